From an optimization exercise on the open Yosys and OpenROAD flow, aimed at small area and a short achievable clock period; shortcuts taken in it are not production practice.
At most, simulation tests tie the RTL to the original design; equivalence was not proved.
The runs stand in the order in which they began. Some may have run side by side, so a run need not build on the results above it, and the first need not be the original design.
Some runs may be left out. An edit can pass the tests and still lose a function that they never use.
Function not checked in runs 1 and 8: the RTL went through the layout flow alone.
The clock cells of runs 7 to 14 come from the design's own scripts or RTL, not from TritonCTS.
The flow treats the clock pin as an ideal source. Dropping or thinning the clock tree relies on that and would not hold on a real chip.

==> flow/design.v <==
module decryptor #(
    parameter N = 3233,         
    parameter d = 2753          
)(
    input  wire         clk,
    input  wire         reset,
    input  wire [15:0]  encrypted_char, 
    output reg  [7:0]   decrypted_char 
);
    reg [31:0] base;            
    reg [31:0] result;          
    reg [15:0] exponent;        
    reg [4:0]  bit_count;       
    reg        computing;       
    reg [15:0] input_buffer;    
    reg [31:0] next_base;
    reg [31:0] next_result;
    reg [15:0] next_exponent;
    reg [4:0]  next_bit_count;
    reg        next_computing;
    reg [15:0] next_input_buffer;
    reg [7:0]  next_decrypted_char;
    always @(*) begin
        next_base = base;
        next_result = result;
        next_exponent = exponent;
        next_bit_count = bit_count;
        next_computing = computing;
        next_input_buffer = input_buffer;
        next_decrypted_char = decrypted_char;
        if (!computing) begin
            if (encrypted_char != input_buffer) begin
                next_input_buffer = encrypted_char;
                next_base = encrypted_char;
                next_result = 32'd1;
                next_exponent = d;
                next_bit_count = 5'd12;   
                next_computing = 1'b1;
            end
        end else begin
            if (bit_count > 0) begin
                if (exponent[0]) begin
                    next_result = (result * base) % N;
                end
                next_base = (base * base) % N;
                next_exponent = exponent >> 1;
                next_bit_count = bit_count - 1;
            end else begin
                next_decrypted_char = result[7:0];   
                next_computing = 1'b0;
            end
        end
    end
    always @(posedge clk or posedge reset) begin
        if (reset) begin
            decrypted_char <= 8'b0;
            base <= 32'b0;
            result <= 32'b0;
            exponent <= 16'b0;
            bit_count <= 5'b0;
            computing <= 1'b0;
            input_buffer <= 16'b0;
        end else begin
            decrypted_char <= next_decrypted_char;
            base <= next_base;
            result <= next_result;
            exponent <= next_exponent;
            bit_count <= next_bit_count;
            computing <= next_computing;
            input_buffer <= next_input_buffer;
        end
    end
endmodule
==> flow/run.sh <==
#!/bin/bash
# synth_recipe.tcl (not shown) runs the flow's synth.tcl, then flattens the netlist and writes it again
# the make line also repeats each setting of config.mk as NAME=value (left out here)
make -C /OpenROAD-flow-scripts/flow DESIGN_CONFIG=/design/flow/config.mk WORK_HOME=/design/flow/orfs CLKGATE_MAP_FILE= SYNTH_SCRIPT=/design/flow/synth_recipe.tcl finish
==> flow/config.mk <==
export PLATFORM = sky130hd
export DESIGN_NAME = decryptor
export DESIGN_NICKNAME = decryptor
export VERILOG_FILES = /design/flow/design.v
export SDC_FILE = /design/flow/constraint.sdc
export NUM_CORES = 4
export LEC_CHECK = 0
export CAP_MARGIN = 20
export CORE_MARGIN = 2
export CORE_UTILIZATION = 40
export SLEW_MARGIN = 20
==> flow/constraint.sdc <==
create_clock -name core_clock -period 40.0 [get_ports {clk}]
set_input_delay 8.0000 -clock core_clock [delete_from_list [all_inputs] [get_ports {clk}]]
set_output_delay 8.0000 -clock core_clock [all_outputs]
set_load 0.01 [all_outputs]
==> impl_metrics.py, run 1 <==
metrics = {
    "grt": {
        "antenna_found_initial": 5,
        "grt_overflow": 0,
        "grt_pass1_wl_mm": 268.0,
        "grt_pass1_vias": 48620,
        "grt_use_total_pct": 22.34,
        "grt_max_degree": 65,
    },
    "clock_network": {
        "cts_buffers": 9,
        "cts_tree": "done",
        "ctsResizeCount": 0,
        "clk_path_buf_depth": 2,
        "clkTransAtPathRegs_ns": 0.10,
        "cts_sinks": 106,
        "cts_root_buffer": "clkbuf_16",
        "cts_setup_buffers": 0,
        "htree_levels": 3,
        "ctsHoldBuffers": 0,
        "clkLatencyLatePin_ns": 0.41,
    },
    "detailed_routing": {
        "via_per_inst": 5.664,
        "routed_wl_mm": 162.6,
        "via_count": 48570,
        "wire_per_inst_um": 18.96,
        "drtIter0Drc": 3566,
        "drtPass1Iterations": 6,
        "ant_nets": 0,
        "drc": 0,
    },
    "critical_path": {
        "r2r_cells": 103,
        "path_buf_inv": 9,
        "start_kind": "flop",
        "cpMaxStageDelayCell": "dfrtp_1",
        "path_class": "flop to flop",
        "worstPathMaxFanout": 25,
        "critical_path.top_delay_family": "compound AO/OA/AOI/OAI gates",
        "required_ns": 40.30,
        "end_kind": "flop",
        "arrival_ns": 34.53,
        "cpPeakStageDelay_ns": 1.01,
        "cp.depth": 103,
        "rrSetupSlack_ns": 5.78,
    },
    "synth": {
        "synth_top_family_by_area": "adder cells",
        "yosysUniqueCellTypes": 192,
        "synth_xor_xnor_area_share_pct": 7.344,
        "yosysTopAreaCellShare_pct": 27.42,
        "yosysTopAreaCell": "fa_1",
        "synthMuxAreaShare_pct": 2.080,
        "syn_avg_cell_area_um2": 8.248,
        "synthSimpleGateAreaFrac_pct": 20.42,
        "yosys.area_share.adder_pct": 33.47,
        "ys.flop_type": "dfrtp_1",
        "synth_compound_area_share_pct": 21.87,
        "syn-cell-area_mm2": 0.05673,
        "async_flop_share_pct": 100.0,
        "ys_seq_area_share_pct": 4.676,
        "syn_nets": 7935,
        "synth_area_leaders": "fa_1 27%, inv_1 6.8%, ha_1 5.8%, and2_1 5.0%, nand2_1 4.8%",
        "ys_ff_latch": 106,
        "synthCells": 6878,
        "synth_edf_count": 0,
        "synth_common_cells": "1,034 x inv_1, 777 x fa_1, 733 x nand2_1",
        "yosys_warnings": 1,
        "yosysMostFrequentCell": "inv_1",
    },
    "sta": {
        "tns_ns": 0,
        "period_needed_ns": 34.22,
        "fmax_ghz": 0.02922,
        "max-slew-margin-rel_pct": 22.74,
        "finClkSkew_ns": 0.02693,
        "fin_worst_hold_slack_ns": 0.4843,
        "worst_pin_slew_ns": 1.152,
        "hold_viol": 0,
        "min_period_over_period_pct": 85.56,
        "slew_viol_final": 0,
        "setup_viol_count_final": 0,
        "grt_setup_unrepaired": "false",
    },
    "floorplan": {
        "dieArea_mm2": 0.1449,
        "initial_core_util_pct": 40.17,
        "rows": 138,
        "die_h_um": 380.6,
        "io_pins": 26,
        "coreArea_mm2": 0.1412,
        "die_w_um": 380.6,
    },
    "flow_run": {
        "drv_cap": 0,
    },
    "hold_path": {
        "holdPathStages": 2,
        "min_path_type": "flop to flop",
    },
    "finish": {
        "final_cells": 8576,
        "area_delta_synth_final_pct": 2.605,
        "fillerInstances": 14510,
        "drive_gt1_share_pct": 9.741,
        "fin_nets": 7735,
    },
    "run_status": {
        "status": "no timing/DRC/antenna violations",
    },
    "place": {
        "dp_hpwl_mm": 130.0,
        "finalWeightedCongestion": 0.9029,
        "dpl.cell_count": 8556,
        "port_buffers": 25,
    },
}
[worst reg2reg max path: cells and delay by family, from the launching register on]
kind / cells / cell delay [ns]
AO/OA/AOI/OAI: 55 / 18.45
flip-flops: 1 / 1.01
AND/OR/NAND/NOR: 21 / 5.84
buffers and inverters: 9 / 1.07
multiplexers: 3 / 1.27
adder cells (fa/ha/maj): 11 / 4.86
XOR/XNOR: 4 / 1.57
[final cells by class]
cell class | count | area [µm²] | area share [%]
clock buffers | 10 | 229.0 | 0.3934
diodes | 3 | 7.507 | 0.01290
well taps | 1890 | 2365 | 4.063
multi-input cells | 5447 | 48350 | 83.07
repair buffers | 73 | 618.1 | 1.062
clock inverters | 6 | 61.31 | 0.1053
inverters | 1041 | 3910 | 6.717
flip-flops and latches | 106 | 2664 | 4.576
[metrics by stage]
stage                     setup slack (ns)  utilization, %  area (µm²)
after floorplan                      12.39               -       56730
after global placement               6.624           40.98       57880
after detailed placement             6.121           40.98       57890
after CTS                            5.953           41.19       58180
after global routing                 2.960           41.21       58210
final                                5.778           41.21       58210
[logic make-up (layout without fill, tap and decap cells)]
group / after synthesis / after routing
simple gates: 2230 / 2230
flops: 106 / 106
xor+xnor: 452 / 452
buf+inv: 1325 / 1130
compound gates: 1603 / 1603
mux: 108 / 108
fa+ha+maj: 1054 / 1054
other cells: 0 / 3
[metal layers]
layer | GRT usage, % | vias up | wire length [µm]
li1 | - | 22790 | -
met1 | 31.67 | 24300 | 75450
met2 | 37.09 | 1316 | 76630
met3 | 2.265 | 163 | 7559
met4 | 4.084 | 4 | 2966
met5 | 0 | - | 34
[sequential cells by signal (all words and copies together), names as in the netlist]
name,flops
base,32
bit_count,5
computing,1
decrypted_char,8
exponent,12
input_buffer,16
result,32
[worst paths after layout]
check,startpoint,to
setup / recovery,base[7],result[7]
hold / removal,exponent[7],exponent[7]
setup reg to reg,base[7],result[7]
hold reg to reg,exponent[7],exponent[7]
max in group asynchronous,reset,base[17]
min in group asynchronous,reset,input_buffer[6]
[layout by cell type (no fill, tap or decap), drive strengths merged, types with 57 or more instances in the layout]
cell,count
nor3,124
a211oi,84
and2,491
xor2,134
o211ai,79
xnor2,316
fa,777
dfrtp,106
or2,57
inv,1041
nand2,749
o21ai,305
a21oi,311
ha,262
nand3,142
a31oi,62
nor2,330
o21a,59
mux2i,60
a21o,97
Power of run 1 is left out: the tool's default activity adds up to more than one toggle a clock period on the data nets, which glitch-free logic cannot reach.
==> run 2, diff against run 1 <==
==> flow/design.v (replaced) <==
module decryptor #(
    parameter N = 3233,         
    parameter d = 2753          
)(
    input  wire         clk,
    input  wire         reset,
    input  wire [15:0]  encrypted_char,
    output reg  [7:0]   decrypted_char
);
    function [5:0] t61;
        input [5:0] x;
        case (x)
            6'd0: t61 = 6'd0;
            6'd1: t61 = 6'd38;
            6'd2: t61 = 6'd47;
            6'd3: t61 = 6'd50;
            6'd4: t61 = 6'd18;
            6'd5: t61 = 6'd51;
            6'd6: t61 = 6'd49;
            6'd7: t61 = 6'd25;
            6'd8: t61 = 6'd3;
            6'd9: t61 = 6'd8;
            6'd10: t61 = 6'd39;
            6'd11: t61 = 6'd52;
            6'd12: t61 = 6'd59;
            6'd13: t61 = 6'd17;
            6'd14: t61 = 6'd55;
            6'd15: t61 = 6'd35;
            6'd16: t61 = 6'd31;
            6'd17: t61 = 6'd46;
            6'd18: t61 = 6'd42;
            6'd19: t61 = 6'd40;
            6'd20: t61 = 6'd37;
            6'd21: t61 = 6'd4;
            6'd22: t61 = 6'd29;
            6'd23: t61 = 6'd34;
            6'd24: t61 = 6'd20;
            6'd25: t61 = 6'd54;
            6'd26: t61 = 6'd13;
            6'd27: t61 = 6'd33;
            6'd28: t61 = 6'd60;
            6'd29: t61 = 6'd5;
            6'd30: t61 = 6'd16;
            6'd31: t61 = 6'd45;
            6'd32: t61 = 6'd56;
            6'd33: t61 = 6'd1;
            6'd34: t61 = 6'd28;
            6'd35: t61 = 6'd48;
            6'd36: t61 = 6'd7;
            6'd37: t61 = 6'd41;
            6'd38: t61 = 6'd27;
            6'd39: t61 = 6'd32;
            6'd40: t61 = 6'd57;
            6'd41: t61 = 6'd24;
            6'd42: t61 = 6'd21;
            6'd43: t61 = 6'd19;
            6'd44: t61 = 6'd15;
            6'd45: t61 = 6'd30;
            6'd46: t61 = 6'd26;
            6'd47: t61 = 6'd6;
            6'd48: t61 = 6'd44;
            6'd49: t61 = 6'd2;
            6'd50: t61 = 6'd9;
            6'd51: t61 = 6'd22;
            6'd52: t61 = 6'd53;
            6'd53: t61 = 6'd58;
            6'd54: t61 = 6'd36;
            6'd55: t61 = 6'd12;
            6'd56: t61 = 6'd10;
            6'd57: t61 = 6'd43;
            6'd58: t61 = 6'd11;
            6'd59: t61 = 6'd14;
            6'd60: t61 = 6'd23;
            default: t61 = 6'd0;
        endcase
    endfunction
    function [5:0] b53;
        input [5:0] x;
        case (x)
            6'd0: b53 = 6'd0;
            6'd1: b53 = 6'd1;
            6'd2: b53 = 6'd20;
            6'd3: b53 = 6'd2;
            6'd4: b53 = 6'd29;
            6'd5: b53 = 6'd14;
            6'd6: b53 = 6'd40;
            6'd7: b53 = 6'd17;
            6'd8: b53 = 6'd50;
            6'd9: b53 = 6'd4;
            6'd10: b53 = 6'd15;
            6'd11: b53 = 6'd9;
            6'd12: b53 = 6'd5;
            6'd13: b53 = 6'd42;
            6'd14: b53 = 6'd22;
            6'd15: b53 = 6'd28;
            6'd16: b53 = 6'd46;
            6'd17: b53 = 6'd43;
            6'd18: b53 = 6'd27;
            6'd19: b53 = 6'd41;
            6'd20: b53 = 6'd35;
            6'd21: b53 = 6'd34;
            6'd22: b53 = 6'd21;
            6'd23: b53 = 6'd23;
            6'd24: b53 = 6'd47;
            6'd25: b53 = 6'd37;
            6'd26: b53 = 6'd45;
            6'd27: b53 = 6'd8;
            6'd28: b53 = 6'd16;
            6'd29: b53 = 6'd6;
            6'd30: b53 = 6'd30;
            6'd31: b53 = 6'd32;
            6'd32: b53 = 6'd19;
            6'd33: b53 = 6'd18;
            6'd34: b53 = 6'd12;
            6'd35: b53 = 6'd26;
            6'd36: b53 = 6'd10;
            6'd37: b53 = 6'd7;
            6'd38: b53 = 6'd25;
            6'd39: b53 = 6'd31;
            6'd40: b53 = 6'd11;
            6'd41: b53 = 6'd48;
            6'd42: b53 = 6'd44;
            6'd43: b53 = 6'd38;
            6'd44: b53 = 6'd49;
            6'd45: b53 = 6'd3;
            6'd46: b53 = 6'd36;
            6'd47: b53 = 6'd13;
            6'd48: b53 = 6'd39;
            6'd49: b53 = 6'd24;
            6'd50: b53 = 6'd51;
            6'd51: b53 = 6'd33;
            6'd52: b53 = 6'd52;
            default: b53 = 6'd0;
        endcase
    endfunction
    function [5:0] u53;
        input [5:0] x;
        case (x)
            6'd0: u53 = 6'd0;
            6'd1: u53 = 6'd38;
            6'd2: u53 = 6'd28;
            6'd3: u53 = 6'd15;
            6'd4: u53 = 6'd4;
            6'd5: u53 = 6'd44;
            6'd6: u53 = 6'd56;
            6'd7: u53 = 6'd36;
            6'd8: u53 = 6'd9;
            6'd9: u53 = 6'd30;
            6'd10: u53 = 6'd21;
            6'd11: u53 = 6'd37;
            6'd12: u53 = 6'd7;
            6'd13: u53 = 6'd10;
            6'd14: u53 = 6'd43;
            6'd15: u53 = 6'd27;
            6'd16: u53 = 6'd40;
            6'd17: u53 = 6'd48;
            6'd18: u53 = 6'd50;
            6'd19: u53 = 6'd33;
            6'd20: u53 = 6'd49;
            6'd21: u53 = 6'd11;
            6'd22: u53 = 6'd5;
            6'd23: u53 = 6'd20;
            6'd24: u53 = 6'd17;
            6'd25: u53 = 6'd3;
            6'd26: u53 = 6'd2;
            6'd27: u53 = 6'd60;
            6'd28: u53 = 6'd59;
            6'd29: u53 = 6'd45;
            6'd30: u53 = 6'd42;
            6'd31: u53 = 6'd57;
            6'd32: u53 = 6'd51;
            6'd33: u53 = 6'd13;
            6'd34: u53 = 6'd29;
            6'd35: u53 = 6'd12;
            6'd36: u53 = 6'd14;
            6'd37: u53 = 6'd22;
            6'd38: u53 = 6'd35;
            6'd39: u53 = 6'd19;
            6'd40: u53 = 6'd52;
            6'd41: u53 = 6'd55;
            6'd42: u53 = 6'd25;
            6'd43: u53 = 6'd41;
            6'd44: u53 = 6'd32;
            6'd45: u53 = 6'd53;
            6'd46: u53 = 6'd26;
            6'd47: u53 = 6'd6;
            6'd48: u53 = 6'd18;
            6'd49: u53 = 6'd58;
            6'd50: u53 = 6'd47;
            6'd51: u53 = 6'd34;
            6'd52: u53 = 6'd24;
            default: u53 = 6'd0;
        endcase
    endfunction
    reg  [3:0]  state;
    reg  [15:0] input_buffer;
    reg  [5:0]  r61, r53;       
    wire idle = (state == 4'd0);
    wire done = (state == 4'd13);
    wire accept = idle & (encrypted_char != input_buffer);
    wire tap = input_buffer[11];
    wire [6:0] s61 = {r61, tap};
    wire [6:0] s53 = {r53, tap};
    wire [5:0] n61 = (s61 >= 7'd61) ? s61 - 7'd61 : s61[5:0];
    wire [5:0] n53 = (s53 >= 7'd53) ? s53 - 7'd53 : s53[5:0];
    wire [5:0] tb = t61(r61);
    wire [5:0] bb = b53(r53);
    wire [5:0] ub = u53(r53);
    wire [6:0] df = {1'b0, tb} - {1'b0, ub};
    wire [5:0] h  = df[6] ? df[5:0] + 6'd61 : df[5:0];
    wire [7:0] x  = {2'b0, bb} + h * 8'd53;
    always @(posedge clk or posedge reset) begin
        if (reset) begin
            state <= 4'd0;
            input_buffer <= 16'd0;
            decrypted_char <= 8'd0;
        end else begin
            if (idle) begin
                input_buffer <= encrypted_char;
                state <= {3'b0, accept};
            end else begin
                input_buffer <= {input_buffer[15:13], input_buffer[11:0], input_buffer[12]};
                state <= done ? 4'd0 : state + 4'd1;
            end
            if (done)
                decrypted_char <= x;
        end
    end
    always @(posedge clk) begin
        if (idle) begin
            r61 <= {2'b0, encrypted_char[15:12]};
            r53 <= {2'b0, encrypted_char[15:12]};
        end else begin
            r61 <= n61;
            r53 <= n53;
        end
    end
endmodule
==> run 2 against run 1 <==
  * Register-to-register slack improved by 27 ns
  * Design area decreased by 91%
  * Global-route usage decreased by 3.7 points
  * Die area decreased by 91%
  * Non-clock buffer count decreased by 43
  * Via count decreased by 91%
  * Clock skew decreased by 0.019 ns
  * Worst hold slack got worse by 0.00092 ns
  * Critical path depth decreased by 102
  * Maximum frequency increased to 3.7 times the previous value
  * Area after synthesis decreased by 92%
  * Core utilization increased by 4.0 points
==> impl_metrics.py, run 2 <==
metrics = {
    "finish": {
        "area_delta_synth_final_pct": 9.618,
        "fillerInstances": 1196,
        "drive_gt1_share_pct": 5.181,
        "final_cell_mix": "89 x nand2_1, 61 x o21ai_0, 55 x nor2_1, 55 x a21oi_1, 51 x ha_1",
        "final_cell_area_mm2": 0.005205,
        "max_flop_register": "input_buffer",
        "top_regs": "input_buffer (16), decrypted_char (8)",
        "largest_register_ffs": 16,
        "insertedDiodeCount": 0,
        "layout_commonest_cell": "nand2_1",
        "fin_nets": 712,
    },
    "clock_network": {
        "cts_buffers": 5,
        "cts_root_buffer": "clkbuf_16",
        "cts_tree": "done",
        "cts_setup_buffers": 0,
        "htree_levels": 2,
        "cts_sinks": 40,
        "clkTransAtPathRegs_ns": 0.06,
        "clk_path_buf_depth": 2,
        "ctsHoldBuffers": 0,
        "ctsResizeCount": 0,
        "clkLatencyLatePin_ns": 0.29,
    },
    "synth": {
        "synth_common_cells": "89 x nand2_1, 61 x o21ai_0, 55 x a21oi_1, 55 x nor2_1, 51 x ha_1",
        "yosysTopAreaCellShare_pct": 14.76,
        "syn_nets": 720,
        "ys_seq_area_share_pct": 19.82,
        "synthMuxAreaShare_pct": 2.530,
        "async_flop_share_pct": 70.00,
        "synth_xor_xnor_area_share_pct": 8.748,
        "synth_top_family_by_area": "compound AO/OA/AOI/OAI gates",
        "synthCells": 644,
        "yosysTopAreaCell": "dfrtp_1",
        "syn-cell-area_mm2": 0.004748,
        "yosys_warnings": 1,
        "syn_avg_cell_area_um2": 7.373,
        "synth_compound_area_share_pct": 25.22,
        "ys_ff_latch": 40,
        "yosys.area_share.adder_pct": 16.39,
        "yosysMostFrequentCell": "nand2_1",
        "synth_area_leaders": "dfrtp_1 15%, ha_1 13%, xnor2_1 7.4%, nand2_1 7.0%, o21ai_0 6.4%",
        "synthSimpleGateAreaFrac_pct": 21.13,
        "synth_edf_count": 0,
        "yosysUniqueCellTypes": 58,
        "ys.flop_type": "dfrtp_1",
    },
    "detailed_routing": {
        "ant_nets": 0,
        "drc": 0,
        "wire_per_inst_um": 15.07,
        "routed_wl_mm": 11.75,
        "via_count": 4414,
        "via_per_inst": 5.659,
        "drtPass1Iterations": 5,
        "drtIter0Drc": 310,
    },
    "floorplan": {
        "rows": 39,
        "dieArea_mm2": 0.01276,
        "die_h_um": 113.0,
        "io_pins": 26,
        "die_w_um": 113.0,
        "coreArea_mm2": 0.01152,
        "initial_core_util_pct": 41.23,
    },
    "critical_path": {
        "r2r_cells": 30,
        "path_buf_inv": 1,
        "reg2reg_to": "decrypted_char[7]",
        "required_ns": 32.00,
        "worstPathMaxFanout": 2,
        "end_kind": "output port",
        "critical_path.top_delay_family": "buffers and inverters",
        "cp.depth": 1,
        "start_kind": "flop",
        "arrival_ns": 1.17,
        "cpPeakStageDelay_ns": 0.55,
        "worstPathCellList": "clkdlybuf4s50_1",
        "path_class": "flop to output port",
        "critPathLaunch": "decrypted_char[2]",
        "r2r-start": "r61[3]",
        "crit_path_end": "decrypted_char[2]",
        "cpMaxStageDelayCell": "clkdlybuf4s50_1",
        "rrSetupSlack_ns": 32.32,
    },
    "place": {
        "finalWeightedCongestion": 0.8972,
        "dpl_cell_area_mm2": 0.005040,
        "port_buffers": 25,
        "dp_hpwl_mm": 8.550,
    },
    "sta": {
        "period_needed_ns": 9.167,
        "grt_setup_unrepaired": "false",
        "max-slew-margin-rel_pct": 28.45,
        "min_period_over_period_pct": 22.92,
        "hold_viol": 0,
        "slew_viol_final": 0,
        "fmax_ghz": 0.1091,
        "setup_viol_count_final": 0,
        "worst_pin_slew_ns": 1.072,
        "finClkSkew_ns": 0.007576,
        "tns_ns": 0,
    },
    "grt": {
        "grt_pass1_vias": 4012,
        "grt_overflow": 0,
        "grt_max_degree": 70,
        "grt_use_total_pct": 18.61,
        "grt_pass1_wl_mm": 19.73,
        "antenna_found_initial": 0,
    },
    "run_status": {
        "status": "no timing/DRC/antenna violations",
    },
    "hold_path": {
        "min_path_type": "flop to flop",
    },
    "flow_run": {
        "drv_cap": 0,
    },
}
-- run 2: layout make-up --
| cell class | instances | area, µm² | area share, % |
|---|---|---|---|
| Multi-Input combinational cell | 528 | 3515 | 67.52 |
| Sequential cell | 40 | 942.2 | 18.10 |
| Timing Repair Buffer | 30 | 287.8 | 5.529 |
| Tap cell | 143 | 178.9 | 3.438 |
| Clock buffer | 6 | 150.1 | 2.885 |
| Inverter | 31 | 116.4 | 2.236 |
| Clock inverter | 2 | 15.01 | 0.2885 |
-- run 2: layer usage --
metal,part of all wire [%],vias up,wire length [µm],track usage [%]
met2,48,91,5612,29.92
met4,0.88,0,103,4.797
met3,3.2,8,382,1.768
li1,-,2237,-,-
met5,0,-,0,0
met1,48,2078,5656,26.94
-- run 2: how the worst min path moves through the flow --
stage / to / cells past startpoint / start
2_1_floorplan: state[3] / 1 / state[3]
3_3_place_gp: decrypted_char[6] / 2 / decrypted_char[6]
3_5_place_dp: decrypted_char[6] / 2 / decrypted_char[6]
4_1_cts: decrypted_char[6] / 2 / decrypted_char[6]
5_1_grt: decrypted_char[4] / 2 / decrypted_char[4]
6_report: decrypted_char[6] / 2 / decrypted_char[6]
-- run 2: per-stage QoR --
stage / hold slack (ns) / utilization (%) / cells / worst slack (ns)
floorplan: 0.4581 / - / 644 / 31.29
global placement: 0.4712 / 43.76 / 772 / 30.66
detailed placement: 0.4755 / 43.76 / 772 / 30.57
CTS: 0.4887 / 45.20 / 780 / 30.81
global route: 0.5120 / 45.20 / 780 / 30.79
finish: 0.4833 / 45.20 / 780 / 30.83
-- run 2: cells by family (layout without fill, tap and decap cells) --
logic type,after synthesis,in the layout
mux,9,9
compound gates,194,194
simple gates,222,222
fa+ha+maj,58,58
xor+xnor,45,45
buf+inv,76,69
flops,40,40
Power of run 2 is left out for the same reason.
==> run 3, diff against run 2 <==
==> flow/flow/run.sh (new file) <==
#!/bin/bash
# Own layout flow: the standard flow (standard.sh) with two changes:
#  * synthesis is the standard flow's script, but ABC maps with an area-oriented script (flow/area.abc)
#    instead of ORFS's delay-oriented one; registers are mapped exactly as before;
#  * ports are buffered with sky130_fd_sc_hd__buf_1 instead of the default buffer.
set -euo pipefail
W=$PWD
F=$W/flow
# ORFS synth.tcl with abc_args replaced right after the preamble that sets them
sed -e "s|^source \$::env(SCRIPTS_DIR)/synth_preamble.tcl\$|&\nset abc_args [list -script $F/area.abc {*}\$lib_args {*}\$lib_dont_use_args]|" \
    "$FLOW_HOME/scripts/synth.tcl" > "$W/own_synth.tcl"
grep -q "area.abc" "$W/own_synth.tcl"
sed -e "s|\$::env(SCRIPTS_DIR)/synth.tcl|$W/own_synth.tcl|" "$W/synth_recipe.tcl" > "$W/own_synth_recipe.tcl"
grep -q "own_synth.tcl" "$W/own_synth_recipe.tcl"
bash "$W/standard.sh" "SYNTH_SCRIPT=$W/own_synth_recipe.tcl" \
    "BUFFER_PORTS_ARGS=-buffer_cell sky130_fd_sc_hd__buf_1" finish > "$W/standard_make.log" 2>&1
==> flow/flow/area.abc (new file) <==
strash
&get -n
&deepsyn -T 20
&put
dch -f
map -a
topo
==> flow/standard.sh (new file) <==
#!/bin/bash
# synth_recipe.tcl (not shown) runs the flow's synth.tcl, then flattens the netlist and writes it again
# the make line also repeats each setting of config.mk as NAME=value (left out here)
make -C /OpenROAD-flow-scripts/flow DESIGN_CONFIG=/design/flow/config.mk WORK_HOME=/design/flow/orfs CLKGATE_MAP_FILE= SYNTH_SCRIPT=/design/flow/synth_recipe.tcl "${@:-finish}"
removed: flow/run.sh
==> run 3 against run 2 <==
  * Count of clock-buffer cells in the layout is 1 higher
  * Global-route usage is 3.6 points higher
  * Largest cell class unchanged
  * Cell count is 1.8% lower
  * Clock skew is 0.0031 ns higher
  * Still clean
  * Critical path depth stayed put
  * Via count is 0.11% higher
  * Sequential share of layout area is 2.5 points higher
==> impl_metrics.py, run 3 <==
metrics = {
    "detailed_routing": {
        "via_count": 4419,
        "wire_per_inst_um": 15.94,
        "via_per_inst": 5.769,
        "routed_wl_mm": 12.21,
        "drtIter0Drc": 349,
        "drtPass1Iterations": 6,
        "ant_nets": 0,
        "drc": 0,
    },
    "critical_path": {
        "path_class": "flop to output port",
        "cpPeakStageDelay_ns": 0.36,
        "r2r_cells": 30,
        "cp.depth": 1,
        "required_ns": 32.00,
        "critical_path.top_delay_family": "flip-flops",
        "start_kind": "flop",
        "worstPathCellList": "buf_1",
        "worstPathMaxFanout": 2,
        "cpMaxStageDelayCell": "dfrtp_1",
        "path_buf_inv": 1,
        "end_kind": "output port",
        "arrival_ns": 0.82,
    },
    "synth": {
        "ys_seq_area_share_pct": 22.60,
        "yosysTopAreaCellShare_pct": 16.83,
        "syn_nets": 671,
        "ys.flop_type": "dfrtp_1",
        "yosys_warnings": 1,
        "ys_ff_latch": 40,
        "syn-cell-area_mm2": 0.004163,
        "synth_common_cells": "97 x clkinv_1, 88 x nor2_1, 83 x nand2_1",
        "yosysUniqueCellTypes": 36,
        "async_flop_share_pct": 70.00,
        "synthCells": 595,
        "synth_edf_count": 0,
        "synth_area_leaders": "dfrtp_1 17%, ha_1 15%, clkinv_1 8.7%, nor2_1 7.9%, nand2_1 7.5%",
        "syn_avg_cell_area_um2": 6.996,
        "yosysMostFrequentCell": "clkinv_1",
        "yosysTopAreaCell": "dfrtp_1",
    },
    "floorplan": {
        "coreArea_mm2": 0.01023,
        "die_w_um": 106.0,
        "dieArea_mm2": 0.01124,
        "initial_core_util_pct": 40.69,
        "io_pins": 26,
        "die_h_um": 106.0,
        "rows": 37,
    },
    "clock_network": {
        "clkTransAtPathRegs_ns": 0.08,
        "ctsHoldBuffers": 0,
        "cts_sinks": 40,
        "cts_setup_buffers": 0,
        "htree_levels": 2,
        "clkLatencyLatePin_ns": 0.29,
        "cts_root_buffer": "clkbuf_8",
        "cts_buffers": 5,
        "clk_path_buf_depth": 2,
        "ctsResizeCount": 0,
        "cts_tree": "done",
    },
    "sta": {
        "fmax_ghz": 0.1134,
        "fin_worst_hold_slack_ns": 0.4893,
        "hold_viol": 0,
        "max-slew-margin-rel_pct": 58.23,
        "period_needed_ns": 8.820,
        "slew_viol_final": 0,
        "timing.final.ws_setup_ns": 31.18,
        "finClkSkew_ns": 0.01070,
        "grt_setup_unrepaired": "false",
        "worst_pin_slew_ns": 0.6265,
        "tns_ns": 0,
        "setup_viol_count_final": 0,
        "min_period_over_period_pct": 22.05,
    },
    "grt": {
        "use_met2_pct": 36.59,
        "grt_overflow": 0,
        "grt_max_degree": 38,
        "grt_busiest_layer": "met2",
        "grt_pass1_wl_mm": 20.36,
        "antenna_found_initial": 0,
        "met3_usage_pct": 3.679,
        "grt_use_met1_pct": 29.57,
        "grt_use_total_pct": 22.17,
        "grt_pass1_vias": 4203,
    },
    "finish": {
        "max_flop_register": "input_buffer",
        "largest_register_ffs": 16,
        "area_delta_synth_final_pct": 9.498,
        "layout_commonest_cell": "clkinv_1",
        "insertedDiodeCount": 0,
        "top_regs": "input_buffer (16), decrypted_char (8)",
        "drive_gt1_share_pct": 2.857,
        "fillerInstances": 1064,
        "final_cell_mix": "96 x clkinv_1, 88 x nor2_1, 83 x nand2_1",
        "fin_nets": 705,
    },
    "place": {
        "dp_hpwl_mm": 9.441,
        "finalWeightedCongestion": 1.016,
        "pre_cts_slack_ns": 31.03,
        "port_buffers": 25,
    },
    "flow_run": {
        "drv_cap": 0,
    },
    "run_status": {
        "status": "no timing/DRC/antenna violations",
    },
    "hold_path": {
        "min_path_type": "flop to flop",
        "holdPathStages": 2,
    },
}
-- run 3: per-layer routing --
layer,vias up,wire length (µm)
met2,219,5546
li1,2131,-
met5,-,0
met1,2015,5309
met4,0,423
met3,54,928
-- run 3: cell type report --
type	instances	area, µm²	share of cell area [%]
Multi-Input combinational cell	458	2858	62.70
Sequential cell	40	940.9	20.64
Inverter	97	364.1	7.988
Tap cell	136	170.2	3.733
Timing Repair Buffer	27	108.9	2.388
Clock buffer	7	107.6	2.361
Clock inverter	1	8.758	0.1921
-- run 3: kinds of logic after synthesis --
family,count (synthesis),synth area share [%]
xor gates and xnor gates,19,3.998
DFF,40,22.60
adders and majority gates,58,18.70
and+or+nand+nor,206,19.96
AOI/OAI and AO/OA,175,26.00
buffers and inverters,97,8.747
-- run 3: worst paths after layout --
kind                              startpoint           endpoint  slack [ns]
setup / recovery           decrypted_char[7]  decrypted_char[7]       31.18
hold / removal             decrypted_char[2]  decrypted_char[2]        0.49
setup reg to reg                      r53[3]  decrypted_char[7]       32.08
hold reg to reg            decrypted_char[2]  decrypted_char[2]        0.49
max in group asynchronous              reset   input_buffer[10]       31.84
min in group asynchronous              reset    input_buffer[5]        7.75
-- run 3: per-stage QoR --
step                      cells  cell area (µm²)  utilization, %
after floorplan             595             4163               -
after global placement      758             4442           43.41
after detailed placement    758             4442           43.41
after CTS                   766             4558           44.55
after global routing        766             4558           44.55
final                       766             4558           44.55
Power of run 3 is left out for the same reason.
==> run 4, diff against run 3 <==
--- a/flow/flow/run.sh
+++ b/flow/flow/run.sh
@@ -2,6 +2,8 @@
 # Own layout flow: the standard flow (standard.sh) with two changes:
 #  * synthesis is the standard flow's script, but ABC maps with an area-oriented script (flow/area.abc)
 #    instead of ORFS's delay-oriented one; registers are mapped exactly as before;
+#  * no full/half-adder extraction and no Kogge-Stone adder map in synthesis, so ABC sees and
+#    optimises all of the logic;
 #  * ports are buffered with sky130_fd_sc_hd__buf_1 instead of the default buffer.
 set -euo pipefail
 W=$PWD
@@ -12,5 +14,5 @@
 grep -q "area.abc" "$W/own_synth.tcl"
 sed -e "s|\$::env(SCRIPTS_DIR)/synth.tcl|$W/own_synth.tcl|" "$W/synth_recipe.tcl" > "$W/own_synth_recipe.tcl"
 grep -q "own_synth.tcl" "$W/own_synth_recipe.tcl"
-bash "$W/standard.sh" "SYNTH_SCRIPT=$W/own_synth_recipe.tcl" \
+bash "$W/standard.sh" "SYNTH_SCRIPT=$W/own_synth_recipe.tcl" ADDER_MAP_FILE= SYNTH_OPERATIONS_ARGS=-booth \
     "BUFFER_PORTS_ARGS=-buffer_cell sky130_fd_sc_hd__buf_1" finish > "$W/standard_make.log" 2>&1
==> run 4 against run 3 <==
  * Synthesized cell count decreased by 6.1%
  * Cell count shrank 8.9%
  * Still clean on timing, DRC and antenna
  * Worst hold slack better by 0.026 ns
  * Via count fell by 13%
  * Setup slack got worse by 0.0030 ns
  * Critical path type unchanged
  * Core utilization rose by 0.87 points
  * Register-to-register slack better by 1.1 ns
  * Die area is 17% lower
  * First-iteration DRC count fell by 0.86%
  * Flip-flop and latch count unchanged
  * Clock skew is 0.0026 ns lower
  * Sequential share of layout area rose by 4.3 points
==> impl_metrics.py, run 4 <==
metrics = {
    "run_status": {
        "status": "no timing/DRC/antenna violations",
    },
    "hold_path": {
        "holdPathStages": 2,
        "hp-start": "input_buffer[0]",
        "whs_endpoint": "input_buffer[1]",
        "min_path_type": "flop to flop",
    },
    "critical_path": {
        "worstPathCellList": "buf_1",
        "reg2reg_to": "decrypted_char[7]",
        "end_kind": "output port",
        "r2r_cells": 35,
        "critPathLaunch": "decrypted_char[2]",
        "worstPathMaxFanout": 2,
        "cp.depth": 1,
        "r2r-start": "r53[3]",
        "rrSetupSlack_ns": 33.20,
        "start_kind": "flop",
        "path_buf_inv": 1,
        "cpMaxStageDelayCell": "dfrtp_1",
        "cpPeakStageDelay_ns": 0.39,
        "path_class": "flop to output port",
        "critical_path.top_delay_family": "flip-flops",
        "arrival_ns": 0.82,
        "required_ns": 32.00,
    },
    "sta": {
        "finClkSkew_ns": 0.008065,
        "hold_viol": 0,
        "max-slew-margin-rel_pct": 37.54,
        "period_needed_ns": 8.823,
        "setup_viol_count_final": 0,
        "grt_setup_unrepaired": "false",
        "slew_viol_final": 0,
        "worst_pin_slew_ns": 0.9319,
        "tns_ns": 0,
        "fmax_ghz": 0.1133,
        "min_period_over_period_pct": 22.06,
    },
    "clock_network": {
        "htree_levels": 2,
        "clkLatencyLatePin_ns": 0.31,
        "cts_tree": "done",
        "ctsHoldBuffers": 0,
        "clk_path_buf_depth": 2,
        "cts_root_buffer": "clkbuf_8",
        "cts_setup_buffers": 0,
        "cts_buffers": 5,
        "ctsResizeCount": 0,
        "cts_sinks": 40,
        "clkTransAtPathRegs_ns": 0.08,
    },
    "detailed_routing": {
        "via_count": 3836,
        "via_per_inst": 5.496,
        "routed_wl_mm": 9.670,
        "drtPass1Iterations": 6,
        "ant_nets": 0,
        "drtIter0Drc": 346,
        "wire_per_inst_um": 13.85,
        "drc": 0,
    },
    "synth": {
        "syn-cell-area_mm2": 0.003448,
        "yosysTopAreaCellShare_pct": 20.32,
        "ys_seq_area_share_pct": 27.29,
        "ys.flop_type": "dfrtp_1",
        "ys_ff_latch": 40,
        "syn_nets": 577,
        "async_flop_share_pct": 70.00,
        "synth_common_cells": "132 x nor2_1, 79 x nand2_1, 78 x clkinv_1",
        "synthCells": 559,
        "yosysTopAreaCell": "dfrtp_1",
        "synth_edf_count": 0,
        "yosys_warnings": 1,
        "syn_avg_cell_area_um2": 6.169,
        "synth_area_leaders": "dfrtp_1 20%, nor2_1 14%, nand2_1 8.6%, clkinv_1 8.5%, o21ai_0 7.1%",
        "yosysUniqueCellTypes": 35,
        "yosysMostFrequentCell": "nor2_1",
    },
    "finish": {
        "insertedDiodeCount": 0,
        "layout_commonest_cell": "nor2_1",
        "largest_register_ffs": 16,
        "final_cell_mix": "132 x nor2_1, 79 x nand2_1, 77 x clkinv_1",
        "max_flop_register": "input_buffer",
        "drive_gt1_share_pct": 3.373,
        "fillerInstances": 868,
        "fin_nets": 610,
        "multi_input_area_mm2": 0.002220,
        "area_delta_synth_final_pct": 9.325,
        "seqCellArea_um2": 940.9,
        "top_regs": "input_buffer (16), decrypted_char (8)",
    },
    "place": {
        "port_buffers": 25,
        "dp_hpwl_mm": 7.451,
        "finalWeightedCongestion": 0.9714,
    },
    "floorplan": {
        "rows": 33,
        "die_w_um": 96.85,
        "die_h_um": 96.85,
        "dieArea_mm2": 0.009380,
        "initial_core_util_pct": 41.55,
        "coreArea_mm2": 0.008299,
        "io_pins": 26,
    },
    "grt": {
        "grt_use_total_pct": 20.82,
        "grt_pass1_wl_mm": 16.47,
        "grt_overflow": 0,
        "antenna_found_initial": 0,
        "grt_pass1_vias": 3568,
        "grt_max_degree": 39,
    },
    "flow_run": {
        "drv_cap": 0,
    },
}
run 4: cell count changes after synthesis, moves of 5 or more:
cell	delta
clkinv_1	-19
nor3_1	+6
a22oi_1	-7
a21oi_1	-5
o2111ai_1	-9
ha_1	-51
nor2_1	+44
o221ai_1	-6
nand3_1	+8
fa_1	-7
o211ai_1	-6
xor2_1	+11
a31oi_1	+5
run 4: logic make-up after synthesis:
logic type               share of synthesized area [%]
AO/OA/AOI/OAI                                    25.07
XOR/XNOR                                         7.874
adder cells (fa/ha/maj)                         0.5806
buffers and inverters                            8.491
flip-flops                                       27.29
AND/OR/NAND/NOR                                  30.70
run 4: metrics by stage:
step | instance area [µm²] | util, % | worst slack (ns) | std cells | hold slack [ns]
after floorplan | 3448 | - | 31.24 | 559 | 0.4607
final | 3770 | 45.42 | 31.18 | 698 | 0.5149
after global placement | 3686 | 44.41 | 30.99 | 690 | 0.4937
after detailed placement | 3686 | 44.41 | 30.95 | 690 | 0.5028
after global routing | 3770 | 45.42 | 31.14 | 698 | 0.5482
after CTS | 3770 | 45.42 | 31.17 | 698 | 0.5214
run 4: worst max-delay path by stage:
stage,to,slack [ns]
floorplan,state[0],31.24
global placement,state[0],30.99
detailed placement,state[0],30.95
CTS,decrypted_char[2],31.17
global route,decrypted_char[2],31.14
finish,decrypted_char[2],31.18
run 4: metal layers:
| metal | part of all wire [%] | GRT usage, % | vias to the layer above |
|---|---|---|---|
| li1 | - | - | 1964 |
| met1 | 46 | 28.36 | 1667 |
| met2 | 45 | 33.87 | 166 |
| met3 | 6.0 | 3.179 | 39 |
| met4 | 2.9 | 6.717 | 0 |
| met5 | 0 | 0 | - |
run 4: layout make-up:
cell class                      instances  share of cell area, %
Inverter                               78                  7.766
Clock buffer                            6                  1.925
Timing Repair Buffer                   26                  2.688
Tap cell                              105                  3.485
Clock inverter                          2                 0.2987
Sequential cell                        40                  24.96
Multi-Input combinational cell        441                  58.88
run 4: worst register-to-register path: cells and delay by family, from the launching register on:
family          cells  cell delay [ns]
simple gates       14             1.67
flops               1             0.69
buf+inv             6             1.07
xor+xnor            3             0.41
compound gates     10             2.02
fa+ha+maj           2             0.77
Power of run 4 is left out for the same reason.
==> run 5, diff against run 4 <==
==> flow/flow/area.abc (replaced) <==
strash
&get -n
&deepsyn -T 20
&put
dch -f
amap
topo
--- a/flow/config.mk
+++ b/flow/config.mk
@@ -8,4 +8,6 @@
 export CAP_MARGIN = 20
 export CORE_MARGIN = 2
 export CORE_UTILIZATION = 40
+export CTS_BUF_LIST = sky130_fd_sc_hd__clkbuf_4 sky130_fd_sc_hd__clkbuf_8
+export CTS_CLUSTER_SIZE = 40
 export SLEW_MARGIN = 20
==> run 5 against run 4 <==
  * Worst hold slack lost 0.027 ns
  * Setup slack lost 0.098 ns
  * Design area shrank 3.2%
  * Die area shrank 4.8%
  * Non-clock buffer count is the same
  * Cell count shrank 5.9%
  * Maximum frequency shrank 1.1%
  * Register-to-register slack lost 0.73 ns
  * Synthesized cell count shrank 7.3%
  * Routed wire length shrank 0.47%
  * First-iteration DRC count grew 23%
==> impl_metrics.py, run 5 <==
metrics = {
    "synth": {
        "yosysTopAreaCell": "dfrtp_1",
        "async_flop_share_pct": 70.00,
        "ys_ff_latch": 40,
        "syn-cell-area_mm2": 0.003276,
        "synth_common_cells": "153 x nor2_1, 56 x clkinv_1, 52 x o21ai_0",
        "yosys_warnings": 1,
        "syn_nets": 536,
        "yosysTopAreaCellShare_pct": 21.39,
        "synthCells": 518,
        "ys.flop_type": "dfrtp_1",
        "syn_avg_cell_area_um2": 6.324,
        "synth_edf_count": 0,
        "ys_seq_area_share_pct": 28.72,
        "yosysMostFrequentCell": "nor2_1",
        "synth_area_leaders": "dfrtp_1 21%, nor2_1 18%, o21ai_0 7.9%, dfxtp_1 7.3%, a21oi_1 6.4%",
        "yosysUniqueCellTypes": 34,
    },
    "clock_network": {
        "clkLatencyLatePin_ns": 0.29,
        "cts_setup_buffers": 0,
        "ctsHoldBuffers": 0,
        "htree_levels": 2,
        "cts_root_buffer": "clkbuf_8",
        "cts_tree": "done",
        "cts_sinks": 40,
        "clk_path_buf_depth": 2,
        "ctsResizeCount": 0,
        "cts_buffers": 5,
        "clkTransAtPathRegs_ns": 0.08,
    },
    "sta": {
        "max-slew-margin-rel_pct": 59.42,
        "finClkSkew_ns": 0.01059,
        "worst_pin_slew_ns": 0.6024,
        "hold_viol": 0,
        "period_needed_ns": 8.921,
        "grt_setup_unrepaired": "false",
        "tns_ns": 0,
        "setup_viol_count_final": 0,
        "min_period_over_period_pct": 22.30,
        "slew_viol_final": 0,
        "fmax_ghz": 0.1121,
    },
    "floorplan": {
        "io_pins": 26,
        "coreArea_mm2": 0.008093,
        "dieArea_mm2": 0.008929,
        "die_w_um": 94.50,
        "initial_core_util_pct": 40.48,
        "die_h_um": 94.50,
        "rows": 33,
    },
    "critical_path": {
        "rrSetupSlack_ns": 32.47,
        "path_class": "input pin to flop",
        "r2r_cells": 42,
        "end_kind": "flop",
        "critical_path.top_delay_family": "compound AO/OA/AOI/OAI gates",
        "cpMaxStageDelayCell": "a2111oi_0",
        "reg2reg_to": "decrypted_char[7]",
        "start_kind": "input pin",
        "worstPathMaxFanout": 3,
        "worstPathCellList": "buf_1 > clkinv_1 > a221o_1 > a2111oi_0 > a31oi_1",
        "path_buf_inv": 2,
        "arrival_ns": 9.07,
        "cpPeakStageDelay_ns": 0.39,
        "r2r-start": "r53[2]",
        "required_ns": 40.15,
    },
    "finish": {
        "top_regs": "input_buffer (16), decrypted_char (8)",
        "insertedDiodeCount": 0,
        "utilization_pct": 45.11,
        "largest_register_ffs": 16,
        "drive_gt1_share_pct": 1.993,
        "max_flop_register": "input_buffer",
        "fin_nets": 569,
        "final_cell_mix": "153 x nor2_1, 55 x clkinv_1, 52 x o21ai_0",
        "area_delta_synth_final_pct": 11.46,
        "layout_commonest_cell": "nor2_1",
    },
    "grt": {
        "grt_pass1_vias": 3459,
        "grt_use_total_pct": 22.52,
        "grt_max_degree": 29,
        "grt_overflow": 0,
        "grt_pass1_wl_mm": 16.24,
        "antenna_found_initial": 0,
    },
    "detailed_routing": {
        "via_count": 3811,
        "via_per_inst": 5.801,
        "wire_per_inst_um": 14.65,
        "met3WireLength_um": 588,
        "wl_met1_mm": 4.350,
        "drtIter0Drc": 427,
        "routed_wl_mm": 9.625,
        "drtPass1Iterations": 6,
        "routed.top_layer": "met4",
        "drc": 0,
        "wl_met2_mm": 4.370,
        "ant_nets": 0,
    },
    "place": {
        "dp_hpwl_mm": 7.400,
        "port_buffers": 25,
        "finalWeightedCongestion": 0.9542,
    },
    "hold_path": {
        "whs_endpoint": "decrypted_char[5]",
        "hp-start": "decrypted_char[5]",
        "min_path_type": "flop to flop",
        "holdPathStages": 2,
    },
    "flow_run": {
        "drv_cap": 0,
    },
    "run_status": {
        "status": "no timing/DRC/antenna violations",
    },
}
==> run 5: cell types whose count changed after synthesis, sizes merged, moves of 7 or more <==
| cell | delta |
|---|---|
| xor2 | -23 |
| nand2 | -42 |
| nor2 | +21 |
| xnor2 | -8 |
| o22a | +7 |
| clkinv | -22 |
| o22ai | +10 |
| nand3 | -18 |
| nor3 | +7 |
==> run 5: cell type report <==
| type | count | area, µm² |
|---|---|---|
| Clock inverter | 2 | 60.06 |
| Multi-Input combinational cell | 422 | 2131 |
| Inverter | 56 | 210.2 |
| Tap cell | 105 | 131.4 |
| Sequential cell | 40 | 940.9 |
| Clock buffer | 6 | 76.32 |
| Fill cell | 873 | 4442 |
| Timing Repair Buffer | 26 | 101.3 |
==> run 5: how the worst max path moves through the flow <==
stage	end	start	depth (start not counted)
after floorplan	state[0]	encrypted_char[5]	6
after global placement	state[0]	encrypted_char[9]	7
after detailed placement	state[0]	encrypted_char[9]	7
after CTS	state[0]	encrypted_char[9]	7
after global routing	state[0]	encrypted_char[11]	8
final	state[0]	encrypted_char[15]	5
==> run 5: logic make-up after synthesis <==
logic type	share of synthesized area [%]
AO/OA/AOI/OAI	33.73
AND/OR/NAND/NOR	31.13
flip-flops	28.72
buffers and inverters	6.417
==> run 5: per-layer routing <==
| metal | vias up | global-route usage, % |
|---|---|---|
| met5 | - | 0 |
| met4 | 0 | 8.575 |
| met3 | 40 | 2.394 |
| met2 | 196 | 37.20 |
| met1 | 1652 | 30.39 |
| li1 | 1923 | - |
==> run 5: worst min-delay path, cell delays in order, from the launching register on <==
cell and delay (ns):
dfrtp_1 0.35, nand2_1 0.04, o21ai_0 0.06
==> run 5: per-stage QoR <==
stage | cells | hold slack [ns] | worst slack, ns | cell area, µm²
after floorplan | 518 | 0.4699 | 31.04 | 3276
after global routing | 657 | 0.5377 | 30.93 | 3651
after global placement | 649 | 0.4637 | 30.87 | 3515
after detailed placement | 649 | 0.4689 | 30.82 | 3515
final | 657 | 0.4876 | 31.08 | 3651
after CTS | 657 | 0.4879 | 31.14 | 3651
Power of run 5 is left out for the same reason.
==> run 6, diff against run 5 <==
==> flow/flow/run.sh (replaced) <==
#!/bin/bash
# Own layout flow: the standard flow (standard.sh) with these changes:
#  * synthesis is the standard flow's script (registers are mapped exactly as there), but:
#    - no full/half-adder extraction and no Kogge-Stone adder map, so ABC sees all the logic;
#    - ABC maps the logic fed by encrypted_char with ORFS's delay-oriented script and the rest
#      with an area-oriented script (flow/abc_split.tcl, flow/area.abc);
#  * ports are buffered with sky130_fd_sc_hd__buf_1 instead of the default buffer.
# Usage: bash flow/run.sh [make target], default finish. Logs: standard_make.log, orfs/logs/.
set -euo pipefail
W=$PWD
F=$W/flow
sed -e "s|^  log_cmd abc {\*}\$abc_args\$|  set ::own_flow_dir $F\n  source $F/abc_split.tcl|" \
    "$FLOW_HOME/scripts/synth.tcl" > "$W/own_synth.tcl"
grep -q "abc_split.tcl" "$W/own_synth.tcl"
sed -e "s|\$::env(SCRIPTS_DIR)/synth.tcl|$W/own_synth.tcl|" "$W/synth_recipe.tcl" > "$W/own_synth_recipe.tcl"
grep -q "own_synth.tcl" "$W/own_synth_recipe.tcl"
bash "$W/standard.sh" "SYNTH_SCRIPT=$W/own_synth_recipe.tcl" ADDER_MAP_FILE= SYNTH_OPERATIONS_ARGS=-booth \
    "BUFFER_PORTS_ARGS=-buffer_cell sky130_fd_sc_hd__buf_1" ${1:-finish} > "$W/standard_make.log" 2>&1
==> flow/flow/abc_split.tcl (new file) <==
# Sourced by the own synthesis in place of ORFS's single ABC call.
# The logic fed by encrypted_char (the change detector and the state update, up to the first
# registers) is mapped with ORFS's own delay-oriented script and arguments; all other logic is
# mapped with the area-oriented script flow/area.abc.
set speed_args $abc_args
set area_args [list -script $::own_flow_dir/area.abc {*}$lib_args {*}$lib_dont_use_args]
select -set incone w:encrypted_char %co*:-sky130_fd_sc_hd__dfrtp_1:-sky130_fd_sc_hd__dfxtp_1
select -list @incone
log_cmd abc {*}$speed_args @incone
log_cmd abc {*}$area_args
==> run 6 against run 5 <==
  * Still clean on timing, DRC and antenna
  * Flip-flop and latch count stayed put
  * Highest routed layer unchanged
  * Maximum frequency is 1.2% higher
  * Die area is 2.4% higher
  * Register-to-register slack better by 0.14 ns
  * Worst hold slack better by 0.0023 ns
  * First-iteration DRC count is 37% lower
  * Routed wire length is 6.3% lower
  * Largest cell class unchanged
==> impl_metrics.py, run 6 <==
metrics = {
    "run_status": {
        "status": "no timing/DRC/antenna violations",
    },
    "synth": {
        "synthCells": 517,
        "yosysUniqueCellTypes": 39,
        "syn_avg_cell_area_um2": 6.498,
        "ys_seq_area_share_pct": 28.01,
        "yosysTopAreaCellShare_pct": 20.86,
        "synth_edf_count": 0,
        "syn-cell-area_mm2": 0.003359,
        "async_flop_share_pct": 70.00,
        "yosysMostFrequentCell": "nor2_1",
        "syn_nets": 535,
        "synth_common_cells": "137 x nor2_1, 59 x o21ai_0, 51 x clkinv_1",
        "ys_ff_latch": 40,
        "ys.flop_type": "dfrtp_1",
        "yosys_warnings": 1,
        "yosysTopAreaCell": "dfrtp_1",
        "synth_area_leaders": "dfrtp_1 21%, nor2_1 15%, o21ai_0 8.8%, dfxtp_1 7.2%, clkinv_1 5.7%",
    },
    "detailed_routing": {
        "ant_nets": 0,
        "via_count": 3635,
        "routed.top_layer": "met4",
        "via_per_inst": 5.567,
        "drtPass1Iterations": 5,
        "drc": 0,
        "wire_per_inst_um": 13.82,
        "wl_met1_mm": 4.240,
        "drtIter0Drc": 268,
        "met3WireLength_um": 624,
        "routed_wl_mm": 9.023,
        "wl_met2_mm": 3.912,
    },
    "clock_network": {
        "cts_sinks": 40,
        "cts_tree": "done",
        "clk_path_buf_depth": 2,
        "htree_levels": 2,
        "ctsResizeCount": 0,
        "clkTransAtPathRegs_ns": 0.08,
        "cts_root_buffer": "clkbuf_8",
        "cts_buffers": 5,
        "clkLatencyLatePin_ns": 0.29,
        "ctsHoldBuffers": 0,
        "cts_setup_buffers": 0,
    },
    "critical_path": {
        "path_buf_inv": 1,
        "end_kind": "output port",
        "cpMaxStageDelayCell": "dfrtp_1",
        "worstPathCellList": "buf_1",
        "path_class": "flop to output port",
        "arrival_ns": 0.81,
        "r2r-start": "r53[2]",
        "worstPathMaxFanout": 2,
        "critPathLaunch": "decrypted_char[2]",
        "rrSetupSlack_ns": 32.61,
        "cpPeakStageDelay_ns": 0.39,
        "required_ns": 32.00,
        "critical_path.top_delay_family": "flip-flops",
        "start_kind": "flop",
    },
    "finish": {
        "fin_nets": 565,
        "final_cell_mix": "137 x nor2_1, 59 x o21ai_0, 50 x clkinv_1",
        "top_regs": "input_buffer (16), decrypted_char (8)",
        "max_flop_register": "input_buffer",
        "fillerInstances": 854,
        "multi_input_area_mm2": 0.002175,
        "drive_gt1_share_pct": 4.197,
        "area_delta_synth_final_pct": 10.09,
        "largest_register_ffs": 16,
        "insertedDiodeCount": 0,
        "layout_commonest_cell": "nor2_1",
        "seqCellArea_um2": 940.9,
    },
    "sta": {
        "slew_viol_final": 0,
        "period_needed_ns": 8.814,
        "setup_viol_count_final": 0,
        "hold_viol": 0,
        "min_period_over_period_pct": 22.03,
        "worst_pin_slew_ns": 0.6843,
        "grt_setup_unrepaired": "false",
        "max-slew-margin-rel_pct": 54.32,
        "fmax_ghz": 0.1135,
        "finClkSkew_ns": 0.009355,
        "tns_ns": 0,
    },
    "grt": {
        "grt_use_total_pct": 20.92,
        "grt_max_degree": 35,
        "grt_pass1_vias": 3275,
        "grt_overflow": 0,
        "antenna_found_initial": 0,
        "grt_pass1_wl_mm": 15.12,
    },
    "place": {
        "dp_hpwl_mm": 7.059,
        "port_buffers": 25,
        "finalWeightedCongestion": 1.002,
    },
    "floorplan": {
        "io_pins": 26,
        "die_h_um": 95.65,
        "die_w_um": 95.65,
        "dieArea_mm2": 0.009148,
        "rows": 33,
        "initial_core_util_pct": 41.09,
        "coreArea_mm2": 0.008175,
    },
    "hold_path": {
        "hp-start": "decrypted_char[4]",
        "min_path_type": "flop to flop",
    },
    "flow_run": {
        "drv_cap": 0,
    },
}
[run 6: per-layer routing]
metal	vias up	global-route usage, %
li1	1863	-
met1	1591	28.36
met2	153	33.74
met3	28	2.925
met4	0	7.857
met5	-	0
[run 6: path summary, 6_finish.rpt]
check | end | cells after the start
max | decrypted_char[2] | 1
min | decrypted_char[4] | 2
max reg2reg | decrypted_char[7] | 37
min reg2reg | decrypted_char[4] | 2
max in group asynchronous | input_buffer[7] | 2
min in group asynchronous | decrypted_char[7] | 2
[run 6: metrics by stage]
step / util [%] / area, µm² / worst slack [ns] / instances / hold slack [ns]
floorplan: - / 3359 / 31.30 / 517 / 0.4878
global placement: 43.85 / 3585 / 31.14 / 645 / 0.4612
detailed placement: 43.85 / 3585 / 31.12 / 645 / 0.4695
CTS: 45.24 / 3699 / 31.17 / 653 / 0.4926
global route: 45.24 / 3699 / 31.13 / 653 / 0.5108
finish: 45.24 / 3699 / 31.19 / 653 / 0.4899
[run 6: area by class of cell]
type / count / share of cell area, %
repair buffers: 26 / 2.740
clock inverters: 3 / 1.218
multi-input cells: 411 / 58.80
well taps: 105 / 3.552
clock buffers: 5 / 1.861
inverters: 63 / 6.394
flip-flops and latches: 40 / 25.44
[run 6: logic make-up (layout without fill, tap and decap cells)]
family,Yosys count,after routing,share of synthesized area (%)
mux,12,12,4.022
flops,40,40,28.01
buf+inv,66,97,7.448
compound gates,158,158,28.57
simple gates,225,225,27.78
xor+xnor,16,16,4.171
Power of run 6 is left out for the same reason.
==> run 7, diff against run 6 <==
==> flow/flow/run.sh (replaced) <==
#!/bin/bash
# Own layout flow: the standard flow (standard.sh) with these changes:
#  * synthesis is the standard flow's script (registers are mapped exactly as there), but:
#    - no full/half-adder extraction and no Kogge-Stone adder map, so ABC sees all the logic;
#    - ABC maps the logic fed by encrypted_char with ORFS's delay-oriented script and the rest
#      with an area-oriented script (flow/abc_split.tcl, flow/area.abc);
#  * ports are buffered with sky130_fd_sc_hd__buf_1 instead of the default buffer;
#  * after ORFS's CTS, the clock tree is rebuilt flat (flow/clock.tcl): the clock port drives
#    a few buffers of one type, each driving one group of registers.
# Logs: standard_make.log and standard_make2.log (make), clock.log, and orfs/logs/.
set -euo pipefail
W=$PWD
F=$W/flow
sed -e "s|^  log_cmd abc {\*}\$abc_args\$|  set ::own_flow_dir $F\n  source $F/abc_split.tcl|" \
    "$FLOW_HOME/scripts/synth.tcl" > "$W/own_synth.tcl"
grep -q "abc_split.tcl" "$W/own_synth.tcl"
sed -e "s|\$::env(SCRIPTS_DIR)/synth.tcl|$W/own_synth.tcl|" "$W/synth_recipe.tcl" > "$W/own_synth_recipe.tcl"
grep -q "own_synth.tcl" "$W/own_synth_recipe.tcl"
STD=(bash "$W/standard.sh" "SYNTH_SCRIPT=$W/own_synth_recipe.tcl" ADDER_MAP_FILE= SYNTH_OPERATIONS_ARGS=-booth
     "BUFFER_PORTS_ARGS=-buffer_cell sky130_fd_sc_hd__buf_1")
"${STD[@]}" cts > "$W/standard_make.log" 2>&1
export RESULTS_DIR=$W/orfs/results/$FLOW_PLATFORM/decryptor/base
export PLATFORM_DIR=$FLOW_HOME/platforms/$FLOW_PLATFORM
export LIB_FILES=$PLATFORM_DIR/lib/sky130_fd_sc_hd__tt_025C_1v80.lib
export OWN_CLOCK_BUFFERS=2 OWN_CLOCK_CELL=sky130_fd_sc_hd__clkbuf_16
openroad -no_init -exit "$F/clock.tcl" > "$W/clock.log" 2>&1
"${STD[@]}" finish > "$W/standard_make2.log" 2>&1
==> flow/flow/clock.tcl (new file) <==
# Replaces the clock tree that ORFS's CTS built with a flat one: the clock port drives
# NBUF buffers directly, and each buffer drives the clock pins of one group of registers
# (registers grouped by position). All registers still get the clock through exactly one
# buffer of the same type, so their clock arrival times stay matched.
set nbuf $::env(OWN_CLOCK_BUFFERS)
set bufcell $::env(OWN_CLOCK_CELL)
read_liberty $::env(LIB_FILES)
read_db $::env(RESULTS_DIR)/4_cts.odb
read_sdc $::env(RESULTS_DIR)/4_cts.sdc
source $::env(PLATFORM_DIR)/setRC.tcl
set db [ord::get_db]
set block [ord::get_db_block]
set clk [$block findNet clk]
# registers' clock pins
set sinks {}
foreach inst [$block getInsts] {
  set m [$inst getMaster]
  if {[$m isSequential]} {
    foreach it [$inst getITerms] {
      if {[[$it getMTerm] getSigType] eq "CLOCK" || [[$it getMTerm] getName] eq "CLK"} { lappend sinks $it }
    }
  }
}
puts "clock sinks: [llength $sinks]"
# remove CTS's buffers and dummy loads, and their nets
set removed 0
foreach inst [$block getInsts] {
  set name [$inst getName]
  if {[string match clkbuf_* $name] || [string match clkload* $name]} {
    odb::dbInst_destroy $inst
    incr removed
  }
}
foreach net [$block getNets] {
  if {[string match clknet_* [$net getName]]} { odb::dbNet_destroy $net }
}
puts "removed $removed CTS cells"
# group sinks by x position
set keyed {}
foreach it $sinks {
  set bb [[$it getInst] getBBox]
  lappend keyed [list [expr {([$bb xMin] + [$bb xMax]) / 2}] [expr {([$bb yMin] + [$bb yMax]) / 2}] $it]
}
set keyed [lsort -integer -index 0 $keyed]
set n [llength $keyed]
set master [$db findMaster $bufcell]
for {set g 0} {$g < $nbuf} {incr g} {
  set lo [expr {$g * $n / $nbuf}]
  set hi [expr {($g + 1) * $n / $nbuf - 1}]
  set net [odb::dbNet_create $block clknet_flat_$g]
  $net setSigType CLOCK
  set buf [odb::dbInst_create $block $master clkbuf_flat_$g]
  [$buf findITerm A] connect $clk
  [$buf findITerm X] connect $net
  set sx 0; set sy 0
  foreach e [lrange $keyed $lo $hi] {
    lassign $e x y it
    $it disconnect
    $it connect $net
    incr sx $x; incr sy $y
  }
  set cnt [expr {$hi - $lo + 1}]
  $buf setLocation [expr {$sx / $cnt}] [expr {$sy / $cnt}]
  $buf setPlacementStatus PLACED
  puts "buffer $g: $cnt sinks"
}
detailed_placement
check_placement -verbose
set_propagated_clock [all_clocks]
estimate_parasitics -placement
report_clock_latency
report_checks -path_delay max -group_path_count 3 -format end
report_checks -path_delay min -group_path_count 3 -format end
write_db $::env(RESULTS_DIR)/4_cts.odb
==> run 7 against run 6 <==
  * Via count is 0.80% lower
  * Die area stayed put
  * Area after synthesis stayed put
  * Design area is 1.7% lower
  * Flip-flop and latch count stayed put
==> impl_metrics.py, run 7 <==
metrics = {
    "run_status": {
        "status": "no timing/DRC/antenna violations",
    },
    "finish": {
        "largest_register_ffs": 16,
        "layout_commonest_cell": "nor2_1",
        "final_cell_mix": "137 x nor2_1, 59 x o21ai_0, 50 x clkinv_1",
        "seqCellArea_um2": 940.9,
        "fillerInstances": 862,
        "max_flop_register": "input_buffer",
        "fin_nets": 562,
        "area_delta_synth_final_pct": 8.194,
        "multi_input_area_mm2": 0.002175,
        "drive_gt1_share_pct": 3.137,
        "top_regs": "input_buffer (16), decrypted_char (8)",
        "insertedDiodeCount": 0,
    },
    "detailed_routing": {
        "drtIter0Drc": 280,
        "wire_per_inst_um": 13.88,
        "routed_wl_mm": 8.983,
        "drtPass1Iterations": 5,
        "drc": 0,
        "ant_nets": 0,
        "via_per_inst": 5.573,
        "via_count": 3606,
    },
    "hold_path": {
        "hp-start": "decrypted_char[4]",
        "min_path_type": "flop to flop",
    },
    "grt": {
        "antenna_found_initial": 0,
        "grt_max_degree": 35,
        "grt_use_total_pct": 20.65,
        "grt_pass1_vias": 3265,
        "grt_pass1_wl_mm": 15.04,
        "grt_overflow": 0,
    },
    "synth": {
        "yosysUniqueCellTypes": 39,
        "synth_edf_count": 0,
        "yosysTopAreaCell": "dfrtp_1",
        "yosysMostFrequentCell": "nor2_1",
        "yosysTopAreaCellShare_pct": 20.86,
        "yosys_warnings": 1,
        "async_flop_share_pct": 70.00,
        "synthCells": 517,
        "synth_area_leaders": "dfrtp_1 21%, nor2_1 15%, o21ai_0 8.8%, dfxtp_1 7.2%, clkinv_1 5.7%",
        "syn-cell-area_mm2": 0.003359,
        "ys_seq_area_share_pct": 28.01,
        "synth_common_cells": "137 x nor2_1, 59 x o21ai_0, 51 x clkinv_1",
        "ys_ff_latch": 40,
        "syn_nets": 535,
        "syn_avg_cell_area_um2": 6.498,
        "ys.flop_type": "dfrtp_1",
    },
    "place": {
        "dp_hpwl_mm": 7.059,
        "port_buffers": 25,
        "finalWeightedCongestion": 1.002,
    },
    "floorplan": {
        "rows": 33,
        "initial_core_util_pct": 41.09,
        "die_w_um": 95.65,
        "coreArea_mm2": 0.008175,
        "dieArea_mm2": 0.009148,
        "io_pins": 26,
        "die_h_um": 95.65,
    },
    "sta": {
        "tns_ns": 0,
        "setup_viol_count_final": 0,
        "finClkSkew_ns": 0.009492,
        "worst_pin_slew_ns": 0.6748,
        "fmax_ghz": 0.1146,
        "hold_viol": 0,
        "grt_setup_unrepaired": "false",
        "slew_viol_final": 0,
        "period_needed_ns": 8.728,
        "min_period_over_period_pct": 21.82,
        "max-slew-margin-rel_pct": 54.95,
    },
    "critical_path": {
        "cpMaxStageDelayCell": "nor4_1",
        "r2r-start": "r53[2]",
        "required_ns": 40.02,
        "end_kind": "flop",
        "critical_path.top_delay_family": "simple AND/OR/NAND/NOR gates",
        "worstPathMaxFanout": 2,
        "start_kind": "input pin",
        "worstPathCellList": "buf_1 > xnor2_1 > nand4_1 > nor4_1 > a21oi_1",
        "cpPeakStageDelay_ns": 0.27,
        "path_class": "input pin to flop",
        "path_buf_inv": 1,
        "arrival_ns": 8.75,
        "critPathLaunch": "encrypted_char[12]",
    },
    "clock_network": {
        "ctsHoldBuffers": 0,
        "cts_sinks": 40,
        "clkTransAtPathRegs_ns": 0.08,
        "cts_setup_buffers": 0,
        "ctsResizeCount": 0,
        "clkLatencyLatePin_ns": 0.15,
    },
    "flow_run": {
        "drv_cap": 0,
    },
}
-- run 7: cell count changes in the layout (fill, tap and decap cells not counted), sizes merged --
cell	change
inv	-2
clkbuf	-3
bufinv	-1
-- run 7: final timing paths --
| check | end | slack (ns) | cells past startpoint |
|---|---|---|---|
| hold reg to reg | decrypted_char[4] | 0.49 | 2 |
| max in group asynchronous | input_buffer[10] | 31.73 | 2 |
| setup / recovery | state[0] | 31.27 | 5 |
| setup reg to reg | decrypted_char[7] | 32.61 | 37 |
| min in group asynchronous | decrypted_char[4] | 7.88 | 2 |
| hold / removal | decrypted_char[4] | 0.49 | 2 |
-- run 7: area by class of cell --
class                      count  share of cell area, %
sequential                    40                  25.89
timing repair buffer          26                  2.788
multi-input combinational    411                  59.83
buffer                         2                  1.377
tap                          105                  3.614
inverter                      63                  6.506
-- run 7: metrics by stage --
| step | area (µm²) | worst slack [ns] | instances | util (%) | hold slack [ns] |
|---|---|---|---|---|---|
| finish | 3635 | 31.27 | 647 | 44.46 | 0.4889 |
| global route | 3635 | 31.23 | 647 | 44.46 | 0.5102 |
| floorplan | 3359 | 31.30 | 517 | - | 0.4878 |
| global placement | 3585 | 31.14 | 645 | 43.85 | 0.4612 |
| detailed placement | 3585 | 31.12 | 645 | 43.85 | 0.4695 |
| CTS | 3699 | 31.17 | 653 | 45.24 | 0.4926 |
-- run 7: metal layers --
metal  routed length [µm]  vias to the layer above  GRT usage (%)
li1                     -                     1851              -
met1                 4171                     1571          28.11
met2                 3974                      160          33.92
met3                  632                       24          2.213
met4                  204                        0          7.262
met5                    0                        -              0
-- run 7: worst register-to-register path: cells and delay by family, from the launching register on --
family	cells	cell delay (ns)
DFF	1	0.52
buffers and inverters	5	0.81
and+or+nand+nor	16	1.87
AOI/OAI and AO/OA	16	4.12
-- run 7: kinds of logic after synthesis --
family                 count (synthesis)  synth area share [%]
AO/OA/AOI/OAI                        158                 28.57
XOR/XNOR                              16                 4.171
buffers and inverters                 66                 7.448
multiplexers                          12                 4.022
AND/OR/NAND/NOR                      225                 27.78
flip-flops                            40                 28.01
Power of run 7 is left out for the same reason.
==> run 8, diff against run 7 <==
==> flow/design.v (replaced) <==
module decryptor #(
    parameter N = 3233,         
    parameter d = 2753          
)(
    input  wire         clk,
    input  wire         reset,
    input  wire [15:0]  encrypted_char,
    output reg  [7:0]   decrypted_char
);
    function [5:0] pow61;
        input [5:0] x;
        case (x)
            6'd0: pow61 = 6'd0;
            6'd1: pow61 = 6'd1;
            6'd2: pow61 = 6'd51;
            6'd3: pow61 = 6'd27;
            6'd4: pow61 = 6'd39;
            6'd5: pow61 = 6'd19;
            6'd6: pow61 = 6'd35;
            6'd7: pow61 = 6'd44;
            6'd8: pow61 = 6'd37;
            6'd9: pow61 = 6'd58;
            6'd10: pow61 = 6'd54;
            6'd11: pow61 = 6'd11;
            6'd12: pow61 = 6'd16;
            6'd13: pow61 = 6'd47;
            6'd14: pow61 = 6'd48;
            6'd15: pow61 = 6'd25;
            6'd16: pow61 = 6'd57;
            6'd17: pow61 = 6'd59;
            6'd18: pow61 = 6'd30;
            6'd19: pow61 = 6'd46;
            6'd20: pow61 = 6'd9;
            6'd21: pow61 = 6'd29;
            6'd22: pow61 = 6'd12;
            6'd23: pow61 = 6'd33;
            6'd24: pow61 = 6'd23;
            6'd25: pow61 = 6'd56;
            6'd26: pow61 = 6'd18;
            6'd27: pow61 = 6'd41;
            6'd28: pow61 = 6'd8;
            6'd29: pow61 = 6'd21;
            6'd30: pow61 = 6'd55;
            6'd31: pow61 = 6'd6;
            6'd32: pow61 = 6'd40;
            6'd33: pow61 = 6'd53;
            6'd34: pow61 = 6'd20;
            6'd35: pow61 = 6'd43;
            6'd36: pow61 = 6'd5;
            6'd37: pow61 = 6'd38;
            6'd38: pow61 = 6'd28;
            6'd39: pow61 = 6'd49;
            6'd40: pow61 = 6'd32;
            6'd41: pow61 = 6'd52;
            6'd42: pow61 = 6'd15;
            6'd43: pow61 = 6'd31;
            6'd44: pow61 = 6'd2;
            6'd45: pow61 = 6'd4;
            6'd46: pow61 = 6'd36;
            6'd47: pow61 = 6'd13;
            6'd48: pow61 = 6'd14;
            6'd49: pow61 = 6'd45;
            6'd50: pow61 = 6'd50;
            6'd51: pow61 = 6'd7;
            6'd52: pow61 = 6'd3;
            6'd53: pow61 = 6'd24;
            6'd54: pow61 = 6'd17;
            6'd55: pow61 = 6'd26;
            6'd56: pow61 = 6'd42;
            6'd57: pow61 = 6'd22;
            6'd58: pow61 = 6'd34;
            6'd59: pow61 = 6'd10;
            6'd60: pow61 = 6'd60;
            default: pow61 = 6'd0;
        endcase
    endfunction
    function [5:0] pow53x20;
        input [5:0] x;
        case (x)
            6'd0: pow53x20 = 6'd0;
            6'd1: pow53x20 = 6'd20;
            6'd2: pow53x20 = 6'd29;
            6'd3: pow53x20 = 6'd40;
            6'd4: pow53x20 = 6'd50;
            6'd5: pow53x20 = 6'd15;
            6'd6: pow53x20 = 6'd5;
            6'd7: pow53x20 = 6'd22;
            6'd8: pow53x20 = 6'd46;
            6'd9: pow53x20 = 6'd27;
            6'd10: pow53x20 = 6'd35;
            6'd11: pow53x20 = 6'd21;
            6'd12: pow53x20 = 6'd47;
            6'd13: pow53x20 = 6'd45;
            6'd14: pow53x20 = 6'd16;
            6'd15: pow53x20 = 6'd30;
            6'd16: pow53x20 = 6'd19;
            6'd17: pow53x20 = 6'd12;
            6'd18: pow53x20 = 6'd10;
            6'd19: pow53x20 = 6'd25;
            6'd20: pow53x20 = 6'd11;
            6'd21: pow53x20 = 6'd44;
            6'd22: pow53x20 = 6'd49;
            6'd23: pow53x20 = 6'd36;
            6'd24: pow53x20 = 6'd39;
            6'd25: pow53x20 = 6'd51;
            6'd26: pow53x20 = 6'd52;
            6'd27: pow53x20 = 6'd1;
            6'd28: pow53x20 = 6'd2;
            6'd29: pow53x20 = 6'd14;
            6'd30: pow53x20 = 6'd17;
            6'd31: pow53x20 = 6'd4;
            6'd32: pow53x20 = 6'd9;
            6'd33: pow53x20 = 6'd42;
            6'd34: pow53x20 = 6'd28;
            6'd35: pow53x20 = 6'd43;
            6'd36: pow53x20 = 6'd41;
            6'd37: pow53x20 = 6'd34;
            6'd38: pow53x20 = 6'd23;
            6'd39: pow53x20 = 6'd37;
            6'd40: pow53x20 = 6'd8;
            6'd41: pow53x20 = 6'd6;
            6'd42: pow53x20 = 6'd32;
            6'd43: pow53x20 = 6'd18;
            6'd44: pow53x20 = 6'd26;
            6'd45: pow53x20 = 6'd7;
            6'd46: pow53x20 = 6'd31;
            6'd47: pow53x20 = 6'd48;
            6'd48: pow53x20 = 6'd38;
            6'd49: pow53x20 = 6'd3;
            6'd50: pow53x20 = 6'd13;
            6'd51: pow53x20 = 6'd24;
            6'd52: pow53x20 = 6'd33;
            default: pow53x20 = 6'd0;
        endcase
    endfunction
    reg  [3:0]  state;
    reg  [15:0] input_buffer;
    reg  [5:0]  r61, r53;       
    wire idle = (state == 4'd0);
    wire done = (state == 4'd13);
    wire accept = idle & (encrypted_char != input_buffer);
    wire tap = input_buffer[11];
    wire [6:0] s61 = {r61, tap};
    wire [6:0] s53 = {r53, tap};
    wire [5:0] n61 = (s61 >= 7'd61) ? s61 - 7'd61 : s61[5:0];
    wire [5:0] n53 = (s53 >= 7'd53) ? s53 - 7'd53 : s53[5:0];
    wire [5:0] pa = pow61(r61);
    wire [5:0] pw = pow53x20(r53);
    reg  [5:0] h_lut;           
    always @(*) begin
        case (pa[2:0])
            3'd0: h_lut = 6'd0;
            3'd1: h_lut = 6'd19;
            3'd2: h_lut = 6'd39;
            3'd3: h_lut = 6'd6;
            3'd4: h_lut = 6'd26;
            3'd5: h_lut = 6'd46;
            3'd6: h_lut = 6'd13;
            default: h_lut = 6'd33;
        endcase
    end
    wire [5:0] h = {3'd0, pa[5:3]} + h_lut + {5'd0, |pa[2:0]};
    wire [6:0] e = {1'b0, pw} - {1'b0, h};
    wire [5:0] k = e[5:0] + (e[6] ? 6'd53 : 6'd0);
    wire [7:0] x = {2'b0, pa} + {k[1:0], 6'b0} - {1'b0, k, 1'b0} - {2'b0, k};
    always @(posedge clk or posedge reset) begin
        if (reset) begin
            state <= 4'd0;
            input_buffer <= 16'd0;
            decrypted_char <= 8'd0;
        end else begin
            if (idle) begin
                input_buffer <= encrypted_char;
                state <= {3'b0, accept};
            end else begin
                input_buffer <= {input_buffer[15:13], input_buffer[11:0], input_buffer[12]};
                state <= done ? 4'd0 : state + 4'd1;
            end
            if (done)
                decrypted_char <= x;
        end
    end
    always @(posedge clk) begin
        if (idle) begin
            r61 <= {2'b0, encrypted_char[15:12]};
            r53 <= {2'b0, encrypted_char[15:12]};
        end else begin
            r61 <= n61;
            r53 <= n53;
        end
    end
endmodule
==> run 8 against run 7 <==
  * Synthesized cell count shrank 2.9%
  * Core utilization shrank 0.35 points
  * Critical path depth grew 49
==> impl_metrics.py, run 8 <==
metrics = {
    "finish": {
        "area_delta_synth_final_pct": 8.355,
        "drive_gt1_share_pct": 3.226,
        "fin_nets": 547,
        "top_regs": "input_buffer (16), decrypted_char (8)",
        "final_cell_mix": "132 x nor2_1, 63 x o21ai_0, 48 x clkinv_1",
        "max_flop_register": "input_buffer",
        "layout_commonest_cell": "nor2_1",
        "insertedDiodeCount": 0,
        "largest_register_ffs": 16,
        "utilization_pct": 44.11,
        "fillerInstances": 872,
    },
    "sta": {
        "max-slew-margin-rel_pct": 46.17,
        "worst_pin_slew_ns": 0.8049,
        "period_needed_ns": 9.061,
        "grt_setup_unrepaired": "false",
        "finClkSkew_ns": 0.005843,
        "setup_viol_count_final": 0,
        "hold_viol": 0,
        "slew_viol_final": 0,
        "min_period_over_period_pct": 22.65,
        "tns_ns": 0,
        "fmax_ghz": 0.1104,
    },
    "synth": {
        "ys_seq_area_share_pct": 28.56,
        "ys_ff_latch": 40,
        "syn-cell-area_mm2": 0.003294,
        "async_flop_share_pct": 70.00,
        "yosysUniqueCellTypes": 40,
        "yosysMostFrequentCell": "nor2_1",
        "synth_area_leaders": "dfrtp_1 21%, nor2_1 15%, o21ai_0 9.6%, dfxtp_1 7.3%, clkinv_1 5.6%",
        "yosysTopAreaCell": "dfrtp_1",
        "syn_avg_cell_area_um2": 6.563,
        "yosys_warnings": 1,
        "synth_edf_count": 0,
        "synthCells": 502,
        "ys.flop_type": "dfrtp_1",
        "synth_common_cells": "132 x nor2_1, 63 x o21ai_0, 49 x clkinv_1",
        "syn_nets": 520,
        "yosysTopAreaCellShare_pct": 21.27,
    },
    "detailed_routing": {
        "wl_met2_mm": 3.878,
        "wire_per_inst_um": 13.11,
        "routed_wl_mm": 8.286,
        "via_per_inst": 5.505,
        "drtPass1Iterations": 4,
        "drc": 0,
        "ant_nets": 0,
        "met3WireLength_um": 347,
        "wl_met1_mm": 3.863,
        "via_count": 3479,
        "routed.top_layer": "met4",
        "drtIter0Drc": 169,
    },
    "floorplan": {
        "die_w_um": 94.75,
        "initial_core_util_pct": 40.71,
        "dieArea_mm2": 0.008978,
        "io_pins": 26,
        "rows": 33,
        "coreArea_mm2": 0.008093,
        "die_h_um": 94.75,
    },
    "grt": {
        "grt_max_degree": 35,
        "grt_pass1_wl_mm": 14.24,
        "grt_overflow": 0,
        "grt_use_total_pct": 19.43,
        "grt_pass1_vias": 3092,
        "antenna_found_initial": 0,
    },
    "critical_path": {
        "crit_top_cell": "nor2_1",
        "arrival_ns": 9.15,
        "worstPathMaxFanout": 10,
        "end_kind": "flop",
        "cpPeakStageDelay_ns": 0.42,
        "start_kind": "flop",
        "path_class": "flop to flop",
        "required_ns": 40.09,
        "cpMaxStageDelayCell": "or3_1",
    },
    "place": {
        "dp_hpwl_mm": 6.589,
        "port_buffers": 25,
        "finalWeightedCongestion": 1.024,
    },
    "clock_network": {
        "ctsHoldBuffers": 0,
        "ctsResizeCount": 0,
        "clkTransAtPathRegs_ns": 0.08,
        "cts_sinks": 40,
        "cts_setup_buffers": 0,
        "clkLatencyLatePin_ns": 0.15,
    },
    "run_status": {
        "status": "no timing/DRC/antenna violations",
    },
    "flow_run": {
        "drv_cap": 0,
    },
    "hold_path": {
        "min_path_type": "flop to flop",
    },
}
run 8: cell type report:
| type | instances | area [µm²] | area share, % |
|---|---|---|---|
| well taps | 105 | 131.4 | 3.680 |
| plain buffers | 2 | 50.05 | 1.402 |
| repair buffers | 26 | 101.3 | 2.839 |
| flip-flops and latches | 40 | 940.9 | 26.36 |
| inverters | 61 | 229.0 | 6.414 |
| multi-input cells | 398 | 2117 | 59.31 |
run 8: worst max-delay path: cells and delay by family, from the launching register on:
| kind | cells | cell delay (ns) |
|---|---|---|
| simple gates | 29 | 3.34 |
| buf+inv | 5 | 0.72 |
| compound gates | 19 | 4.33 |
| xor+xnor | 1 | 0.24 |
| flops | 1 | 0.40 |
run 8: cells by family after synthesis:
group | Yosys count | synth area share, %
xor+xnor | 17 | 4.519
simple gates | 206 | 25.18
mux | 12 | 4.102
compound gates | 163 | 30.27
buf+inv | 64 | 7.368
flops | 40 | 28.56
run 8: metrics by stage:
step                      setup slack [ns]  hold WS (ns)  cell area (µm²)  std cells
after global placement               30.87        0.4627             3520        630
final                                30.94        0.4871             3570        632
after global routing                 29.63        0.5192             3570        632
after CTS                            31.04        0.4865             3617        638
after floorplan                      31.31        0.4880             3294        502
after detailed placement             30.87        0.4702             3520        630
run 8: per-layer routing:
layer	up-vias	global-route usage, %
li1	1802	-
met1	1563	27.00
met2	96	31.74
met3	18	1.995
met4	0	6.039
met5	-	0
run 8: final timing paths:
| check | from | endpoint | slack, ns | cells past startpoint |
|---|---|---|---|---|
| setup / recovery | r61[2] | decrypted_char[7] | 30.94 | 54 |
| hold / removal | decrypted_char[6] | decrypted_char[6] | 0.49 | 2 |
| setup reg to reg | r61[2] | decrypted_char[7] | 30.94 | 54 |
| hold reg to reg | decrypted_char[6] | decrypted_char[6] | 0.49 | 2 |
| max in group asynchronous | reset | input_buffer[12] | 31.73 | 2 |
| min in group asynchronous | reset | decrypted_char[6] | 7.88 | 2 |
Power of run 8 is left out for the same reason.
==> run 9, diff against run 8 <==
==> flow/design.v (replaced) <==
module decryptor #(
    parameter N = 3233,         
    parameter d = 2753          
)(
    input  wire         clk,
    input  wire         reset,
    input  wire [15:0]  encrypted_char,
    output reg  [7:0]   decrypted_char
);
    function [5:0] pow61_half;
        input [4:0] x;
        case (x)
            5'd0: pow61_half = 6'd0;
            5'd1: pow61_half = 6'd1;
            5'd2: pow61_half = 6'd51;
            5'd3: pow61_half = 6'd27;
            5'd4: pow61_half = 6'd39;
            5'd5: pow61_half = 6'd19;
            5'd6: pow61_half = 6'd35;
            5'd7: pow61_half = 6'd44;
            5'd8: pow61_half = 6'd37;
            5'd9: pow61_half = 6'd58;
            5'd10: pow61_half = 6'd54;
            5'd11: pow61_half = 6'd11;
            5'd12: pow61_half = 6'd16;
            5'd13: pow61_half = 6'd47;
            5'd14: pow61_half = 6'd48;
            5'd15: pow61_half = 6'd25;
            5'd16: pow61_half = 6'd57;
            5'd17: pow61_half = 6'd59;
            5'd18: pow61_half = 6'd30;
            5'd19: pow61_half = 6'd46;
            5'd20: pow61_half = 6'd9;
            5'd21: pow61_half = 6'd29;
            5'd22: pow61_half = 6'd12;
            5'd23: pow61_half = 6'd33;
            5'd24: pow61_half = 6'd23;
            5'd25: pow61_half = 6'd56;
            5'd26: pow61_half = 6'd18;
            5'd27: pow61_half = 6'd41;
            5'd28: pow61_half = 6'd8;
            5'd29: pow61_half = 6'd21;
            5'd30: pow61_half = 6'd55;
            default: pow61_half = 6'd0;
        endcase
    endfunction
    function [5:0] pow53x20_half;
        input [4:0] x;
        case (x)
            5'd0: pow53x20_half = 6'd0;
            5'd1: pow53x20_half = 6'd20;
            5'd2: pow53x20_half = 6'd29;
            5'd3: pow53x20_half = 6'd40;
            5'd4: pow53x20_half = 6'd50;
            5'd5: pow53x20_half = 6'd15;
            5'd6: pow53x20_half = 6'd5;
            5'd7: pow53x20_half = 6'd22;
            5'd8: pow53x20_half = 6'd46;
            5'd9: pow53x20_half = 6'd27;
            5'd10: pow53x20_half = 6'd35;
            5'd11: pow53x20_half = 6'd21;
            5'd12: pow53x20_half = 6'd47;
            5'd13: pow53x20_half = 6'd45;
            5'd14: pow53x20_half = 6'd16;
            5'd15: pow53x20_half = 6'd30;
            5'd16: pow53x20_half = 6'd19;
            5'd17: pow53x20_half = 6'd12;
            5'd18: pow53x20_half = 6'd10;
            5'd19: pow53x20_half = 6'd25;
            5'd20: pow53x20_half = 6'd11;
            5'd21: pow53x20_half = 6'd44;
            5'd22: pow53x20_half = 6'd49;
            5'd23: pow53x20_half = 6'd36;
            5'd24: pow53x20_half = 6'd39;
            5'd25: pow53x20_half = 6'd51;
            5'd26: pow53x20_half = 6'd52;
            default: pow53x20_half = 6'd0;
        endcase
    endfunction
    reg  [3:0]  state;
    reg  [15:0] input_buffer;
    reg  [5:0]  r61, r53;
    wire idle = (state == 4'd0);
    wire lookup = (state == 4'd12);
    wire done = (state == 4'd13);
    wire accept = idle & (encrypted_char != input_buffer);
    wire tap = input_buffer[10];
    wire [6:0] s61 = {r61, tap};
    wire [6:0] s53 = {r53, tap};
    wire [5:0] n61 = (s61 >= 7'd61) ? s61 - 7'd61 : s61[5:0];
    wire [5:0] n53 = (s53 >= 7'd53) ? s53 - 7'd53 : s53[5:0];
    wire        neg61 = (r61 > 6'd30);
    wire        neg53 = (r53 > 6'd26);
    wire [5:0]  m61 = neg61 ? 6'd61 - r61 : r61;
    wire [5:0]  m53 = neg53 ? 6'd53 - r53 : r53;
    wire [5:0]  t61 = pow61_half(m61[4:0]);
    wire [5:0]  t53 = pow53x20_half(m53[4:0]);
    wire [5:0]  pa_next = neg61 ? 6'd61 - t61 : t61;
    wire [5:0]  pw_next = neg53 ? 6'd53 - t53 : t53;
    reg  [5:0] h_lut;           
    always @(*) begin
        case (r61[2:0])
            3'd0: h_lut = 6'd0;
            3'd1: h_lut = 6'd19;
            3'd2: h_lut = 6'd39;
            3'd3: h_lut = 6'd6;
            3'd4: h_lut = 6'd26;
            3'd5: h_lut = 6'd46;
            3'd6: h_lut = 6'd13;
            default: h_lut = 6'd33;
        endcase
    end
    wire [5:0] h = {3'd0, r61[5:3]} + h_lut + {5'd0, |r61[2:0]};
    wire [6:0] e = {1'b0, r53} - {1'b0, h};
    wire [5:0] k = e[5:0] + (e[6] ? 6'd53 : 6'd0);
    wire [7:0] x = {2'b0, r61} + {k[1:0], 6'b0} - {1'b0, k, 1'b0} - {2'b0, k};
    always @(posedge clk or posedge reset) begin
        if (reset) begin
            state <= 4'd0;
            input_buffer <= 16'd0;
            decrypted_char <= 8'd0;
        end else begin
            if (idle) begin
                input_buffer <= encrypted_char;
                state <= {3'b0, accept};
            end else begin
                input_buffer <= {input_buffer[15:13], input_buffer[11:0], input_buffer[12]};
                state <= done ? 4'd0 : state + 4'd1;
            end
            if (done)
                decrypted_char <= x;
        end
    end
    always @(posedge clk) begin
        if (idle) begin
            r61 <= {1'b0, encrypted_char[15:11]};
            r53 <= {1'b0, encrypted_char[15:11]};
        end else if (lookup) begin
            r61 <= pa_next;
            r53 <= pw_next;
        end else begin
            r61 <= n61;
            r53 <= n53;
        end
    end
endmodule
==> run 9 against run 8 <==
  * Cell count shrank 3.5%
  * Synthesized cell count shrank 3.8%
  * Area after synthesis shrank 2.3%
  * Register-to-register slack gained 1.2 ns
  * Critical path depth shrank 49
  * Highest routed layer unchanged
  * Global-route usage grew 0.071 points
==> impl_metrics.py, run 9 <==
metrics = {
    "critical_path": {
        "start_kind": "input pin",
        "end_kind": "flop",
        "reg2reg_to": "decrypted_char[7]",
        "cpPeakStageDelay_ns": 0.26,
        "rrSetupSlack_ns": 32.12,
        "path_class": "input pin to flop",
        "worstPathMaxFanout": 2,
        "required_ns": 40.02,
        "critical_path.top_delay_family": "simple AND/OR/NAND/NOR gates",
        "worstPathCellList": "buf_1 > xnor2_1 > nand4_1 > nor4_1 > a21oi_1",
        "r2r-start": "r61[1]",
        "r2r_cells": 45,
        "cpMaxStageDelayCell": "nor4_1",
        "arrival_ns": 8.74,
        "path_buf_inv": 1,
    },
    "clock_network": {
        "cts_sinks": 40,
        "cts_setup_buffers": 0,
        "clkTransAtPathRegs_ns": 0.08,
        "ctsResizeCount": 0,
        "clkLatencyLatePin_ns": 0.16,
        "ctsHoldBuffers": 0,
    },
    "synth": {
        "yosys_warnings": 1,
        "ys_seq_area_share_pct": 29.24,
        "yosysTopAreaCell": "dfrtp_1",
        "yosysUniqueCellTypes": 39,
        "yosysTopAreaCellShare_pct": 21.77,
        "yosysMostFrequentCell": "nor2_1",
        "syn_nets": 501,
        "synthCells": 483,
        "synth_edf_count": 0,
        "ys.flop_type": "dfrtp_1",
        "synth_common_cells": "92 x nor2_1, 79 x o21ai_0, 48 x clkinv_1",
        "syn-cell-area_mm2": 0.003218,
        "ys_ff_latch": 40,
        "async_flop_share_pct": 70.00,
        "syn_avg_cell_area_um2": 6.663,
        "synth_area_leaders": "dfrtp_1 22%, o21ai_0 12%, nor2_1 11%, dfxtp_1 7.5%, a21oi_1 6.8%",
    },
    "hold_path": {
        "hp-start": "decrypted_char[1]",
        "min_path_type": "flop to flop",
        "whs_endpoint": "decrypted_char[1]",
        "holdPathStages": 2,
    },
    "detailed_routing": {
        "routed_wl_mm": 8.029,
        "wire_per_inst_um": 13.16,
        "via_count": 3234,
        "drtIter0Drc": 213,
        "drc": 0,
        "ant_nets": 0,
        "via_per_inst": 5.302,
        "drtPass1Iterations": 5,
    },
    "floorplan": {
        "dieArea_mm2": 0.008779,
        "rows": 32,
        "initial_core_util_pct": 41.43,
        "die_h_um": 93.70,
        "io_pins": 26,
        "coreArea_mm2": 0.007767,
        "die_w_um": 93.70,
    },
    "sta": {
        "period_needed_ns": 8.721,
        "setup_viol_count_final": 0,
        "worst_pin_slew_ns": 0.7282,
        "finClkSkew_ns": 0.01243,
        "hold_viol": 0,
        "max-slew-margin-rel_pct": 51.30,
        "grt_setup_unrepaired": "false",
        "tns_ns": 0,
        "slew_viol_final": 0,
        "fmax_ghz": 0.1147,
        "min_period_over_period_pct": 21.80,
    },
    "finish": {
        "final_cells": 610,
        "area_delta_synth_final_pct": 8.320,
        "insertedDiodeCount": 0,
        "utilization_pct": 44.88,
        "final_cell_mix": "92 x nor2_1, 79 x o21ai_0, 47 x clkinv_1",
        "top_regs": "input_buffer (16), decrypted_char (8)",
        "drive_gt1_share_pct": 3.346,
        "largest_register_ffs": 16,
        "layout_commonest_cell": "nor2_1",
        "fin_nets": 528,
        "max_flop_register": "input_buffer",
    },
    "grt": {
        "grt_use_total_pct": 19.50,
        "antenna_found_initial": 0,
        "grt_overflow": 0,
        "grt_pass1_vias": 2998,
        "grt_pass1_wl_mm": 13.97,
        "grt_max_degree": 36,
    },
    "place": {
        "dpl.cell_count": 608,
        "dp_hpwl_mm": 6.422,
        "finalWeightedCongestion": 0.9085,
        "port_buffers": 25,
    },
    "run_status": {
        "status": "no timing/DRC/antenna violations",
    },
    "flow_run": {
        "drv_cap": 0,
    },
}
## run 9: changes by cell type after synthesis, sizes merged, moves of 3 or more
cell   previous run  this run
o31ai             5         1
nor2            132        92
nand3             1         5
a21o              5         1
o22ai            13         7
a21oi            33        44
o21ai            63        79
o32ai             5         2
a22oi             3         7
inv              12        15
## run 9: cell families after synthesis
group / after synthesis / share of synthesized area [%]
DFF: 40 / 29.24
muxes: 11 / 3.849
AOI/OAI and AO/OA: 179 / 32.62
xor gates and xnor gates: 16 / 4.354
and+or+nand+nor: 170 / 21.81
buffers and inverters: 67 / 8.125
## run 9: through the flow
| step | cell area, µm² | hold WS, ns | worst slack [ns] |
|---|---|---|---|
| after CTS | 3551 | 0.5031 | 31.16 |
| after global placement | 3436 | 0.4683 | 31.14 |
| after detailed placement | 3436 | 0.4757 | 31.10 |
| final | 3486 | 0.5015 | 31.28 |
| after global routing | 3486 | 0.5216 | 30.76 |
| after floorplan | 3218 | 0.5023 | 31.31 |
## run 9: how the worst max path moves through the flow
stage,end,depth (start not counted),slack [ns],from
3_3_place_gp,state[0],5,31.14,encrypted_char[11]
2_1_floorplan,state[0],4,31.31,encrypted_char[3]
6_report,state[0],5,31.28,encrypted_char[11]
5_1_grt,decrypted_char[7],45,30.76,r61[1]
4_1_cts,decrypted_char[0],1,31.16,decrypted_char[0]
3_5_place_dp,state[0],5,31.10,encrypted_char[11]
## run 9: final cells by class
class                           count  area [µm²]
Sequential cell                    40       940.9
Fill cell                         834        4282
Tap cell                          102       127.6
Multi-Input combinational cell    376        2022
Inverter                           63       236.5
Timing Repair Buffer               27       108.9
Buffer                              2       50.05
## run 9: metal layers
| metal | vias to the layer above | wire length [µm] | track usage [%] |
|---|---|---|---|
| met3 | 6 | 224 | 2.006 |
| met4 | 0 | 54 | 3.865 |
| li1 | 1747 | - | - |
| met2 | 46 | 3845 | 33.21 |
| met5 | - | 0 | 0 |
| met1 | 1435 | 3905 | 26.91 |
## run 9: worst register-to-register path, delay by kind of cell, from the launching register on
kind	cells	cell delay, ns
AOI/OAI and AO/OA	20	3.61
DFF	1	0.57
buffers and inverters	6	1.25
and+or+nand+nor	19	2.40
Power of run 9 is left out for the same reason.
==> run 10, diff against run 9 <==
--- a/flow/flow/run.sh
+++ b/flow/flow/run.sh
@@ -2,11 +2,12 @@
 # Own layout flow: the standard flow (standard.sh) with these changes:
 #  * synthesis is the standard flow's script (registers are mapped exactly as there), but:
 #    - no full/half-adder extraction and no Kogge-Stone adder map, so ABC sees all the logic;
-#    - ABC maps the logic fed by encrypted_char with ORFS's delay-oriented script and the rest
-#      with an area-oriented script (flow/abc_split.tcl, flow/area.abc);
+#    - ABC maps the logic from encrypted_char to the state register with ORFS's delay-oriented
+#      script and the rest with an area-oriented script (flow/abc_split.tcl, flow/area.abc);
 #  * ports are buffered with sky130_fd_sc_hd__buf_1 instead of the default buffer;
 #  * after ORFS's CTS, the clock tree is rebuilt flat (flow/clock.tcl): the clock port drives
-#    a few buffers of one type, each driving one group of registers.
+#    a few buffers of one type, each driving one group of registers; then gates on paths with
+#    less than OWN_SETUP_MARGIN ns of setup slack are resized.
 # Logs: standard_make.log and standard_make2.log (make), clock.log, and orfs/logs/.
 set -euo pipefail
 W=$PWD
@@ -22,6 +23,6 @@
 export RESULTS_DIR=$W/orfs/results/$FLOW_PLATFORM/decryptor/base
 export PLATFORM_DIR=$FLOW_HOME/platforms/$FLOW_PLATFORM
 export LIB_FILES=$PLATFORM_DIR/lib/sky130_fd_sc_hd__tt_025C_1v80.lib
-export OWN_CLOCK_BUFFERS=2 OWN_CLOCK_CELL=sky130_fd_sc_hd__clkbuf_16
+export OWN_CLOCK_BUFFERS=2 OWN_CLOCK_CELL=sky130_fd_sc_hd__clkbuf_16 OWN_SETUP_MARGIN=31.3
 openroad -no_init -exit "$F/clock.tcl" > "$W/clock.log" 2>&1
 "${STD[@]}" finish > "$W/standard_make2.log" 2>&1
==> flow/flow/abc_split.tcl (replaced) <==
# Sourced by the own synthesis in place of ORFS's single ABC call.
# The logic from encrypted_char to the state register (the change detector) is mapped with
# ORFS's own delay-oriented script and arguments; all other logic is mapped with the
# area-oriented script flow/area.abc.
set speed_args $abc_args
set area_args [list -script $::own_flow_dir/area.abc {*}$lib_args {*}$lib_dont_use_args]
set own_ffs "-sky130_fd_sc_hd__dfrtp_1:-sky130_fd_sc_hd__dfxtp_1"
select -set own_from_in w:encrypted_char %co*:$own_ffs
select -set own_state_ffs w:state %ci1 c:* %i
select -set own_to_state @own_state_ffs %ci1:+sky130_fd_sc_hd__dfrtp_1\[D\] %ci*:$own_ffs
select -set own_cone @own_from_in @own_to_state %i c:* %i
log "own flow: [llength [split [string trim [tee -q -s result.string select -list @own_cone]] "\n"]] cells in the delay-mapped cone"
log_cmd abc {*}$speed_args @own_cone
log_cmd abc {*}$area_args
--- a/flow/flow/clock.tcl
+++ b/flow/flow/clock.tcl
@@ -68,6 +68,14 @@
 check_placement -verbose
 set_propagated_clock [all_clocks]
 estimate_parasitics -placement
+# Resize gates (no buffering) on the paths whose setup slack is under OWN_SETUP_MARGIN ns.
+# Only the design's own SDC is used; the margin just sets how far the sizing goes.
+if {[info exists ::env(OWN_SETUP_MARGIN)]} {
+  repair_timing -setup -setup_margin $::env(OWN_SETUP_MARGIN) -sequence "sizeup,swap" -verbose
+  detailed_placement
+  check_placement -verbose
+  estimate_parasitics -placement
+}
 report_clock_latency
 report_checks -path_delay max -group_path_count 3 -format end
 report_checks -path_delay min -group_path_count 3 -format end
==> run 10 against run 9 <==
  * Still clean
  * Maximum frequency fell by 0.19%
  * Sequential share of layout area rose by 0.45 points
  * Cell count fell by 1.3%
  * Setup slack got worse by 0.017 ns
  * Critical endpoint unchanged
==> impl_metrics.py, run 10 <==
metrics = {
    "sta": {
        "max-slew-margin-rel_pct": 46.76,
        "period_needed_ns": 8.738,
        "worst_pin_slew_ns": 0.7964,
        "fin_worst_hold_slack_ns": 0.4750,
        "hold_viol": 0,
        "setup_viol_count_final": 0,
        "finClkSkew_ns": 0.005371,
        "tns_ns": 0,
        "slew_viol_final": 0,
        "fmax_ghz": 0.1144,
        "grt_setup_unrepaired": "false",
        "min_period_over_period_pct": 21.84,
    },
    "floorplan": {
        "die_w_um": 92.40,
        "coreArea_mm2": 0.007647,
        "io_pins": 26,
        "die_h_um": 92.40,
        "initial_core_util_pct": 40.87,
        "rows": 32,
        "dieArea_mm2": 0.008537,
    },
    "finish": {
        "fillerInstances": 779,
        "multi_input_area_mm2": 0.001998,
        "insertedDiodeCount": 0,
        "final_cell_mix": "97 x nor2_1, 69 x o21ai_0, 56 x nand2_1",
        "drive_gt1_share_pct": 2.000,
        "final_cell_area_mm2": 0.003428,
        "seqCellArea_um2": 940.9,
        "utilization_pct": 44.83,
        "max_flop_register": "input_buffer",
        "area_delta_synth_final_pct": 9.688,
        "largest_register_ffs": 16,
        "top_regs": "input_buffer (16), decrypted_char (8)",
        "fin_nets": 520,
        "layout_commonest_cell": "nor2_1",
    },
    "critical_path": {
        "path_class": "input pin to flop",
        "worstPathMaxFanout": 2,
        "start_kind": "input pin",
        "arrival_ns": 8.76,
        "end_kind": "flop",
        "required_ns": 40.02,
        "rrSetupSlack_ns": 33.22,
    },
    "synth": {
        "synth_edf_count": 0,
        "ys.flop_type": "dfrtp_1",
        "syn-cell-area_mm2": 0.003125,
        "synthCells": 473,
        "yosys_warnings": 1,
        "synth_area_leaders": "dfrtp_1 22%, nor2_1 12%, o21ai_0 11%, dfxtp_1 7.7%, nand2_1 6.7%",
        "yosysUniqueCellTypes": 36,
        "yosysTopAreaCell": "dfrtp_1",
        "ys_ff_latch": 40,
        "yosysTopAreaCellShare_pct": 22.42,
        "synth_common_cells": "97 x nor2_1, 69 x o21ai_0, 56 x nand2_1",
        "syn_nets": 491,
        "async_flop_share_pct": 70.00,
        "syn_avg_cell_area_um2": 6.608,
        "ys_seq_area_share_pct": 30.10,
        "yosysMostFrequentCell": "nor2_1",
    },
    "place": {
        "port_buffers": 25,
        "dp_hpwl_mm": 6.237,
        "finalWeightedCongestion": 0.8559,
        "dpl_cell_area_mm2": 0.003347,
    },
    "grt": {
        "antenna_found_initial": 0,
        "grt_pass1_vias": 2912,
        "grt_use_total_pct": 19.11,
        "grt_max_degree": 29,
        "grt_overflow": 0,
        "grt_pass1_wl_mm": 13.46,
    },
    "clock_network": {
        "cts_sinks": 40,
        "clkTransAtPathRegs_ns": 0.08,
        "ctsResizeCount": 0,
        "cts_setup_buffers": 0,
        "ctsHoldBuffers": 0,
        "clkLatencyLatePin_ns": 0.15,
    },
    "run_status": {
        "status": "no timing/DRC/antenna violations",
    },
    "detailed_routing": {
        "drtIter0Drc": 168,
        "via_count": 3274,
        "wire_per_inst_um": 13.07,
        "ant_nets": 0,
        "drc": 0,
        "drtPass1Iterations": 5,
        "routed_wl_mm": 7.866,
        "via_per_inst": 5.439,
    },
    "flow_run": {
        "drv_cap": 0,
    },
    "hold_path": {
        "min_path_type": "flop to flop",
    },
}
run 10: kinds of logic after synthesis:
logic type	count (synthesis)	share of synthesized area (%)
AND/OR/NAND/NOR	183	23.78
AO/OA/AOI/OAI	179	35.03
buffers and inverters	55	6.605
flip-flops	40	30.10
XOR/XNOR	16	4.483
run 10: layer usage:
layer | share of wire, % | global-route usage [%] | up-vias | wire (µm)
met5 | 0 | 0 | - | 0
met4 | 1.5 | 4.602 | 0 | 121
met3 | 3.4 | 1.709 | 9 | 264
met2 | 45 | 31.14 | 64 | 3526
met1 | 50 | 27.42 | 1456 | 3953
li1 | - | - | 1745 | -
run 10: worst paths after layout:
| kind | cells past startpoint | startpoint | endpoint |
|---|---|---|---|
| max in group asynchronous | 2 | reset | input_buffer[3] |
| worst max register to register | 40 | r61[1] | decrypted_char[7] |
| worst max-delay path | 5 | encrypted_char[14] | state[0] |
| min in group asynchronous | 2 | reset | decrypted_char[3] |
| worst min-delay path | 1 | state[3] | state[3] |
| worst min register to register | 1 | state[3] | state[3] |
run 10: layout make-up:
class                   instances  share of cell area (%)
well taps                     102                   3.723
multi-input cells             378                   58.28
repair buffers                 25                   3.066
inverters                      55                   6.022
plain buffers                   2                   1.460
flip-flops and latches         40                   27.45
run 10: stage by stage:
stage	std cells	setup WS, ns
2_1_floorplan	473	31.29
3_3_place_gp	600	31.09
3_5_place_dp	600	31.05
4_1_cts	608	31.18
5_1_grt	602	31.16
6_report	602	31.26
run 10: critical path, cell delays in order:
cell	delay, ns
buf_6	0.10
xnor2_2	0.15
nand4_1	0.13
nor4_1	0.29
a21oi_1	0.09
Power of run 10 is left out for the same reason.
==> run 11, diff against run 10 <==
==> flow/design.v (replaced) <==
module decryptor #(
    parameter N = 3233,         
    parameter d = 2753          
)(
    input  wire         clk,
    input  wire         reset,
    input  wire [15:0]  encrypted_char,
    output reg  [7:0]   decrypted_char
);
    function [5:0] pow61_half;
        input [4:0] x;
        case (x)
            5'd0: pow61_half = 6'd0;
            5'd1: pow61_half = 6'd1;
            5'd2: pow61_half = 6'd2;
            5'd3: pow61_half = 6'd52;
            5'd4: pow61_half = 6'd28;
            5'd5: pow61_half = 6'd40;
            5'd6: pow61_half = 6'd20;
            5'd7: pow61_half = 6'd36;
            5'd8: pow61_half = 6'd45;
            5'd9: pow61_half = 6'd38;
            5'd10: pow61_half = 6'd59;
            5'd11: pow61_half = 6'd55;
            5'd12: pow61_half = 6'd12;
            5'd13: pow61_half = 6'd17;
            5'd14: pow61_half = 6'd48;
            5'd15: pow61_half = 6'd49;
            5'd16: pow61_half = 6'd26;
            5'd17: pow61_half = 6'd58;
            5'd18: pow61_half = 6'd60;
            5'd19: pow61_half = 6'd31;
            5'd20: pow61_half = 6'd47;
            5'd21: pow61_half = 6'd10;
            5'd22: pow61_half = 6'd30;
            5'd23: pow61_half = 6'd13;
            5'd24: pow61_half = 6'd34;
            5'd25: pow61_half = 6'd24;
            5'd26: pow61_half = 6'd57;
            5'd27: pow61_half = 6'd19;
            5'd28: pow61_half = 6'd42;
            5'd29: pow61_half = 6'd9;
            5'd30: pow61_half = 6'd22;
            5'd31: pow61_half = 6'd56;
        endcase
    endfunction
    function [5:0] pow53x20_half;
        input [4:0] x;
        case (x)
            5'd0: pow53x20_half = 6'd0;
            5'd1: pow53x20_half = 6'd0;
            5'd2: pow53x20_half = 6'd0;
            5'd3: pow53x20_half = 6'd0;
            5'd4: pow53x20_half = 6'd0;
            5'd5: pow53x20_half = 6'd5;
            5'd6: pow53x20_half = 6'd25;
            5'd7: pow53x20_half = 6'd34;
            5'd8: pow53x20_half = 6'd45;
            5'd9: pow53x20_half = 6'd55;
            5'd10: pow53x20_half = 6'd20;
            5'd11: pow53x20_half = 6'd10;
            5'd12: pow53x20_half = 6'd27;
            5'd13: pow53x20_half = 6'd51;
            5'd14: pow53x20_half = 6'd32;
            5'd15: pow53x20_half = 6'd40;
            5'd16: pow53x20_half = 6'd26;
            5'd17: pow53x20_half = 6'd52;
            5'd18: pow53x20_half = 6'd50;
            5'd19: pow53x20_half = 6'd21;
            5'd20: pow53x20_half = 6'd35;
            5'd21: pow53x20_half = 6'd24;
            5'd22: pow53x20_half = 6'd17;
            5'd23: pow53x20_half = 6'd15;
            5'd24: pow53x20_half = 6'd30;
            5'd25: pow53x20_half = 6'd16;
            5'd26: pow53x20_half = 6'd49;
            5'd27: pow53x20_half = 6'd54;
            5'd28: pow53x20_half = 6'd41;
            5'd29: pow53x20_half = 6'd44;
            5'd30: pow53x20_half = 6'd56;
            5'd31: pow53x20_half = 6'd57;
        endcase
    endfunction
    reg  [3:0]  state;
    reg  [15:0] input_buffer;
    reg  [5:0]  r61, r53;
    wire idle = (state == 4'd0);
    wire lookup = (state == 4'd12);
    wire done = (state == 4'd13);
    wire accept = idle & (encrypted_char != input_buffer);
    wire tap = input_buffer[10];
    wire [6:0] s61 = {r61, tap};
    wire [6:0] s53 = {r53, tap};
    wire [5:0] n61 = (s61 >= 7'd61) ? s61 - 7'd61 : s61[5:0];
    wire [5:0] n53 = (s53 >= 7'd53) ? s53 - 7'd53 : s53[5:0];
    wire [5:0]  u61 = r61 + 6'd1;                       
    wire [5:0]  u53 = r53 + 6'd5;                       
    wire [5:0]  t61 = pow61_half(u61[4:0] ^ {5{u61[5]}});
    wire [5:0]  t53 = pow53x20_half(u53[4:0] ^ {5{u53[5]}});
    wire [5:0]  pa_next = t61 ^ {6{u61[5]}};            
    wire [5:0]  pw_next = t53 ^ {6{u53[5]}};            
    reg  [5:0] h_lut;
    always @(*) begin
        case (r61[2:0])
            3'd0: h_lut = 6'd38;
            3'd1: h_lut = 6'd5;
            3'd2: h_lut = 6'd25;
            3'd3: h_lut = 6'd45;
            3'd4: h_lut = 6'd12;
            3'd5: h_lut = 6'd32;
            3'd6: h_lut = 6'd52;
            default: h_lut = 6'd19;
        endcase
    end
    wire [5:0] h = {3'd0, r61[5:3]} + h_lut;
    wire [6:0] e = {1'b0, r53} - {1'b0, h};
    wire [5:0] k = e[5:0] + (e[6] ? 6'd53 : 6'd0);
    wire [7:0] x = {2'b0, r61} + {k[1:0], 6'b0} - {1'b0, k, 1'b0} - {2'b0, k} - 8'd1;
    always @(posedge clk or posedge reset) begin
        if (reset) begin
            state <= 4'd0;
            input_buffer <= 16'd0;
            decrypted_char <= 8'd0;
        end else begin
            if (idle) begin
                input_buffer <= encrypted_char;
                state <= {3'b0, accept};
            end else begin
                input_buffer <= {input_buffer[15:13], input_buffer[11:0], input_buffer[12]};
                state <= done ? 4'd0 : state + 4'd1;
            end
            if (done)
                decrypted_char <= x;
        end
    end
    always @(posedge clk) begin
        if (idle) begin
            r61 <= {1'b0, encrypted_char[15:11]};
            r53 <= {1'b0, encrypted_char[15:11]};
        end else if (lookup) begin
            r61 <= pa_next;
            r53 <= pw_next;
        end else begin
            r61 <= n61;
            r53 <= n53;
        end
    end
endmodule
--- a/flow/flow/run.sh
+++ b/flow/flow/run.sh
@@ -23,6 +23,6 @@
 export RESULTS_DIR=$W/orfs/results/$FLOW_PLATFORM/decryptor/base
 export PLATFORM_DIR=$FLOW_HOME/platforms/$FLOW_PLATFORM
 export LIB_FILES=$PLATFORM_DIR/lib/sky130_fd_sc_hd__tt_025C_1v80.lib
-export OWN_CLOCK_BUFFERS=2 OWN_CLOCK_CELL=sky130_fd_sc_hd__clkbuf_16 OWN_SETUP_MARGIN=31.3
+export OWN_CLOCK_BUFFERS=2 OWN_CLOCK_CELL=sky130_fd_sc_hd__clkbuf_16
 openroad -no_init -exit "$F/clock.tcl" > "$W/clock.log" 2>&1
 "${STD[@]}" finish > "$W/standard_make2.log" 2>&1
==> run 11 against run 10 <==
  * Via count increased by 2.2%
  * Critical path type unchanged
  * Still clean
  * Highest routed layer unchanged
  * Sequential share of layout area about the same
  * Maximum frequency barely moved
  * Routed wire length is 0.39% higher
  * Setup slack worse by 0.0077 ns
  * Area after synthesis is 0.24% higher
==> impl_metrics.py, run 11 <==
metrics = {
    "finish": {
        "max_flop_register": "input_buffer",
        "final_cell_mix": "106 x nor2_1, 61 x o21ai_0, 58 x nand2_1",
        "fillerInstances": 799,
        "drive_gt1_share_pct": 1.188,
        "fin_nets": 525,
        "area_delta_synth_final_pct": 9.305,
        "insertedDiodeCount": 0,
        "largest_register_ffs": 16,
        "layout_commonest_cell": "nor2_1",
        "top_regs": "input_buffer (16), decrypted_char (8)",
    },
    "grt": {
        "antenna_found_initial": 0,
        "grt_pass1_wl_mm": 13.23,
        "grt_overflow": 0,
        "grt_pass1_vias": 2909,
        "grt_use_total_pct": 18.69,
        "grt_max_degree": 33,
    },
    "synth": {
        "ys_ff_latch": 40,
        "yosysUniqueCellTypes": 35,
        "ys.flop_type": "dfrtp_1",
        "yosysTopAreaCellShare_pct": 22.36,
        "yosysTopAreaCell": "dfrtp_1",
        "async_flop_share_pct": 70.00,
        "synth_common_cells": "106 x nor2_1, 61 x o21ai_0, 58 x nand2_1",
        "syn_avg_cell_area_um2": 6.582,
        "syn_nets": 494,
        "yosysMostFrequentCell": "nor2_1",
        "yosys_warnings": 1,
        "synth_edf_count": 0,
        "ys_seq_area_share_pct": 30.03,
        "synth_area_leaders": "dfrtp_1 22%, nor2_1 13%, o21ai_0 9.7%, dfxtp_1 7.7%, nand2_1 6.9%",
        "syn-cell-area_mm2": 0.003133,
        "synthCells": 476,
    },
    "sta": {
        "worst_pin_slew_ns": 0.9783,
        "setup_viol_count_final": 0,
        "finClkSkew_ns": 0.006511,
        "grt_setup_unrepaired": "false",
        "period_needed_ns": 8.746,
        "max-slew-margin-rel_pct": 34.09,
        "slew_viol_final": 0,
        "tns_ns": 0,
        "fmax_ghz": 0.1143,
        "min_period_over_period_pct": 21.86,
        "hold_viol": 0,
    },
    "detailed_routing": {
        "drc": 0,
        "drtPass1Iterations": 7,
        "ant_nets": 0,
        "drtIter0Drc": 227,
        "wire_per_inst_um": 13.01,
        "via_per_inst": 5.514,
        "routed_wl_mm": 7.897,
        "via_count": 3347,
    },
    "floorplan": {
        "die_w_um": 92.50,
        "coreArea_mm2": 0.007647,
        "die_h_um": 92.50,
        "initial_core_util_pct": 40.97,
        "rows": 32,
        "dieArea_mm2": 0.008556,
        "io_pins": 26,
    },
    "run_status": {
        "status": "no timing/DRC/antenna violations",
    },
    "critical_path": {
        "start_kind": "input pin",
        "worstPathMaxFanout": 2,
        "arrival_ns": 8.76,
        "path_class": "input pin to flop",
        "required_ns": 40.02,
        "cpMaxStageDelayCell": "nor4_1",
        "end_kind": "flop",
        "path_buf_inv": 1,
        "cpPeakStageDelay_ns": 0.28,
        "critical_path.top_delay_family": "simple AND/OR/NAND/NOR gates",
        "worstPathCellList": "buf_1 > xnor2_1 > nand4_1 > nor4_1 > a21oi_1",
    },
    "place": {
        "finalWeightedCongestion": 0.8968,
        "port_buffers": 25,
        "dp_hpwl_mm": 6.271,
    },
    "clock_network": {
        "ctsHoldBuffers": 0,
        "cts_sinks": 40,
        "cts_setup_buffers": 0,
        "clkTransAtPathRegs_ns": 0.08,
        "clkLatencyLatePin_ns": 0.15,
        "ctsResizeCount": 0,
    },
    "flow_run": {
        "drv_cap": 0,
    },
    "hold_path": {
        "min_path_type": "flop to flop",
    },
}
## run 11: changes by cell type in the layout (fill, tap and decap cells not counted), sizes merged, moves of 3 or more
| cell | previous run | this run |
|---|---|---|
| a21oi | 39 | 33 |
| and2 | 1 | 4 |
| buf | 22 | 27 |
| clkbuf | 5 | 2 |
| nand3 | 3 | 10 |
| nor2 | 97 | 106 |
| o21a | 10 | 5 |
| o21ai | 69 | 61 |
| o221ai | 3 | 7 |
## run 11: cells by family (layout without fill, tap and decap cells)
logic type,Yosys count,after routing,synth area share (%)
AO/OA/AOI/OAI,164,164,32.59
XOR/XNOR,17,17,4.752
buffers and inverters,55,84,6.590
AND/OR/NAND/NOR,200,200,26.04
flip-flops,40,40,30.03
## run 11: worst paths after layout
check                                        from                end  slack, ns  cells after the start
worst max-delay path            encrypted_char[8]           state[0]      31.25                      5
worst min-delay path            decrypted_char[5]  decrypted_char[5]       0.50                      2
worst max register to register             r61[1]  decrypted_char[7]      33.21                     40
worst min register to register  decrypted_char[5]  decrypted_char[5]       0.50                      2
max in group asynchronous                   reset   input_buffer[13]      31.73                      2
min in group asynchronous                   reset    input_buffer[8]       7.88                      2
## run 11: metrics by stage
stage | instance area (µm²) | setup WS, ns | cells | hold slack, ns | util [%]
after global placement | 3374 | 31.12 | 605 | 0.4639 | 44.13
after detailed placement | 3374 | 31.10 | 605 | 0.4889 | 44.13
after CTS | 3511 | 31.17 | 613 | 0.5079 | 45.91
final | 3425 | 31.25 | 607 | 0.5032 | 44.78
after global routing | 3425 | 31.14 | 607 | 0.5327 | 44.78
after floorplan | 3133 | 31.22 | 476 | 0.4670 | -
## run 11: worst register-to-register path, delay by kind of cell (launching register included)
family	cells	cell delay, ns
AOI/OAI and AO/OA	16	2.77
xor gates and xnor gates	1	0.11
buffers and inverters	5	0.88
DFF	1	0.70
and+or+nand+nor	18	2.22
## run 11: final cells by class
class	instances	area, µm²	area share, %
multi-input combinational	381	1991	58.13
sequential	40	940.9	27.48
inverter	55	206.4	6.029
tap	102	127.6	3.727
timing repair buffer	27	108.9	3.179
buffer	2	50.05	1.461
## run 11: routing by layer
metal | GRT usage (%) | part of all wire (%)
met1 | 25.70 | 48
met4 | 2.985 | 1.2
met2 | 32.24 | 48
met5 | 0 | 0
met3 | 2.034 | 3.6
Power of run 11 is left out for the same reason.
==> run 12, diff against run 11 <==
--- a/flow/flow/run.sh
+++ b/flow/flow/run.sh
@@ -6,8 +6,8 @@
 #      script and the rest with an area-oriented script (flow/abc_split.tcl, flow/area.abc);
 #  * ports are buffered with sky130_fd_sc_hd__buf_1 instead of the default buffer;
 #  * after ORFS's CTS, the clock tree is rebuilt flat (flow/clock.tcl): the clock port drives
-#    a few buffers of one type, each driving one group of registers; then gates on paths with
-#    less than OWN_SETUP_MARGIN ns of setup slack are resized.
+#    a few buffers of one type, each driving one group of registers (if OWN_SETUP_MARGIN is
+#    set, gates on paths with less setup slack than that are then resized; not used here).
 # Logs: standard_make.log and standard_make2.log (make), clock.log, and orfs/logs/.
 set -euo pipefail
 W=$PWD
--- a/flow/config.mk
+++ b/flow/config.mk
@@ -7,7 +7,5 @@
 export LEC_CHECK = 0
 export CAP_MARGIN = 20
 export CORE_MARGIN = 2
-export CORE_UTILIZATION = 40
-export CTS_BUF_LIST = sky130_fd_sc_hd__clkbuf_4 sky130_fd_sc_hd__clkbuf_8
-export CTS_CLUSTER_SIZE = 40
+export CORE_UTILIZATION = 65
 export SLEW_MARGIN = 20
==> run 12 against run 11 <==
  * Critical path type unchanged
  * Critical endpoint unchanged
  * Maximum frequency shrank 2.3%
  * Critical path depth unchanged
  * Design area fell by 1.8%
  * Synthesized cell count stayed put
  * Largest cell class unchanged
  * Flip-flop and latch count is the same
  * Setup slack got worse by 0.21 ns
  * Sequential share of layout area up 0.49 points
  * First-iteration DRC count rose by 21%
  * Via count up 1.3%
  * Global-route usage rose by 11 points
  * Worst hold slack lost 0.026 ns
==> impl_metrics.py, run 12 <==
metrics = {
    "run_status": {
        "status": "no timing/DRC/antenna violations",
    },
    "critical_path": {
        "reg2reg_to": "decrypted_char[7]",
        "rrSetupSlack_ns": 33.05,
        "cpPeakStageDelay_ns": 0.39,
        "path_buf_inv": 1,
        "arrival_ns": 8.98,
        "start_kind": "input pin",
        "required_ns": 40.02,
        "cp.depth": 5,
        "r2r_cells": 38,
        "worstPathMaxFanout": 2,
        "r2r-start": "r61[1]",
        "cpMaxStageDelayCell": "nor4_1",
        "critical_path.top_delay_family": "simple AND/OR/NAND/NOR gates",
        "crit_path_end": "state[0]",
        "worstPathCellList": "buf_1 > xnor2_1 > nand4_1 > nor4_1 > a21oi_1",
        "critPathLaunch": "encrypted_char[10]",
        "path_class": "input pin to flop",
        "end_kind": "flop",
    },
    "finish": {
        "layout_commonest_cell": "nor2_1",
        "final_cells": 559,
        "drive_gt1_share_pct": 1.188,
        "max_flop_register": "input_buffer",
        "final_cell_mix": "106 x nor2_1, 61 x o21ai_0, 58 x nand2_1",
        "top_regs": "input_buffer (16), decrypted_char (8)",
        "fin_nets": 525,
        "insertedDiodeCount": 0,
        "largest_register_ffs": 16,
        "area_delta_synth_final_pct": 7.388,
        "fillerInstances": 403,
    },
    "synth": {
        "synth_common_cells": "106 x nor2_1, 61 x o21ai_0, 58 x nand2_1",
        "ys.flop_type": "dfrtp_1",
        "synthCells": 476,
        "yosysUniqueCellTypes": 35,
        "yosysTopAreaCell": "dfrtp_1",
        "syn_avg_cell_area_um2": 6.582,
        "syn_nets": 494,
        "yosysTopAreaCellShare_pct": 22.36,
        "syn-cell-area_mm2": 0.003133,
        "yosys_warnings": 1,
        "yosysMostFrequentCell": "nor2_1",
        "async_flop_share_pct": 70.00,
        "synth_edf_count": 0,
        "synth_area_leaders": "dfrtp_1 22%, nor2_1 13%, o21ai_0 9.7%, dfxtp_1 7.7%, nand2_1 6.9%",
        "ys_seq_area_share_pct": 30.03,
        "ys_ff_latch": 40,
    },
    "grt": {
        "grt_overflow": 0,
        "grt_use_total_pct": 29.47,
        "grt_pass1_vias": 2856,
        "grt_max_degree": 33,
        "grt_pass1_wl_mm": 12.73,
        "antenna_found_initial": 0,
    },
    "sta": {
        "period_needed_ns": 8.953,
        "fin_worst_hold_slack_ns": 0.4775,
        "finClkSkew_ns": 0.004342,
        "max-slew-margin-rel_pct": 37.35,
        "hold_viol": 0,
        "slew_viol_final": 0,
        "tns_ns": 0,
        "min_period_over_period_pct": 22.38,
        "worst_pin_slew_ns": 0.9299,
        "grt_setup_unrepaired": "false",
        "setup_viol_count_final": 0,
        "fmax_ghz": 0.1117,
    },
    "place": {
        "dp_hpwl_mm": 5.778,
        "port_buffers": 25,
        "dpl.cell_count": 557,
        "finalWeightedCongestion": 0.9439,
    },
    "floorplan": {
        "initial_core_util_pct": 66.77,
        "dieArea_mm2": 0.005391,
        "die_h_um": 73.43,
        "io_pins": 26,
        "rows": 25,
        "coreArea_mm2": 0.004692,
        "die_w_um": 73.43,
    },
    "flow_run": {
        "drv_cap": 0,
    },
    "detailed_routing": {
        "ant_nets": 0,
        "drtPass1Iterations": 6,
        "via_count": 3391,
        "routed_wl_mm": 7.560,
        "drtIter0Drc": 274,
        "drc": 0,
        "via_per_inst": 6.066,
        "wire_per_inst_um": 13.52,
    },
    "clock_network": {
        "cts_setup_buffers": 0,
        "ctsResizeCount": 0,
        "cts_sinks": 40,
        "clkTransAtPathRegs_ns": 0.08,
        "clkLatencyLatePin_ns": 0.15,
        "ctsHoldBuffers": 0,
    },
    "hold_path": {
        "min_path_type": "flop to flop",
    },
}
-- run 12: worst min path at each step --
stage	to	depth (start not counted)	from	slack [ns]
floorplan	input_buffer[13]	2	input_buffer[13]	0.47
global placement	decrypted_char[5]	2	decrypted_char[5]	0.46
detailed placement	decrypted_char[5]	2	decrypted_char[5]	0.47
CTS	decrypted_char[5]	2	decrypted_char[5]	0.48
global route	decrypted_char[5]	2	decrypted_char[5]	0.50
finish	decrypted_char[5]	2	decrypted_char[5]	0.48
-- run 12: cell families after synthesis --
logic type | Yosys count | share of synthesized area [%]
buffers and inverters | 55 | 6.590
flip-flops | 40 | 30.03
XOR/XNOR | 17 | 4.752
AO/OA/AOI/OAI | 164 | 32.59
AND/OR/NAND/NOR | 200 | 26.04
-- run 12: layout make-up --
type / count / area [µm²] / area share, %
sequential: 40 / 940.9 / 27.97
buffer: 2 / 50.05 / 1.488
inverter: 55 / 206.4 / 6.136
multi-input combinational: 381 / 1991 / 59.17
timing repair buffer: 27 / 108.9 / 3.235
tap: 54 / 67.56 / 2.008
-- run 12: tightest hold or removal path, cell delays in order, from the launching register on --
cell and delay, ns:
dfrtp_1 0.35, nand2_1 0.05, o31ai_1 0.05
-- run 12: per-layer routing --
metal	GRT usage, %	part of all wire [%]
met1	40.83	45
met2	51.35	49
met3	3.018	5.2
met4	3.636	0.48
met5	0	0
-- run 12: through the flow --
step,setup WS [ns],util [%],instance area (µm²)
CTS,31.17,72.96,3423
floorplan,31.22,-,3133
finish,31.05,71.71,3364
detailed placement,31.07,70.64,3314
global route,30.99,71.71,3364
global placement,31.11,70.64,3314
Power of run 12 is left out for the same reason.
==> run 13, diff against run 12 <==
==> flow/flow/area.abc (replaced) <==
strash
&get -n
&deepsyn -T 20
&put
dch -f
amap
strash
dch -f
amap
topo
--- a/flow/config.mk
+++ b/flow/config.mk
@@ -7,5 +7,7 @@
 export LEC_CHECK = 0
 export CAP_MARGIN = 20
 export CORE_MARGIN = 2
-export CORE_UTILIZATION = 65
+export CORE_UTILIZATION = 40
+export CTS_BUF_LIST = sky130_fd_sc_hd__clkbuf_4 sky130_fd_sc_hd__clkbuf_8
+export CTS_CLUSTER_SIZE = 40
 export SLEW_MARGIN = 20
==> run 13 against run 12 <==
  * Still clean
  * Sequential share of layout area fell by 0.20 points
  * Critical path depth unchanged
  * Clock skew down 0.0016 ns
  * Global-route usage fell by 9.9 points
  * Design area is 0.71% higher
  * Die area increased by 57%
  * Routed wire length rose by 4.8%
  * Synthesized cell count up 1.1%
  * Area after synthesis down 1.2%
  * Worst hold slack improved by 0.034 ns
  * Maximum frequency rose by 2.1%
  * Largest cell class unchanged
  * Highest routed layer unchanged
==> impl_metrics.py, run 13 <==
metrics = {
    "finish": {
        "final_cell_mix": "109 x nor2_1, 69 x o21ai_0, 65 x nand2_1",
        "multi_input_area_mm2": 0.001977,
        "area_delta_synth_final_pct": 9.414,
        "max_flop_register": "input_buffer",
        "top_regs": "input_buffer (16), decrypted_char (8)",
        "seqCellArea_um2": 940.9,
        "final_cell_area_mm2": 0.003388,
        "largest_register_ffs": 16,
        "fillerInstances": 823,
        "utilization_pct": 44.54,
        "insertedDiodeCount": 0,
        "layout_commonest_cell": "nor2_1",
        "drive_gt1_share_pct": 1.176,
        "fin_nets": 530,
    },
    "flow_run": {
        "drv_cap": 0,
    },
    "detailed_routing": {
        "via_per_inst": 5.433,
        "wire_per_inst_um": 12.94,
        "drtPass1Iterations": 4,
        "met3WireLength_um": 326,
        "via_count": 3325,
        "wl_met1_mm": 3.944,
        "drc": 0,
        "ant_nets": 0,
        "routed.top_layer": "met4",
        "routed_wl_mm": 7.922,
        "drtIter0Drc": 154,
        "wl_met2_mm": 3.586,
    },
    "synth": {
        "synth_compound_area_share_pct": 32.73,
        "ys_ff_latch": 40,
        "synthMuxAreaShare_pct": 0,
        "synth_area_leaders": "dfrtp_1 23%, nor2_1 13%, o21ai_0 11%, nand2_1 7.9%, dfxtp_1 7.8%",
        "yosys_warnings": 1,
        "yosysMostFrequentCell": "nor2_1",
        "syn-cell-area_mm2": 0.003097,
        "synth_common_cells": "109 x nor2_1, 69 x o21ai_0, 65 x nand2_1",
        "yosysUniqueCellTypes": 31,
        "synthSimpleGateAreaFrac_pct": 26.42,
        "synth_edf_count": 0,
        "syn_avg_cell_area_um2": 6.438,
        "ys.flop_type": "dfrtp_1",
        "syn_nets": 499,
        "synthCells": 481,
        "yosysTopAreaCell": "dfrtp_1",
        "synth_xor_xnor_area_share_pct": 4.525,
        "async_flop_share_pct": 70.00,
        "yosys.area_share.adder_pct": 0,
        "yosysTopAreaCellShare_pct": 22.63,
        "synth_top_family_by_area": "compound AO/OA/AOI/OAI gates",
        "ys_seq_area_share_pct": 30.38,
    },
    "sta": {
        "min_period_over_period_pct": 21.93,
        "finClkSkew_ns": 0.002767,
        "fin_worst_hold_slack_ns": 0.5117,
        "fmax_ghz": 0.1140,
        "tns_ns": 0,
        "period_needed_ns": 8.773,
        "max-slew-margin-rel_pct": 28.53,
        "slew_viol_final": 0,
        "setup_viol_count_final": 0,
        "grt_setup_unrepaired": "false",
        "hold_viol": 0,
        "worst_pin_slew_ns": 1.061,
    },
    "floorplan": {
        "io_pins": 26,
        "initial_core_util_pct": 40.71,
        "coreArea_mm2": 0.007607,
        "dieArea_mm2": 0.008461,
        "rows": 32,
        "die_w_um": 91.99,
        "die_h_um": 91.99,
    },
    "critical_path": {
        "arrival_ns": 8.80,
        "r2r-start": "r61[1]",
        "rrSetupSlack_ns": 33.48,
        "start_kind": "input pin",
        "required_ns": 40.03,
        "critPathLaunch": "encrypted_char[14]",
        "end_kind": "flop",
        "worstPathMaxFanout": 2,
        "path_class": "input pin to flop",
    },
    "grt": {
        "grt_use_total_pct": 19.60,
        "grt_pass1_vias": 3044,
        "grt_pass1_wl_mm": 13.79,
        "grt_max_degree": 32,
        "grt_overflow": 0,
        "antenna_found_initial": 0,
    },
    "place": {
        "port_buffers": 25,
        "dpl_cell_area_mm2": 0.003338,
        "finalWeightedCongestion": 0.8940,
        "dp_hpwl_mm": 6.274,
    },
    "clock_network": {
        "ctsHoldBuffers": 0,
        "cts_setup_buffers": 0,
        "ctsResizeCount": 0,
        "clkLatencyLatePin_ns": 0.15,
        "cts_sinks": 40,
        "clkTransAtPathRegs_ns": 0.08,
    },
    "hold_path": {
        "hp-start": "input_buffer[13]",
        "min_path_type": "flop to flop",
    },
    "run_status": {
        "status": "no timing/DRC/antenna violations",
    },
}
## run 13: cell types whose count changed after synthesis, sizes merged, moves of 4 or more
cell / change
o221ai: -7
o21ai: +8
nand3: -4
o22a: +12
a31oi: -6
nand2: +7
o22ai: +6
clkinv: -6
a22o: -11
a21oi: +12
## run 13: worst paths after layout
kind / to / cells after the start
worst min-delay path: input_buffer[13] / 2
worst max register to register: decrypted_char[7] / 37
min in group asynchronous: input_buffer[2] / 2
worst min register to register: input_buffer[13] / 2
worst max-delay path: state[0] / 5
max in group asynchronous: input_buffer[10] / 2
## run 13: per-stage QoR
step           worst slack [ns]  std cells
2_1_floorplan             31.22        481
3_3_place_gp              31.10        610
3_5_place_dp              31.05        610
4_1_cts                   31.17        618
5_1_grt                   31.16        612
6_report                  31.23        612
## run 13: logic make-up (layout without fill, tap and decap cells)
| family | after synthesis | in the layout |
|---|---|---|
| simple gates | 204 | 204 |
| compound gates | 172 | 172 |
| buf+inv | 49 | 78 |
| flops | 40 | 40 |
| xor+xnor | 16 | 16 |
## run 13: critical path: stages
cell and delay [ns]:
buf_1 0.12, xnor2_1 0.14, nand4_1 0.13, nor4_1 0.31, a21oi_1 0.10
## run 13: cell type report
type	count	area share, %
multi-input combinational	392	58.35
sequential	40	27.77
inverter	49	5.428
tap	102	3.767
timing repair buffer	27	3.213
buffer	2	1.477
## run 13: layer usage
layer  GRT usage, %  vias up
met4          2.239        0
met3          2.054        7
met1          28.45     1480
met5              0        -
met2          32.60       70
li1               -     1768
Power of run 13 is left out for the same reason.
==> run 14, diff against run 13 <==
--- a/flow/flow/run.sh
+++ b/flow/flow/run.sh
@@ -7,7 +7,7 @@
 #  * ports are buffered with sky130_fd_sc_hd__buf_1 instead of the default buffer;
 #  * after ORFS's CTS, the clock tree is rebuilt flat (flow/clock.tcl): the clock port drives
 #    a few buffers of one type, each driving one group of registers (if OWN_SETUP_MARGIN is
-#    set, gates on paths with less setup slack than that are then resized; not used here).
+#    set, gates on paths with less setup slack than that are then resized).
 # Logs: standard_make.log and standard_make2.log (make), clock.log, and orfs/logs/.
 set -euo pipefail
 W=$PWD
@@ -23,6 +23,6 @@
 export RESULTS_DIR=$W/orfs/results/$FLOW_PLATFORM/decryptor/base
 export PLATFORM_DIR=$FLOW_HOME/platforms/$FLOW_PLATFORM
 export LIB_FILES=$PLATFORM_DIR/lib/sky130_fd_sc_hd__tt_025C_1v80.lib
-export OWN_CLOCK_BUFFERS=2 OWN_CLOCK_CELL=sky130_fd_sc_hd__clkbuf_16
+export OWN_CLOCK_BUFFERS=2 OWN_CLOCK_CELL=sky130_fd_sc_hd__clkbuf_16 OWN_SETUP_MARGIN=31.28
 openroad -no_init -exit "$F/clock.tcl" > "$W/clock.log" 2>&1
 "${STD[@]}" finish > "$W/standard_make2.log" 2>&1
==> run 14 against run 13 <==
  * Still clean on timing, DRC and antenna
  * Clock skew barely moved
  * Area after synthesis did not move
  * Global-route usage barely moved
  * Routed wire length fell by 0.13%
==> impl_metrics.py, run 14 <==
metrics = {
    "sta": {
        "fmax_ghz": 0.1145,
        "hold_viol": 0,
        "slew_viol_final": 0,
        "tns_ns": 0,
        "finClkSkew_ns": 0.002621,
        "setup_viol_count_final": 0,
        "worst_pin_slew_ns": 1.066,
        "min_period_over_period_pct": 21.83,
        "timing.final.ws_setup_ns": 31.27,
        "grt_setup_unrepaired": "false",
        "period_needed_ns": 8.734,
        "max-slew-margin-rel_pct": 28.19,
        "fin_worst_hold_slack_ns": 0.5102,
    },
    "critical_path": {
        "crit_path_end": "state[0]",
        "start_kind": "input pin",
        "worstPathMaxFanout": 2,
        "end_kind": "flop",
        "critPathLaunch": "encrypted_char[4]",
        "required_ns": 40.03,
        "arrival_ns": 8.76,
        "path_class": "input pin to flop",
        "rrSetupSlack_ns": 33.50,
        "reg2reg_to": "decrypted_char[7]",
        "r2r-start": "r61[1]",
        "r2r_cells": 36,
    },
    "synth": {
        "yosysMostFrequentCell": "nor2_1",
        "synth_edf_count": 0,
        "yosysTopAreaCellShare_pct": 22.63,
        "ys.flop_type": "dfrtp_1",
        "synth_compound_area_share_pct": 32.73,
        "yosys_warnings": 1,
        "ys_ff_latch": 40,
        "synthSimpleGateAreaFrac_pct": 26.42,
        "synth_top_family_by_area": "compound AO/OA/AOI/OAI gates",
        "synthMuxAreaShare_pct": 0,
        "syn-cell-area_mm2": 0.003097,
        "synth_common_cells": "109 x nor2_1, 69 x o21ai_0, 65 x nand2_1",
        "async_flop_share_pct": 70.00,
        "synth_area_leaders": "dfrtp_1 23%, nor2_1 13%, o21ai_0 11%, nand2_1 7.9%, dfxtp_1 7.8%",
        "yosys.area_share.adder_pct": 0,
        "syn_nets": 499,
        "synthCells": 481,
        "syn_avg_cell_area_um2": 6.438,
        "synth_xor_xnor_area_share_pct": 4.525,
        "yosysUniqueCellTypes": 31,
        "yosysTopAreaCell": "dfrtp_1",
        "ys_seq_area_share_pct": 30.38,
    },
    "finish": {
        "insertedDiodeCount": 0,
        "final_cells": 612,
        "layout_commonest_cell": "nor2_1",
        "fin_nets": 530,
        "top_regs": "input_buffer (16), decrypted_char (8)",
        "max_flop_register": "input_buffer",
        "area_delta_synth_final_pct": 9.940,
        "drive_gt1_share_pct": 1.765,
        "final_cell_mix": "109 x nor2_1, 69 x o21ai_0, 65 x nand2_1",
        "largest_register_ffs": 16,
    },
    "detailed_routing": {
        "drtPass1Iterations": 4,
        "via_count": 3322,
        "drtIter0Drc": 173,
        "via_per_inst": 5.428,
        "routed_wl_mm": 7.912,
        "ant_nets": 0,
        "drc": 0,
        "wire_per_inst_um": 12.93,
    },
    "grt": {
        "antenna_found_initial": 0,
        "grt_max_degree": 32,
        "grt_use_total_pct": 19.57,
        "grt_overflow": 0,
        "grt_pass1_vias": 3036,
        "grt_pass1_wl_mm": 13.77,
    },
    "clock_network": {
        "cts_sinks": 40,
        "clkTransAtPathRegs_ns": 0.08,
        "ctsHoldBuffers": 0,
        "clkLatencyLatePin_ns": 0.15,
        "ctsResizeCount": 0,
        "cts_setup_buffers": 0,
    },
    "hold_path": {
        "holdPathStages": 2,
        "min_path_type": "flop to flop",
    },
    "place": {
        "dpl.cell_count": 610,
        "pre_cts_slack_ns": 31.05,
        "dp_hpwl_mm": 6.274,
        "finalWeightedCongestion": 0.8940,
        "port_buffers": 25,
    },
    "floorplan": {
        "die_w_um": 91.99,
        "io_pins": 26,
        "coreArea_mm2": 0.007607,
        "dieArea_mm2": 0.008461,
        "rows": 32,
        "die_h_um": 91.99,
        "initial_core_util_pct": 40.71,
    },
    "flow_run": {
        "drv_cap": 0,
    },
    "run_status": {
        "status": "no timing/DRC/antenna violations",
    },
}
-- run 14: through the flow --
stage | utilization [%] | area, µm²
floorplan | - | 3097
global placement | 43.88 | 3338
detailed placement | 43.88 | 3338
CTS | 45.05 | 3427
global route | 44.75 | 3405
finish | 44.75 | 3405
-- run 14: per-layer routing --
| metal | wire [µm] | vias to the layer above | part of all wire [%] | GRT usage, % |
|---|---|---|---|---|
| met4 | 63 | 0 | 0.80 | 2.239 |
| met1 | 3918 | 1473 | 50 | 28.42 |
| met3 | 359 | 7 | 4.5 | 2.054 |
| met2 | 3570 | 74 | 45 | 32.54 |
| met5 | 0 | - | 0 | 0 |
| li1 | - | 1768 | - | - |
-- run 14: cell type report --
| class | instances | area, µm² |
|---|---|---|
| multi-input combinational | 392 | 1984 |
| tap | 102 | 127.6 |
| timing repair buffer | 27 | 117.6 |
| sequential | 40 | 940.9 |
| buffer | 2 | 50.05 |
| fill | 818 | 4203 |
| inverter | 49 | 183.9 |
-- run 14: worst min path at each step --
stage | startpoint | end | slack, ns
2_1_floorplan | input_buffer[13] | input_buffer[13] | 0.47
3_3_place_gp | input_buffer[13] | input_buffer[13] | 0.49
3_5_place_dp | input_buffer[13] | input_buffer[13] | 0.50
4_1_cts | input_buffer[13] | input_buffer[13] | 0.52
5_1_grt | decrypted_char[5] | decrypted_char[5] | 0.53
6_report | input_buffer[14] | input_buffer[14] | 0.51
-- run 14: critical path: stages --
cell and delay (ns):
buf_1 0.09, xnor2_1 0.16, nand4_1 0.11, nor4_1 0.30, a21oi_1 0.10
-- run 14: cells by family after synthesis --
family	count (synthesis)
xor gates and xnor gates	16
DFF	40
and+or+nand+nor	204
buffers and inverters	49
AOI/OAI and AO/OA	172
Power of run 14 is left out for the same reason.

port drivers added, routing unchanged:
The results above use ideal ports. As a check the final layouts listed here were re-extracted and re-timed, cells and wires unchanged. Step 1 (the two cells are an assumption about what drives the block):
set clk [get_ports {clk}]
set_driving_cell -lib_cell sky130_fd_sc_hd__clkbuf_16 $clk
set_driving_cell -lib_cell sky130_fd_sc_hd__buf_2 [delete_from_list [all_inputs] $clk]
Step 2 also shifts input and output timing later by t, the mid clock arrival at the registers, as if the neighbouring blocks saw the same clock. Three values: ideal, step 1, step 2; two values: the first two.
| run | t (ns) | setup slack, ns | hold WS [ns] |
|---|---|---|---|
| run 1 | 0.452 | 5.777 / 5.777 / 5.777 | 0.484 / 0.484 / 0.484 |
| run 2 | 0.319 | 30.833 / 30.796 / 30.555 | 0.483 / 0.483 / 0.483 |
| run 3 | 0.317 | 31.180 / 31.151 / 30.983 | 0.489 / 0.489 / 0.489 |
| run 4 | 0.333 | 31.177 / 31.148 / 30.930 | 0.515 / 0.515 / 0.515 |
| run 5 | 0.314 | 31.080 / 31.086 / 30.772 | 0.488 / 0.488 / 0.488 |
| run 6 | 0.314 | 31.186 / 31.160 / 31.103 | 0.490 / 0.490 / 0.490 |
| run 7 | 0.191 | 31.272 / 31.290 / 31.109 | 0.489 / 0.489 / 0.489 |
| run 8 | 0.195 | 30.939 / 30.939 / 30.904 | 0.487 / 0.487 / 0.487 |
| run 9 | 0.193 | 31.279 / 31.282 / 31.109 | 0.502 / 0.502 / 0.502 |
| run 10 | 0.198 | 31.262 / 31.281 / 31.083 | 0.475 / 0.475 / 0.475 |
| run 11 | 0.191 | 31.254 / 31.283 / 31.092 | 0.503 / 0.503 / 0.503 |
| run 12 | 0.189 | 31.046 / 31.067 / 30.878 | 0.478 / 0.478 / 0.478 |
| run 13 | 0.194 | 31.227 / 31.250 / 31.057 | 0.512 / 0.512 / 0.512 |
| run 14 | 0.194 | 31.266 / 31.263 / 31.094 | 0.510 / 0.510 / 0.510 |
After both steps every run listed still meets setup and hold. The setup slack of run 5, which loses most, moves by +0.006 ns with the drivers and by -0.308 ns with both steps.
